Context: an optimization exercise on an open-source flow, tuned for small area and a short achievable clock period. The choices shown serve that exercise and are no tape-out recipe. RTL that was checked went through simulation tests only; none was proved equivalent to the original. Order is by start time. A run may have started before the one above it ended, and the first run may already hold edits. Some runs may be left out. An edit can pass the tests and still lose a function that they never use. Function not checked in run 2: the RTL went through the layout flow alone. Power and IR drop assume default switching activity.

### design/flow/run.sh
#!/bin/bash
# synth_recipe.tcl (not shown) runs the flow's synth.tcl, then flattens the netlist and writes it again
# the make line also repeats each setting of config.mk as NAME=value (left out here)
make -C /OpenROAD-flow-scripts/flow DESIGN_CONFIG=/design/flow/config.mk WORK_HOME=/design/flow/orfs CLKGATE_MAP_FILE= SYNTH_SCRIPT=/design/flow/synth_recipe.tcl finish
### design/flow/config.mk
export PLATFORM = sky130hd
export DESIGN_NAME = rob
export DESIGN_NICKNAME = rob
export VERILOG_FILES = /design/flow/design.v
export SDC_FILE = /design/flow/constraint.sdc
export NUM_CORES = 8
export LEC_CHECK = 0
export CAP_MARGIN = 40
export CORE_MARGIN = 2
export CORE_UTILIZATION = 25
export PLACE_DENSITY = 0.32
export SETUP_SLACK_MARGIN = 0.3
export SLEW_MARGIN = 40
### design/flow/constraint.sdc
create_clock -name core_clock -period 12.0 [get_ports {clk}]
set_input_delay 2.4000 -clock core_clock [delete_from_list [all_inputs] [get_ports {clk}]]
set_output_delay 2.4000 -clock core_clock [all_outputs]
set_load 0.01 [all_outputs]
### design/flow/design.v
`timescale 1ns / 1ps
module rob(
    input clk,
    input reset,
    input logic [3:0] inserted,
    input logic [4:0] archReg0,
    input logic [7:0] physReg0,
    input logic [10:0] opcode0,
    input logic [4:0] archReg1,
    input logic [7:0] physReg1,
    input logic [10:0] opcode1,
    input logic [4:0] archReg2,
    input logic [7:0] physReg2,
    input logic [10:0] opcode2,
    input logic [4:0] archReg3,
    input logic [7:0] physReg3,
    input logic [10:0] opcode3,
    input logic flushInst,
    input logic [6:0] flushIndex,
    input logic exception,
    input logic [6:0] exceptionIndex,
    input logic [3:0] executed,
    input logic [6:0] executedIndex0,
    input logic [6:0] executedIndex1,
    input logic [6:0] executedIndex2,
    input logic [6:0] executedIndex3,
    output logic [2:0] numCommited,
    output logic [3:0] commitValid,
    output logic [4:0] commitArchReg0,
    output logic [7:0] commitPhysReg0,
    output logic [10:0] commitOpcode0,
    output logic [4:0] commitArchReg1,
    output logic [7:0] commitPhysReg1,
    output logic [10:0] commitOpcode1,
    output logic [4:0] commitArchReg2,
    output logic [7:0] commitPhysReg2,
    output logic [10:0] commitOpcode2,
    output logic [4:0] commitArchReg3,
    output logic [7:0] commitPhysReg3,
    output logic [10:0] commitOpcode3,
    output logic full
);
    logic [26:0] Q[127:0];
    logic [6:0] head;
    logic [6:0] head_next;
    logic [6:0] tail;
    logic [6:0] tail_next;
    logic [6:0] sum_head;
    logic [6:0] sum_tail;
    logic [26:0] inserted_0_reg;
    logic [26:0] inserted_1_reg;
    logic [26:0] inserted_2_reg;
    logic [26:0] inserted_3_reg;
    logic executed_0_reg;
    logic executed_1_reg;
    logic executed_2_reg;
    logic executed_3_reg;
    logic flushbit;
    logic exceptionbit;
    logic [3:0] executedCommitTime;    
    logic [3:0] validCommitTime;
    logic [3:0] exceptionCommitTime;
    logic full_reg;
    logic [7:0] full_count;
    logic [2:0] insert_amount;
    logic [2:0] retire_amount;
    logic [3:0] retireMask;
    logic [6:0] head_p1, head_p2, head_p3;
    logic [6:0] tail_p1, tail_p2, tail_p3;
    assign head_p1 = head + 7'd1;
    assign head_p2 = head + 7'd2;
    assign head_p3 = head + 7'd3;
    assign tail_p1 = tail + 7'd1;
    assign tail_p2 = tail + 7'd2;
    assign tail_p3 = tail + 7'd3;
    assign full = full_reg;
    assign insert_amount = (full_reg) ? 0:({2'b0, inserted[0]} + {2'b0, inserted[1]} + {2'b0, inserted[2]} + {2'b0, inserted[3]});
    assign tail_next = (full_reg) ? tail:(tail + insert_amount);
    assign full_reg = (full_count > 124);
    assign flushbit = (flushInst) ? 1'b0 : Q[flushIndex][0];
    assign exceptionbit = (exception) ? 1'b1 : Q[exceptionIndex][1];
    assign executedCommitTime = {Q[head_p3][2], Q[head_p2][2], Q[head_p1][2], Q[head][2]};
    assign validCommitTime = {Q[head_p3][0], Q[head_p2][0], Q[head_p1][0], Q[head][0]};
    assign exceptionCommitTime = {Q[head_p3][1], Q[head_p2][1], Q[head_p1][1], Q[head][1]};
    assign inserted_0_reg = (full_reg) ? Q[tail]:{archReg0, physReg0, opcode0, 1'b0, 1'b0, 1'b1}; 
    assign inserted_1_reg = (full_reg) ? Q[tail_p1]:{archReg1, physReg1, opcode1, 1'b0, 1'b0, 1'b1}; 
    assign inserted_2_reg = (full_reg) ? Q[tail_p2]:{archReg2, physReg2, opcode2, 1'b0, 1'b0, 1'b1};      
    assign inserted_3_reg = (full_reg) ? Q[tail_p3]:{archReg3, physReg3, opcode3, 1'b0, 1'b0, 1'b1}; 
    assign executed_0_reg = (executed[0]) ? 1'b1 : Q[executedIndex0][2];
    assign executed_1_reg = (executed[1]) ? 1'b1 : Q[executedIndex1][2];    
    assign executed_2_reg = (executed[2]) ? 1'b1 : Q[executedIndex2][2];
    assign executed_3_reg = (executed[3]) ? 1'b1 : Q[executedIndex3][2];
    always_comb begin
        casex (executedCommitTime)
            4'bxxx0:begin
            head_next = head + 0;
            numCommited = 0;
            retireMask = 4'b0000;
            end
            4'bxx01: begin
            head_next = head + 1;
            retireMask = 4'b0001;
            numCommited = {2'b0,validCommitTime[0] & (~exceptionCommitTime[0])};
            end
            4'bx011:begin
            head_next = head + 2;
            retireMask = 4'b0011;
            numCommited = {2'b0,validCommitTime[0] & (~exceptionCommitTime[0])} + {2'b0,validCommitTime[1] & (~exceptionCommitTime[1])}; 
            end
            4'b0111:begin
            head_next = head + 3;
            retireMask = 4'b0111;
            numCommited = {2'b0,validCommitTime[0] & (~exceptionCommitTime[0])} + {2'b0,validCommitTime[1] & (~exceptionCommitTime[1])} + {2'b0,validCommitTime[2] & (~exceptionCommitTime[2])};   
            end
            4'b1111:begin
            head_next = head + 4;            
            retireMask = 4'b1111;
            numCommited = {2'b0,validCommitTime[0] & (~exceptionCommitTime[0])} + {2'b0,validCommitTime[1] & (~exceptionCommitTime[1])} + {2'b0,validCommitTime[2] & (~exceptionCommitTime[2])} + {2'b0,validCommitTime[3] & (~exceptionCommitTime[3])};    
            end
            default:begin            
            head_next = head + 0;
            numCommited = 0;
            retireMask = 4'b0000;
            end
        endcase
    end
    assign retire_amount = {2'b0, retireMask[0]} + {2'b0, retireMask[1]} + {2'b0, retireMask[2]} + {2'b0, retireMask[3]};
    assign commitValid = retireMask & validCommitTime & (~exceptionCommitTime);
    assign {commitArchReg0, commitPhysReg0, commitOpcode0} = Q[head][26:3];
    assign {commitArchReg1, commitPhysReg1, commitOpcode1} = Q[head_p1][26:3];
    assign {commitArchReg2, commitPhysReg2, commitOpcode2} = Q[head_p2][26:3];
    assign {commitArchReg3, commitPhysReg3, commitOpcode3} = Q[head_p3][26:3];
    always_ff @ (posedge clk) begin
        if(~reset) begin
           for (int r = 0; r < 128; r++) Q[r] <= 27'b0;
           head <= 0;
           tail <= 0;
           full_count <= 0;
        end
        else begin
            full_count <= full_count + insert_amount - retire_amount;
            Q[tail] <= inserted_0_reg;
            Q[tail_p1] <= inserted_1_reg;
            Q[tail_p2] <= inserted_2_reg;
            Q[tail_p3] <= inserted_3_reg;
            tail <= tail_next;   
            if (flushInst) Q[flushIndex][0] <= flushbit;
            if (exception) Q[exceptionIndex][1] <= exceptionbit;
            if (executed[0]) Q[executedIndex0][2] <= executed_0_reg;
            if (executed[1]) Q[executedIndex1][2] <= executed_1_reg;
            if (executed[2]) Q[executedIndex2][2] <= executed_2_reg;
            if (executed[3]) Q[executedIndex3][2] <= executed_3_reg;
            head <= head_next;
        end
    end
endmodule
==> results of run 1 <==
[sequential cells by signal, indices dropped and copies added, names as in the netlist, named ones only]
register and flops:
Q 3456, full_count 8, head 7, tail 7
[cell usage after synthesis, drive strengths merged (92+ instances only)]
library cell	count	share of area
o21ai	92	0.0016
a22oi	133	0.0035
nand2	5440	0.072
a21oi	988	0.017
mux4	4200	0.33
nor2	1516	0.020
buf	822	0.014
nor2b	101	0.0022
o22ai	252	0.0055
mux2i	94	0.0033
nor3	97	0.0018
dfxtp	413	0.029
a222oi	2975	0.10
edfxtp	3072	0.32
nand3	284	0.0050
inv	120	0.0016
clkbuf	2888	0.038
[worst paths after layout]
path                                    to  slack [ns]                 start
setup / recovery          commitOpcode3[8]        1.12  head[1]$_SDFFE_PN0P_
setup reg to reg  full_count[7]$_SDFF_PN0_        4.44  head[1]$_SDFFE_PN0P_
hold reg to reg          Q[114][1]$_DFF_P_        0.45     Q[114][1]$_DFF_P_
hold / removal           Q[114][1]$_DFF_P_        0.45     Q[114][1]$_DFF_P_
[tightest hold or removal path: stages (launching register included)]
cell,delay [ns]
dfxtp_1,0.32
nand2_1,0.04
o21ai_0,0.05
[layout make-up]
| cell class | count | area (um2) | area share |
|---|---|---|---|
| sequential | 3485 | 101000 | 0.301 |
| antenna | 1542 | 3860 | 0.0116 |
| tap | 15200 | 19000 | 0.0569 |
| multi-input combinational | 17100 | 176000 | 0.527 |
| timing repair buffer | 1791 | 17800 | 0.0535 |
| clock buffer | 688 | 14300 | 0.0430 |
| inverter | 122 | 503 | 0.00151 |
| clock inverter | 231 | 1830 | 0.00549 |
[cells in the final DEF, fill, tap and decap left out, types with 140 or more instances in the layout]
cell type | synthesis | routed
nand2_1 | 5440 | 5304
mux4_2 | 4179 | 4178
edfxtp_1 | 3072 | 3072
a222oi_1 | 2975 | 2975
diode_2 | 0 | 1542
buf_4 | 37 | 1129
nor2_1 | 1516 | 1050
a21oi_1 | 987 | 987
clkbuf_16 | 0 | 548
dfxtp_1 | 413 | 402
nor2_4 | 0 | 333
buf_6 | 10 | 288
nand3_1 | 284 | 252
o22ai_1 | 252 | 252
clkdlybuf4s50_1 | 0 | 140
[metal layers]
layer	GRT usage	wire, um
met1	0.482	853000
met2	0.548	982000
met3	0.221	396000
met4	0.354	248000
met5	0.0424	8020
[report_power, final]
| group | switching (uW) | internal [uW] |
|---|---|---|
| clock | 7190 | 8850 |
| sequential | 824 | 14100 |
| combinational | 9100 | 3280 |
| total | 17100 | 26200 |
[cells by family (layout without fill, tap and decap cells)]
kind of cell,Yosys count,after routing,share of synthesized area
AO/OA/AOI/OAI,4860,4860,0.145
XOR/XNOR,51,51,0.00157
adder cells (fa/ha/maj),38,38,0.00190
buffers and inverters,3832,2832,0.0535
flip-flops,3485,3485,0.353
multiplexers,4346,4346,0.337
other,0,1542,0
AND/OR/NAND/NOR,7775,7775,0.108
[metrics by stage]
step / hold slack (ns) / power [uW] / instances / utilization
global route: 0.468 / 43200 / 39700 / 0.292
finish: 0.447 / 43300 / 40100 / 0.293
detailed placement: 0.436 / 26300 / 37600 / 0.274
floorplan: 0.416 / 19300 / 24400 / -
CTS: 0.449 / 42000 / 38500 / 0.289
global placement: 0.425 / 26200 / 37500 / 0.271
==> impl_metrics.ini, run 1 <==
[logic_synthesis]
avgSynthCellArea_um2 = 11.7
async_flop_share = 0
synth_ff_type = edfxtp_1
netlist_area_um2 = 285000
syn_nets = 24600
synth-edff-count = 3072
ys_ff_latch = 3485
yosysUniqueCellTypes = 87
syn_inst = 24400
ys_seq_area_frac = 0.353
synth_warnings = 1

[power]
leakage_uw = 0.110
powerDensity_nw_per_um2 = 130
ir_worst_vdd_uv = 180

[worst_setup_path]
critPathRequiredTime_ns = 9.60
cp-end-kind = primary output
crit_family = buffers and inverters
path_max_fanout = 86
reg2reg_depth = 24
crit_cells = 13
critPathKind = reg -> out
cp_cell_sequence = inv_2 > buf_4 > ha_4 > buf_12 > buf_12 > buf_12 > buf_12 > mux4_2 > mux4_2 > mux4_2 > nand2_1 > nand2_1 > clkdlybuf4s50_1
max_stage_delay_ns = 0.92
cp_common_cell = buf_12
path_buf_inv = 7
crit_arrival_ns = 8.48
critical_path.slowest_cell = dfxtp_4
critPathLaunchType = flip-flop

[placement]
gp_congestion = 1.02
dp_hpwl_mm = 1580
io_buffers = 253
dpl_cell_area_um2 = 312000
post-place-ws_ns = 2.61

[clock_tree]
root_buffer = clkbuf_16
htree_levels = 6
cts_resized = 0
clock_latency_ns = 1.27
post-cts-setup-buffers = 0
cts_hold_buf = 0
clockBufferDepth = 5
cts_buffers = 528
cts_tree = yes
cts.sinks = 3485
path_clk_slew_ns = 0.06

[sta]
rsz0062_at_grt = false
maxSlewViolCount = 0
fmax_mhz = 91.9
setup_viol = 0
setup_tns_ns = 0
max-slew-margin-rel = 0.215
post-route-min-period_ns = 10.88
tightest_slew_ns = 1.18
layout_setup_ws_ns = 1.12
finalHoldViolCount = 0
finalClockSkew_ns = 0.126
fin_crit_sh = 0.907

[detailed_routing]
drt_iter0_drc = 80700
antenna_left = 0
wl_mm = 2490
vias_per_cell = 7.42
first_pass_iters = 15
wl_per_cell_um = 62.0
drcViolationCount = 0
num_vias = 298000

[floorplan]
die_h_mm = 1.07
start_util = 0.250
fp.dieW_mm = 1.07
ioPinCount = 254
num_rows = 392
dieArea_um2 = 1150000
core-area_um2 = 1140000

[global_routing]
grt_max_degree = 143
grt_antenna_before_repair = 592
overflow = 0
grt_pass1_vias = 258000
grt_util_all_layers = 0.415
grt_pass1_wl_mm = 3090

[cells_and_area]
final_net_count = 23200
fin_area_um2 = 334000
syn_to_final_growth_pct = 17.0
drive_above_1_share = 0.322
nFillCells = 115000

[worst_hold_path]
min_path_cells = 2
holdCritPathClass = reg -> reg

[run_status]
outcome = finished clean

[run]
cap_violations = 0
==> run 2: changes to the inputs <==
==> design/flow/design.v (replaced) <==
`timescale 1ns / 1ps
module rob(
    input clk,
    input reset,
    input logic [3:0] inserted,
    input logic [4:0] archReg0,
    input logic [7:0] physReg0,
    input logic [10:0] opcode0,
    input logic [4:0] archReg1,
    input logic [7:0] physReg1,
    input logic [10:0] opcode1,
    input logic [4:0] archReg2,
    input logic [7:0] physReg2,
    input logic [10:0] opcode2,
    input logic [4:0] archReg3,
    input logic [7:0] physReg3,
    input logic [10:0] opcode3,
    input logic flushInst,
    input logic [6:0] flushIndex,
    input logic exception,
    input logic [6:0] exceptionIndex,
    input logic [3:0] executed,
    input logic [6:0] executedIndex0,
    input logic [6:0] executedIndex1,
    input logic [6:0] executedIndex2,
    input logic [6:0] executedIndex3,
    output logic [2:0] numCommited,
    output logic [3:0] commitValid,
    output logic [4:0] commitArchReg0,
    output logic [7:0] commitPhysReg0,
    output logic [10:0] commitOpcode0,
    output logic [4:0] commitArchReg1,
    output logic [7:0] commitPhysReg1,
    output logic [10:0] commitOpcode1,
    output logic [4:0] commitArchReg2,
    output logic [7:0] commitPhysReg2,
    output logic [10:0] commitOpcode2,
    output logic [4:0] commitArchReg3,
    output logic [7:0] commitPhysReg3,
    output logic [10:0] commitOpcode3,
    output logic full
);
    logic [6:0] head, tail;
    logic [7:0] count;
    logic full_r;
    logic [127:0][23:0] P;      
    logic [127:0] E, OK;        
    logic [3:0] FE, FOK;        
    logic [3:0][4:0] rq;        
    logic [3:0][23:0] din;
    assign din[0] = {archReg0, physReg0, opcode0};
    assign din[1] = {archReg1, physReg1, opcode1};
    assign din[2] = {archReg2, physReg2, opcode2};
    assign din[3] = {archReg3, physReg3, opcode3};
    logic [3:0][6:0] xidx;
    assign xidx[0] = executedIndex0;
    assign xidx[1] = executedIndex1;
    assign xidx[2] = executedIndex2;
    assign xidx[3] = executedIndex3;
    logic [4:0] N;              
    logic [3:0] T;              
    always_comb begin
        T[0] = FE[0];
        T[1] = FE[0] & FE[1];
        T[2] = FE[0] & FE[1] & FE[2];
        T[3] = FE[0] & FE[1] & FE[2] & FE[3];
        N[0] = ~FE[0];
        N[1] = T[0] & ~FE[1];
        N[2] = T[1] & ~FE[2];
        N[3] = T[2] & ~FE[3];
        N[4] = T[3];
    end
    logic [3:0] H;              
    always_comb for (int b = 0; b < 4; b++) H[b] = (head[1:0] == 2'(b));
    logic [3:0] cvr;
    logic [2:0] ncr;
    logic [3:0][23:0] O;        
    assign commitValid = cvr;
    assign numCommited = ncr;
    assign full = full_r;
    assign {commitArchReg0, commitPhysReg0, commitOpcode0} = O[0];
    assign {commitArchReg1, commitPhysReg1, commitOpcode1} = O[1];
    assign {commitArchReg2, commitPhysReg2, commitOpcode2} = O[2];
    assign {commitArchReg3, commitPhysReg3, commitOpcode3} = O[3];
    logic [4:0] M;              
    always_comb begin
        case (inserted)
            4'b0000: M = 5'b00001;
            4'b0001, 4'b0010, 4'b0100, 4'b1000: M = 5'b00010;
            4'b0111, 4'b1011, 4'b1101, 4'b1110: M = 5'b01000;
            4'b1111: M = 5'b10000;
            default: M = 5'b00100;
        endcase
        if (full_r) M = 5'b00001;
    end
    logic [3:0] TL;             
    always_comb for (int b = 0; b < 4; b++) TL[b] = (tail[1:0] == 2'(b));
    logic [3:0][4:0] wrow;      
    logic [3:0][23:0] wd;       
    logic [3:0][31:0] wsel;     
    always_comb begin
        for (int b = 0; b < 4; b++) begin
            wrow[b] = tail[6:2] + {4'd0, (2'(b) < tail[1:0])};
            wd[b] = 24'd0;
            for (int k = 0; k < 4; k++)
                wd[b] = wd[b] | ({24{TL[(b - k) & 3]}} & din[k]);
            for (int r = 0; r < 32; r++)
                wsel[b][r] = ~full_r & (wrow[b] == 5'(r));
        end
    end
    logic [127:0] hitE, hitF;
    always_comb begin
        for (int i = 0; i < 128; i++) begin
            hitE[i] = 1'b0;
            for (int p = 0; p < 4; p++)
                if (executed[p] && xidx[p] == 7'(i)) hitE[i] = 1'b1;
            hitF[i] = (flushInst && flushIndex == 7'(i)) || (exception && exceptionIndex == 7'(i));
        end
    end
    logic [3:0] AE, AOK;
    logic [3:0][23:0] rdat;
    always_comb begin
        for (int b = 0; b < 4; b++) begin
            AE[b] = 1'b0;
            AOK[b] = 1'b0;
            rdat[b] = 24'd0;
            for (int r = 0; r < 32; r++) begin
                if (rq[b] == 5'(r)) begin
                    AE[b] = AE[b] | E[4*r+b];
                    AOK[b] = AOK[b] | OK[4*r+b];
                end
                rdat[b] = rdat[b] | ({24{rq[b] == 5'(r)}} & P[4*r+b]);
            end
        end
    end
    logic [7:0] SE, SOK;
    always_comb begin
        for (int j = 0; j < 4; j++) begin
            SE[j] = FE[j];
            SOK[j] = FOK[j];
            SE[4+j] = 1'b0;
            SOK[4+j] = 1'b0;
            for (int b = 0; b < 4; b++) begin
                SE[4+j] = SE[4+j] | (H[(b - j) & 3] & AE[b]);
                SOK[4+j] = SOK[4+j] | (H[(b - j) & 3] & AOK[b]);
            end
        end
    end
    logic [7:0][6:0] hp;
    logic [7:0] wrh;
    always_comb begin
        for (int j = 0; j < 8; j++) begin
            hp[j] = head + 7'(j);
            wrh[j] = ~full_r && (count <= 8'(j)) && (count + 8'd3 >= 8'(j));
        end
    end
    logic [3:0] FE_n, FOK_n;
    always_comb begin
        for (int k = 0; k < 4; k++) begin
            logic [6:0] tgt;
            logic srcE, srcOK, wr, hit, hitf;
            tgt = 7'd0;
            srcE = 1'b0;
            srcOK = 1'b0;
            wr = 1'b0;
            for (int j = 0; j < 5; j++) begin
                tgt = tgt | ({7{N[j]}} & hp[j+k]);
                srcE = srcE | (N[j] & SE[j+k]);
                srcOK = srcOK | (N[j] & SOK[j+k]);
                wr = wr | (N[j] & wrh[j+k]);
            end
            hit = 1'b0;
            for (int p = 0; p < 4; p++)
                hit = hit | (executed[p] & (xidx[p] == tgt));
            hitf = (flushInst & (flushIndex == tgt)) | (exception & (exceptionIndex == tgt));
            FE_n[k] = hit | (srcE & ~wr);
            FOK_n[k] = ~hitf & (srcOK | wr);
        end
    end
    logic [3:0] cv_n;
    always_comb begin
        cv_n[0] = FE_n[0] & FOK_n[0];
        cv_n[1] = FE_n[0] & FE_n[1] & FOK_n[1];
        cv_n[2] = FE_n[0] & FE_n[1] & FE_n[2] & FOK_n[2];
        cv_n[3] = FE_n[0] & FE_n[1] & FE_n[2] & FE_n[3] & FOK_n[3];
    end
    logic [3:0] retire_b;
    always_comb begin
        for (int b = 0; b < 4; b++) begin
            retire_b[b] = 1'b0;
            for (int k = 0; k < 4; k++)
                retire_b[b] = retire_b[b] | (H[(b - k) & 3] & T[k]);
        end
    end
    logic [4:0][6:0] tail_c;
    logic [4:0][7:0] count_c;
    logic [4:0] full_c;
    logic [8:0][7:0] cd;        
    always_comb begin
        for (int d = 0; d < 9; d++) cd[d] = count + 8'(d) - 8'd4;
        for (int j = 0; j < 5; j++) begin
            tail_c[j] = tail + 7'(j);
            count_c[j] = 8'd0;
            for (int i = 0; i < 5; i++)
                count_c[j] = count_c[j] | ({8{N[i]}} & cd[j - i + 4]);
            full_c[j] = 1'b0;
            for (int i = 0; i < 5; i++)
                full_c[j] = full_c[j] | (N[i] & (cd[j - i + 4] > 8'd124));
        end
    end
    always_ff @(posedge clk) begin
        for (int i = 0; i < 128; i++)
            if (wsel[i % 4][i / 4]) P[i] <= wd[i % 4];
    end
    always_ff @(posedge clk) begin
        for (int i = 0; i < 128; i++) begin
            if (!reset && i < 4) E[i] <= 1'b0;
            else E[i] <= hitE[i] | (E[i] & ~wsel[i % 4][i / 4]);
            OK[i] <= ~hitF[i] & (OK[i] | wsel[i % 4][i / 4]);
        end
    end
    logic [3:0][23:0] O_n;
    always_comb begin
        for (int k = 0; k < 4; k++) begin
            logic [3:0] selO, selB, selD;
            logic wr;
            wr = 1'b0;
            for (int j = 0; j < 5; j++) wr = wr | (N[j] & wrh[j+k]);
            for (int q = 0; q < 4; q++) selO[q] = (q >= k) ? (N[(q - k) % 5] & ~wr) : 1'b0;
            for (int b = 0; b < 4; b++) begin
                selB[b] = 1'b0;
                for (int j = 0; j < 5; j++)
                    if (j + k >= 4) selB[b] = selB[b] | (N[j] & H[(b - j - k) & 3]);
                selB[b] = selB[b] & ~wr;
            end
            for (int p = 0; p < 4; p++) begin
                selD[p] = 1'b0;
                for (int j = 0; j < 5; j++)
                    selD[p] = selD[p] | (N[j] & wrh[j+k] & (count[1:0] == 2'(j + k - p)));
            end
            O_n[k] = 24'd0;
            for (int q = 0; q < 4; q++) O_n[k] = O_n[k] | ({24{selO[q]}} & O[q]);
            for (int b = 0; b < 4; b++) O_n[k] = O_n[k] | ({24{selB[b]}} & rdat[b]);
            for (int p = 0; p < 4; p++) O_n[k] = O_n[k] | ({24{selD[p]}} & din[p]);
        end
    end
    always_ff @(posedge clk) O <= O_n;
    always_ff @(posedge clk) begin
        FOK <= FOK_n;
        if (!reset) begin
            head <= 7'd0;
            tail <= 7'd0;
            count <= 8'd0;
            full_r <= 1'b0;
            FE <= 4'd0;
            cvr <= 4'd0;
            ncr <= 3'd0;
            for (int b = 0; b < 4; b++) rq[b] <= 5'd1;
        end else begin
            logic [6:0] tn;
            logic [7:0] cn;
            logic fn;
            tn = 7'd0;
            cn = 8'd0;
            fn = 1'b0;
            for (int j = 0; j < 5; j++) begin
                tn = tn | ({7{M[j]}} & tail_c[j]);
                cn = cn | ({8{M[j]}} & count_c[j]);
                fn = fn | (M[j] & full_c[j]);
            end
            tail <= tn;
            count <= cn;
            full_r <= fn;
            head <= head + {4'd0, n_bin(N)};
            FE <= FE_n;
            cvr <= cv_n;
            ncr <= {2'b0, cv_n[0]} + {2'b0, cv_n[1]} + {2'b0, cv_n[2]} + {2'b0, cv_n[3]};
            for (int b = 0; b < 4; b++) rq[b] <= rq[b] + {4'd0, retire_b[b]};
        end
    end
    function automatic [2:0] n_bin(input [4:0] oh);
        n_bin = {oh[4], oh[3] | oh[2], oh[3] | oh[1]};
    endfunction
endmodule
==> design/flow/flow/run.sh (new file) <==
#!/bin/bash
# The standard layout, with timing repair aimed at a slack margin of MARGIN ns
# (the clock period and constraints stay the design's).
set -euo pipefail
MARGIN=8.3
bash standard.sh SETUP_SLACK_MARGIN=$MARGIN finish > standard.log 2>&1
==> design/flow/standard.sh (new file) <==
#!/bin/bash
# synth_recipe.tcl (not shown) runs the flow's synth.tcl, then flattens the netlist and writes it again
# the make line also repeats each setting of config.mk as NAME=value (left out here)
make -C /OpenROAD-flow-scripts/flow DESIGN_CONFIG=/design/flow/config.mk WORK_HOME=/design/flow/orfs CLKGATE_MAP_FILE= SYNTH_SCRIPT=/design/flow/synth_recipe.tcl "${@:-finish}"
==> design/flow/config.mk (replaced) <==
export PLATFORM = sky130hd
export DESIGN_NAME = rob
export DESIGN_NICKNAME = rob
export VERILOG_FILES = /design/flow/design.v
export SDC_FILE = /design/flow/constraint.sdc
export NUM_CORES = 8
export LEC_CHECK = 0
export CAP_MARGIN = 20
export CORE_MARGIN = 2
export CORE_UTILIZATION = 45
export PLACE_DENSITY = 0.6
export SLEW_MARGIN = 20
removed: design/flow/run.sh
==> run 2 against run 1 <==
The flow now stops in 5_1_grt. Synthesized area fell by 49%. Synthesized cell count fell by 56%.
==> impl_metrics.ini, run 2 <==
[run_status]
outcome = did not finish
stop_stage = 5_1_grt
tool.error = [ERROR GRT-0232] Routing congestion too high. Check the congestion heatmap in the GUI.

[logic_synthesis]
ys_ff_latch = 3482
ys_seq_area_frac = 0.690
yosysUniqueCellTypes = 110
avgSynthCellArea_um2 = 13.6
synth_warnings = 1
yosysMostFrequentCell = edfxtp_1
netlist_area_um2 = 146000
synth_ff_type = edfxtp_1
syn_inst = 10700
async_flop_share = 0
synthTopCellsByCount = edfxtp_1, a22oi_1, nand2_1
synth-edff-count = 3072
synth_top_area_cell = edfxtp_1
syn_nets = 10900
synth_top_area_share = 0.633
synthTopCellsByArea = edfxtp_1, a22oi_1, dfxtp_1

[floorplan]
start_util = 0.453
fp.dieW_um = 573
die_h_um = 573
ioPinCount = 254
num_rows = 208

[placement]
dp_hpwl_mm = 401
gp_congestion = 1.03
dp_cells = 14900
io_buffers = 253

[clock_tree]
clockBufferDepth = 4
cts_hold_buf = 0
root_buffer = clkbuf_16
cts.sinks = 3482
htree_levels = 5
cts_buffers = 358

[global_routing]
grt_max_degree = 65
overflow = 1
grt_util_all_layers = 0.414
==> run 2: cell count changes after synthesis, sizes merged, moves of 567 or more <==
| cell | previous run | this run |
|---|---|---|
| clkbuf | 2888 | 621 |
| nor2 | 1516 | 584 |
| a21oi | 988 | 135 |
| a222oi | 2975 | 142 |
| mux4 | 4200 | 1 |
| a22oi | 133 | 1981 |
| nand2 | 5440 | 769 |
| buf | 822 | 255 |
==> run 2: how the worst min path moves through the flow <==
stage / startpoint / to / slack (ns) / cells after the start
2_1_floorplan: E[28]$_DFF_P_ / E[28]$_DFF_P_ / 0.43 / 2
3_3_place_gp: E[59]$_DFF_P_ / E[59]$_DFF_P_ / 0.45 / 2
3_5_place_dp: E[59]$_DFF_P_ / E[59]$_DFF_P_ / 0.45 / 2
4_1_cts: E[59]$_DFF_P_ / E[59]$_DFF_P_ / 0.46 / 2
==> run 2: cell families after synthesis <==
group,synth area share
AOI/OAI and AO/OA,0.173
xor gates and xnor gates,0.0119
adders and majority gates,0.00586
buffers and inverters,0.0273
DFF,0.690
muxes,0.00416
and+or+nand+nor,0.0885
==> run 2: metrics by stage <==
| step | hold WS (ns) | total power, uW | area (um2) | worst slack (ns) | util |
|---|---|---|---|---|---|
| after CTS | 0.459 | 31900 | 172000 | 7.27 | 0.534 |
| after detailed placement | 0.449 | 20300 | 156000 | 5.30 | 0.484 |
| after global placement | 0.453 | 20200 | 156000 | 5.25 | 0.484 |
| after floorplan | 0.431 | 17500 | 146000 | 6.96 | - |
==> run 2: power by group through the flow <==
stage / combinational (uW) / sequential, uW / clock [uW]
detailed placement: 4650 / 15700 / 0
floorplan: 2130 / 15400 / 0
CTS: 5310 / 15500 / 11100
global placement: 4540 / 15700 / 0
==> run 2: repair_timing <==
action	in CTS
buffers inserted	209
cloned	19
gates resized for setup	1282
endpoints found under the setup margin	3844
pin swaps	85
==> run 2: metal layers <==
| metal | GRT overflow | track usage |
|---|---|---|
| met1 | 0 | 0.502 |
| met4 | 0 | 0.287 |
| met2 | 0 | 0.604 |
| met5 | 0 | 0.0147 |
| met3 | 1 | 0.163 |
==> run 3: changes to the inputs <==
--- a/design/flow/design.v
+++ b/design/flow/design.v
@@ -42,4 +42,5 @@
 );
     logic [6:0] head, tail;
+    logic [3:0] hhi1;           
     logic [7:0] count;
     logic full_r;
@@ -48,4 +49,6 @@
     logic [3:0] FE, FOK;        
     logic [3:0][4:0] rq;        
+    logic [3:0][3:0] rfa;       
+    logic [3:0][7:0] rfb;       
     logic [3:0][23:0] din;
     assign din[0] = {archReg0, physReg0, opcode0};
@@ -126,8 +129,6 @@
             rdat[b] = 24'd0;
             for (int r = 0; r < 32; r++) begin
-                if (rq[b] == 5'(r)) begin
-                    AE[b] = AE[b] | E[4*r+b];
-                    AOK[b] = AOK[b] | OK[4*r+b];
-                end
+                AE[b] = AE[b] | (rfa[b][r / 8] & rfb[b][r % 8] & E[4*r+b]);
+                AOK[b] = AOK[b] | (rfa[b][r / 8] & rfb[b][r % 8] & OK[4*r+b]);
                 rdat[b] = rdat[b] | ({24{rq[b] == 5'(r)}} & P[4*r+b]);
             end
@@ -151,5 +152,7 @@
     always_comb begin
         for (int j = 0; j < 8; j++) begin
-            hp[j] = head + 7'(j);
+            logic [3:0] lo;
+            lo = {1'b0, head[2:0]} + 4'(j);
+            hp[j] = {lo[3] ? hhi1 : head[6:3], lo[2:0]};
             wrh[j] = ~full_r && (count <= 8'(j)) && (count + 8'd3 >= 8'(j));
         end
@@ -185,4 +188,14 @@
         cv_n[3] = FE_n[0] & FE_n[1] & FE_n[2] & FE_n[3] & FOK_n[3];
     end
+    logic [2:0] nc_n;
+    always_comb begin
+        case (cv_n)
+            4'b0000: nc_n = 3'd0;
+            4'b0001, 4'b0010, 4'b0100, 4'b1000: nc_n = 3'd1;
+            4'b0111, 4'b1011, 4'b1101, 4'b1110: nc_n = 3'd3;
+            4'b1111: nc_n = 3'd4;
+            default: nc_n = 3'd2;
+        endcase
+    end
     logic [3:0] retire_b;
     always_comb begin
@@ -250,4 +263,5 @@
         if (!reset) begin
             head <= 7'd0;
+            hhi1 <= 4'd1;
             tail <= 7'd0;
             count <= 8'd0;
@@ -256,5 +270,9 @@
             cvr <= 4'd0;
             ncr <= 3'd0;
-            for (int b = 0; b < 4; b++) rq[b] <= 5'd1;
+            for (int b = 0; b < 4; b++) begin
+                rq[b] <= 5'd1;
+                rfa[b] <= 4'b0001;
+                rfb[b] <= 8'b00000010;
+            end
         end else begin
             logic [6:0] tn;
@@ -272,13 +290,22 @@
             count <= cn;
             full_r <= fn;
-            head <= head + {4'd0, n_bin(N)};
+            begin
+                logic [6:0] hn;
+                hn = 7'd0;
+                for (int j = 0; j < 5; j++) hn = hn | ({7{N[j]}} & hp[j]);
+                head <= hn;
+                hhi1 <= hn[6:3] + 4'd1;
+            end
             FE <= FE_n;
             cvr <= cv_n;
-            ncr <= {2'b0, cv_n[0]} + {2'b0, cv_n[1]} + {2'b0, cv_n[2]} + {2'b0, cv_n[3]};
-            for (int b = 0; b < 4; b++) rq[b] <= rq[b] + {4'd0, retire_b[b]};
-        end
-    end
-    function automatic [2:0] n_bin(input [4:0] oh);
-        n_bin = {oh[4], oh[3] | oh[2], oh[3] | oh[1]};
-    endfunction
+            ncr <= nc_n;
+            for (int b = 0; b < 4; b++) begin
+                rq[b] <= rq[b] + {4'd0, retire_b[b]};
+                if (retire_b[b]) begin
+                    rfb[b] <= {rfb[b][6:0], rfb[b][7]};
+                    if (rfb[b][7]) rfa[b] <= {rfa[b][2:0], rfa[b][3]};
+                end
+            end
+        end
+    end
 endmodule
==> design/flow/flow/run.sh (replaced) <==
#!/bin/bash
# The standard layout (standard.sh), with two changes to how it is made:
#  - timing repair aims at a setup slack of MARGIN ns instead of the default, so the
#    resizer keeps working on paths well inside the (unchanged) clock period;
#  - clock tree sinks are clustered in groups of up to 24 flip-flops, without dummy loads.
# The clock period and constraints are the design's; make's output goes to standard.log,
# each ORFS step's own log is under orfs/logs/.
set -euo pipefail
MARGIN=8.2
CTS="-sink_clustering_enable -repair_clock_nets -sink_clustering_size 24 -sink_clustering_max_diameter 100 -dont_use_dummy_load"
bash standard.sh SETUP_SLACK_MARGIN=$MARGIN "CTS_ARGS=$CTS" finish > standard.log 2>&1
--- a/design/flow/config.mk
+++ b/design/flow/config.mk
@@ -8,5 +8,5 @@
 export CAP_MARGIN = 20
 export CORE_MARGIN = 2
-export CORE_UTILIZATION = 45
-export PLACE_DENSITY = 0.6
+export CORE_UTILIZATION = 40
+export PLACE_DENSITY = 0.52
 export SLEW_MARGIN = 20
==> run 3 against run 2 <==
Now clean on timing, DRC and antenna. Synthesized cell count decreased by 3.3%. Synthesized area decreased by 0.38%.
==> impl_metrics.ini, run 3 <==
[run_status]
outcome = finished clean

[floorplan]
num_rows = 221
dieArea_um2 = 368000
ioPinCount = 254
start_util = 0.401
core-area_um2 = 362000
fp.dieW_um = 606
die_h_um = 606

[clock_tree]
path_clk_slew_ns = 0.07
root_buffer = clkbuf_16
cts_tree = yes
htree_levels = 4
cts_buffers = 180
clock_latency_ns = 1.00
clockBufferDepth = 4
cts_hold_buf = 0
cts.sinks = 3534

[detailed_routing]
wl_per_cell_um = 46.5
wl_mm = 721
antenna_left = 0
drt_iter0_drc = 21500
vias_per_cell = 7.26
num_vias = 112000
drcViolationCount = 0
first_pass_iters = 15

[cells_and_area]
regMostFlops = P
syn_to_final_growth_pct = 14.7
final_common_cell = edfxtp_1
final_net_count = 10900
largest_reg_flops = 3072
top_regs = P x3072, E x128, OK x128
final_cell_mix = edfxtp_1, a22oi_1, a221oi_1
drive_above_1_share = 0.171
nFillCells = 31900

[logic_synthesis]
synth_ff_type = edfxtp_1
synth_warnings = 1
syn_nets = 10600
ys_ff_latch = 3534
yosysMostFrequentCell = edfxtp_1
synthTopCellsByCount = edfxtp_1, a22oi_1, clkbuf_1
ys_seq_area_frac = 0.699
synth_top_area_share = 0.636
syn_inst = 10400
yosysUniqueCellTypes = 109
async_flop_share = 0
synth_top_area_cell = edfxtp_1
synthTopCellsByArea = edfxtp_1, a22oi_1, dfxtp_1
avgSynthCellArea_um2 = 14.0
netlist_area_um2 = 145000
synth-edff-count = 3072

[worst_setup_path]
reg2reg_from = rfb[9]$_SDFFE_PN1N_
crit_arrival_ns = 4.90
crit_family = simple AND/OR/NAND/NOR gates
critPathKind = in -> reg
path_max_fanout = 13
path_buf_inv = 1
worstSetupStartpoint = executedIndex0[5]
reg2reg_slack_ns = 7.95
cp_cell_sequence = buf_2 > or3_1 > a211o_1 > nor4_1 > or4_4 > o32ai_4 > nor4_4 > ha_2 > or3b_1 > a31oi_1
r2r_end = ncr[1]$_SDFF_PN0_
endpoint = ncr[1]$_SDFF_PN0_
critical_path.slowest_cell = or3_1
critPathLaunchType = primary input
max_stage_delay_ns = 0.40
critPathRequiredTime_ns = 12.81
reg2reg_depth = 13
crit_cells = 10
cp-end-kind = flip-flop

[global_routing]
grt_pass1_vias = 104000
grt_pass1_wl_mm = 941
grt_max_degree = 62
grt_antenna_before_repair = 37
overflow = 0
grt_util_all_layers = 0.377

[sta]
fin_crit_sh = 0.341
setup_tns_ns = 0
max-slew-margin-rel = 0.185
tightest_slew_ns = 1.22
layout_setup_ws_ns = 7.91
setup_viol = 0
post-route-min-period_ns = 4.09
maxSlewViolCount = 0
rsz0062_at_grt = true
finalClockSkew_ns = 0.166
fmax_mhz = 244
finalHoldViolCount = 0

[power]
p_sw_frac = 0.306
leakage_uw = 0.0518
internal_power_uw = 19100
p_switching_uw = 8460
power_uw = 27600
powerDensity_nw_per_um2 = 166
pwr-share-clk = 0.240
p_seq_frac = 0.559
ir_worst_vdd_uv = 117
p_comb_frac = 0.201

[worst_hold_path]
holdCritPathClass = reg -> reg

[placement]
gp_congestion = 0.984
dp_hpwl_mm = 407
io_buffers = 253
post-place-ws_ns = 6.21

[run]
cap_violations = 0
run 3: changes by cell type after synthesis, moves of 50 or more:
cell | previous run | this run
a21oi_1 | 131 | 189
a221oi_1 | 280 | 529
a22o_1 | 166 | 450
a22oi_1 | 1981 | 1542
and2_1 | 86 | 34
buf_2 | 99 | 27
clkbuf_1 | 619 | 688
dfxtp_1 | 410 | 462
nand2_1 | 768 | 446
nand3_1 | 251 | 332
nor3_1 | 184 | 102
nor4_1 | 74 | 24
run 3: final cells by class:
| cell class | instances | area (um2) | area share |
|---|---|---|---|
| antenna | 24 | 60.1 | 0.000361 |
| clock buffer | 180 | 4500 | 0.0271 |
| inverter | 90 | 393 | 0.00236 |
| multi-input combinational | 5919 | 44000 | 0.264 |
| sequential | 3534 | 102000 | 0.612 |
| tap | 4794 | 6000 | 0.0360 |
| timing repair buffer | 944 | 9590 | 0.0576 |
run 3: power groups by stage:
stage	Combinational [uW]	Sequential, uW	Clock [uW]
2_1_floorplan	1920	15300	0
3_3_place_gp	4240	15600	0
3_5_place_dp	4330	15600	0
4_1_cts	4950	15400	6610
5_1_grt	5560	15400	6990
6_report	5540	15400	6630
run 3: through the flow:
step | instance area (um2) | instances | util | hold WS [ns]
global route | 166000 | 15500 | 0.460 | 0.503
global placement | 156000 | 14900 | 0.430 | 0.454
finish | 166000 | 15500 | 0.460 | 0.468
detailed placement | 156000 | 15000 | 0.430 | 0.453
CTS | 164000 | 15300 | 0.453 | 0.465
floorplan | 145000 | 10400 | - | 0.434
run 3: metal layers:
| metal | GRT usage | share of wire |
|---|---|---|
| met1 | 0.481 | 0.36 |
| met2 | 0.568 | 0.43 |
| met3 | 0.109 | 0.13 |
| met4 | 0.229 | 0.079 |
| met5 | 0.000653 | 0.00053 |
run 3: worst min-delay path by stage:
stage,startpoint,end,slack (ns),cells after the start
finish,E[57]$_DFF_P_,E[57]$_DFF_P_,0.47,2
global route,E[53]$_DFF_P_,E[53]$_DFF_P_,0.50,2
CTS,E[57]$_DFF_P_,E[57]$_DFF_P_,0.46,2
detailed placement,E[57]$_DFF_P_,E[57]$_DFF_P_,0.45,2
global placement,E[94]$_DFF_P_,E[94]$_DFF_P_,0.45,2
floorplan,E[31]$_DFF_P_,E[31]$_DFF_P_,0.43,2
run 3: kinds of logic (layout without fill, tap and decap cells):
| family | count (synthesis) | in the layout | synth area share |
|---|---|---|---|
| muxes | 52 | 52 | 0.00372 |
| DFF | 3534 | 3534 | 0.699 |
| xor gates and xnor gates | 177 | 177 | 0.0109 |
| adders and majority gates | 60 | 60 | 0.00517 |
| and+or+nand+nor | 2237 | 2252 | 0.0762 |
| buffers and inverters | 924 | 1214 | 0.0245 |
| AOI/OAI and AO/OA | 3378 | 3378 | 0.180 |
| other | 0 | 24 | 0 |
run 3: worst reg2reg max path, stage by stage (launching register included):
cell       delay, ns
dfxtp_1         0.81
a22oi_1         0.22
a21oi_1         0.26
or3_1           0.39
o31ai_1         0.17
and4_1          0.32
a211oi_1        0.37
a2111oi_2       0.11
nor3_1          0.36
nand2b_1        0.17
inv_1           0.13
ha_2            0.17
or3b_1          0.34
a31oi_1         0.13
run 3: timing repair:
item / 4_1_cts / 5_1_grt
pin swaps: 74 / 85
setup endpoints to repair: 3199 / 2159
gates resized for setup: 1259 / 260
setup buffers: 177 / 111
cloned: 16 / 17
==> run 4: changes to the inputs <==
--- a/design/flow/design.v
+++ b/design/flow/design.v
@@ -44,5 +44,8 @@
     logic [3:0] hhi1;           
     logic [7:0] count;
-    logic full_r;
+    logic full_r;               
+    logic nfull_r;              
+    logic fi;
+    assign fi = ~nfull_r;
     logic [127:0][23:0] P;      
     logic [127:0] E, OK;        
@@ -78,12 +81,13 @@
     logic [3:0] cvr;
     logic [2:0] ncr;
-    logic [3:0][23:0] O;        
+    logic [3:0][23:0] Oq;       
+    logic [3:0][23:0] On;       
     assign commitValid = cvr;
     assign numCommited = ncr;
     assign full = full_r;
-    assign {commitArchReg0, commitPhysReg0, commitOpcode0} = O[0];
-    assign {commitArchReg1, commitPhysReg1, commitOpcode1} = O[1];
-    assign {commitArchReg2, commitPhysReg2, commitOpcode2} = O[2];
-    assign {commitArchReg3, commitPhysReg3, commitOpcode3} = O[3];
+    assign {commitArchReg0, commitPhysReg0, commitOpcode0} = Oq[0];
+    assign {commitArchReg1, commitPhysReg1, commitOpcode1} = Oq[1];
+    assign {commitArchReg2, commitPhysReg2, commitOpcode2} = Oq[2];
+    assign {commitArchReg3, commitPhysReg3, commitOpcode3} = Oq[3];
     logic [4:0] M;              
     always_comb begin
@@ -95,19 +99,19 @@
             default: M = 5'b00100;
         endcase
-        if (full_r) M = 5'b00001;
+        if (fi) M = 5'b00001;
     end
     logic [3:0] TL;             
     always_comb for (int b = 0; b < 4; b++) TL[b] = (tail[1:0] == 2'(b));
-    logic [3:0][4:0] wrow;      
+    logic [3:0][3:0] wa;        
+    logic [3:0][7:0] wb;        
     logic [3:0][23:0] wd;       
     logic [3:0][31:0] wsel;     
     always_comb begin
         for (int b = 0; b < 4; b++) begin
-            wrow[b] = tail[6:2] + {4'd0, (2'(b) < tail[1:0])};
             wd[b] = 24'd0;
             for (int k = 0; k < 4; k++)
                 wd[b] = wd[b] | ({24{TL[(b - k) & 3]}} & din[k]);
             for (int r = 0; r < 32; r++)
-                wsel[b][r] = ~full_r & (wrow[b] == 5'(r));
+                wsel[b][r] = ~fi & wa[b][r / 8] & wb[b][r % 8];
         end
     end
@@ -149,5 +153,5 @@
     end
     logic [7:0][6:0] hp;
-    logic [7:0] wrh;
+    logic [7:0] wrh;            
     always_comb begin
         for (int j = 0; j < 8; j++) begin
@@ -155,5 +159,4 @@
             lo = {1'b0, head[2:0]} + 4'(j);
             hp[j] = {lo[3] ? hhi1 : head[6:3], lo[2:0]};
-            wrh[j] = ~full_r && (count <= 8'(j)) && (count + 8'd3 >= 8'(j));
         end
     end
@@ -189,12 +192,42 @@
     end
     logic [2:0] nc_n;
+    logic [4:0] Nn;
     always_comb begin
-        case (cv_n)
-            4'b0000: nc_n = 3'd0;
-            4'b0001, 4'b0010, 4'b0100, 4'b1000: nc_n = 3'd1;
-            4'b0111, 4'b1011, 4'b1101, 4'b1110: nc_n = 3'd3;
-            4'b1111: nc_n = 3'd4;
-            default: nc_n = 3'd2;
-        endcase
+        Nn[0] = ~FE_n[0];
+        Nn[1] = FE_n[0] & ~FE_n[1];
+        Nn[2] = FE_n[0] & FE_n[1] & ~FE_n[2];
+        Nn[3] = FE_n[0] & FE_n[1] & FE_n[2] & ~FE_n[3];
+        Nn[4] = FE_n[0] & FE_n[1] & FE_n[2] & FE_n[3];
+        nc_n[0] = (Nn[1] & FOK_n[0])
+            | (Nn[2] & ~FOK_n[0] & FOK_n[1])
+            | (Nn[2] & FOK_n[0] & ~FOK_n[1])
+            | (Nn[3] & ~FOK_n[0] & ~FOK_n[1] & FOK_n[2])
+            | (Nn[3] & ~FOK_n[0] & FOK_n[1] & ~FOK_n[2])
+            | (Nn[3] & FOK_n[0] & ~FOK_n[1] & ~FOK_n[2])
+            | (Nn[3] & FOK_n[0] & FOK_n[1] & FOK_n[2])
+            | (Nn[4] & ~FOK_n[0] & ~FOK_n[1] & ~FOK_n[2] & FOK_n[3])
+            | (Nn[4] & ~FOK_n[0] & ~FOK_n[1] & FOK_n[2] & ~FOK_n[3])
+            | (Nn[4] & ~FOK_n[0] & FOK_n[1] & ~FOK_n[2] & ~FOK_n[3])
+            | (Nn[4] & ~FOK_n[0] & FOK_n[1] & FOK_n[2] & FOK_n[3])
+            | (Nn[4] & FOK_n[0] & ~FOK_n[1] & ~FOK_n[2] & ~FOK_n[3])
+            | (Nn[4] & FOK_n[0] & ~FOK_n[1] & FOK_n[2] & FOK_n[3])
+            | (Nn[4] & FOK_n[0] & FOK_n[1] & ~FOK_n[2] & FOK_n[3])
+            | (Nn[4] & FOK_n[0] & FOK_n[1] & FOK_n[2] & ~FOK_n[3]);
+        nc_n[1] = (Nn[2] & FOK_n[0] & FOK_n[1])
+            | (Nn[3] & ~FOK_n[0] & FOK_n[1] & FOK_n[2])
+            | (Nn[3] & FOK_n[0] & ~FOK_n[1] & FOK_n[2])
+            | (Nn[3] & FOK_n[0] & FOK_n[1] & ~FOK_n[2])
+            | (Nn[3] & FOK_n[0] & FOK_n[1] & FOK_n[2])
+            | (Nn[4] & ~FOK_n[0] & ~FOK_n[1] & FOK_n[2] & FOK_n[3])
+            | (Nn[4] & ~FOK_n[0] & FOK_n[1] & ~FOK_n[2] & FOK_n[3])
+            | (Nn[4] & ~FOK_n[0] & FOK_n[1] & FOK_n[2] & ~FOK_n[3])
+            | (Nn[4] & ~FOK_n[0] & FOK_n[1] & FOK_n[2] & FOK_n[3])
+            | (Nn[4] & FOK_n[0] & ~FOK_n[1] & ~FOK_n[2] & FOK_n[3])
+            | (Nn[4] & FOK_n[0] & ~FOK_n[1] & FOK_n[2] & ~FOK_n[3])
+            | (Nn[4] & FOK_n[0] & ~FOK_n[1] & FOK_n[2] & FOK_n[3])
+            | (Nn[4] & FOK_n[0] & FOK_n[1] & ~FOK_n[2] & ~FOK_n[3])
+            | (Nn[4] & FOK_n[0] & FOK_n[1] & ~FOK_n[2] & FOK_n[3])
+            | (Nn[4] & FOK_n[0] & FOK_n[1] & FOK_n[2] & ~FOK_n[3]);
+        nc_n[2] = (Nn[4] & FOK_n[0] & FOK_n[1] & FOK_n[2] & FOK_n[3]);
     end
     logic [3:0] retire_b;
@@ -210,4 +243,5 @@
     logic [4:0] full_c;
     logic [8:0][7:0] cd;        
+    logic [4:0][7:0] wrh_c;
     always_comb begin
         for (int d = 0; d < 9; d++) cd[d] = count + 8'(d) - 8'd4;
@@ -220,4 +254,6 @@
             for (int i = 0; i < 5; i++)
                 full_c[j] = full_c[j] | (N[i] & (cd[j - i + 4] > 8'd124));
+            for (int q = 0; q < 8; q++)
+                wrh_c[j][q] = ~full_c[j] && (count_c[j] <= 8'(q)) && (count_c[j] + 8'd3 >= 8'(q));
         end
     end
@@ -253,10 +289,13 @@
             end
             O_n[k] = 24'd0;
-            for (int q = 0; q < 4; q++) O_n[k] = O_n[k] | ({24{selO[q]}} & O[q]);
+            for (int q = 0; q < 4; q++) O_n[k] = O_n[k] | ({24{selO[q]}} & ~On[q]);
             for (int b = 0; b < 4; b++) O_n[k] = O_n[k] | ({24{selB[b]}} & rdat[b]);
             for (int p = 0; p < 4; p++) O_n[k] = O_n[k] | ({24{selD[p]}} & din[p]);
         end
     end
-    always_ff @(posedge clk) O <= O_n;
+    always_ff @(posedge clk) begin
+        Oq <= O_n;
+        On <= ~O_n;
+    end
     always_ff @(posedge clk) begin
         FOK <= FOK_n;
@@ -267,4 +306,6 @@
             count <= 8'd0;
             full_r <= 1'b0;
+            nfull_r <= 1'b1;
+            wrh <= 8'b00001111;
             FE <= 4'd0;
             cvr <= 4'd0;
@@ -274,4 +315,6 @@
                 rfa[b] <= 4'b0001;
                 rfb[b] <= 8'b00000010;
+                wa[b] <= 4'b0001;
+                wb[b] <= 8'b00000001;
             end
         end else begin
@@ -290,4 +333,11 @@
             count <= cn;
             full_r <= fn;
+            nfull_r <= ~fn;
+            begin
+                logic [7:0] wn;
+                wn = 8'd0;
+                for (int j = 0; j < 5; j++) wn = wn | ({8{M[j]}} & wrh_c[j]);
+                wrh <= wn;
+            end
             begin
                 logic [6:0] hn;
@@ -301,4 +351,15 @@
             ncr <= nc_n;
             for (int b = 0; b < 4; b++) begin
+                logic adv;
+                adv = 1'b0;
+                for (int j = 1; j < 5; j++)
+                    for (int o = 0; o < 4; o++)
+                        if (o < j) adv = adv | (M[j] & TL[(b - o) & 3]);
+                if (adv) begin
+                    wb[b] <= {wb[b][6:0], wb[b][7]};
+                    if (wb[b][7]) wa[b] <= {wa[b][2:0], wa[b][3]};
+                end
+            end
+            for (int b = 0; b < 4; b++) begin
                 rq[b] <= rq[b] + {4'd0, retire_b[b]};
                 if (retire_b[b]) begin
==> design/flow/flow/run.sh (replaced) <==
#!/bin/bash
# The standard layout (standard.sh), with these changes to how it is made:
#  - timing repair aims at a setup slack of MARGIN ns instead of the default, so the
#    resizer keeps working on paths well inside the (unchanged) clock period;
#  - clock tree sinks are clustered in groups of up to 24 flip-flops, without dummy loads;
#  - the port buffers are plain buffers (buf_2), which the resizer can size, rather than
#    delay cells;
#  - before detailed placement, flow/pre_dp.tcl puts each flip-flop that drives an output
#    port buffer beside that buffer.
# The clock period and constraints are the design's; make's output goes to standard.log,
# each ORFS step's own log is under orfs/logs/.
set -euo pipefail
HERE=$(pwd)
MARGIN=8.1
CTS="-sink_clustering_enable -repair_clock_nets -sink_clustering_size 24 -sink_clustering_max_diameter 100 -dont_use_dummy_load"
bash standard.sh SETUP_SLACK_MARGIN=$MARGIN "CTS_ARGS=$CTS" \
  "BUFFER_PORTS_ARGS=-buffer_cell sky130_fd_sc_hd__buf_2" \
  PRE_DETAIL_PLACE_TCL=$HERE/flow/pre_dp.tcl finish > standard.log 2>&1
==> design/flow/flow/pre_dp.tcl (new file) <==
# Before detailed placement: put each flip-flop that drives an output port's buffer (and
# nothing else) right beside that buffer, so the register-to-port wire is short. Detailed
# placement then legalizes the moved cells.
set block [ord::get_db_block]
set die [$block getDieArea]
set cx [expr {([$die xMin] + [$die xMax]) / 2}]
set cy [expr {([$die yMin] + [$die yMax]) / 2}]
set moved 0
foreach bt [$block getBTerms] {
  if {[$bt getIoType] != "OUTPUT"} { continue }
  set net [$bt getNet]
  if {$net == "NULL"} { continue }
  set buf ""
  foreach it [$net getITerms] { if {[$it isOutputSignal]} { set buf [$it getInst] } }
  if {$buf == ""} { continue }
  set in ""
  foreach it [$buf getITerms] { if {[$it isInputSignal]} { set in [$it getNet] } }
  if {$in == "" || $in == "NULL"} { continue }
  if {[llength [$in getITerms]] != 2 || [llength [$in getBTerms]] != 0} { continue }
  set ff ""
  foreach it [$in getITerms] { if {[$it isOutputSignal]} { set ff [$it getInst] } }
  if {$ff == "" || ![[$ff getMaster] isSequential]} { continue }
  set bl [$buf getLocation]
  set bx [lindex $bl 0]; set by [lindex $bl 1]
  set dx [expr {$cx - $bx}]; set dy [expr {$cy - $by}]
  set d [expr {sqrt(double($dx*$dx + $dy*$dy))}]
  if {$d < 1} { set d 1 }
  set step 8000.0
  set nx [expr {int($bx + $dx / $d * $step)}]
  set ny [expr {int($by + $dy / $d * $step)}]
  $ff setLocation $nx $ny
  incr moved
}
puts "pre_dp: moved $moved output flip-flops beside their port buffers"
==> design/flow/config.mk (replaced) <==
export PLATFORM = sky130hd
export DESIGN_NAME = rob
export DESIGN_NICKNAME = rob
export VERILOG_FILES = /design/flow/design.v
export SDC_FILE = /design/flow/constraint.sdc
export NUM_CORES = 8
export LEC_CHECK = 0
export CAP_MARGIN = 10
export CORE_MARGIN = 2
export CORE_UTILIZATION = 42
export PLACE_DENSITY = 0.55
export SLEW_MARGIN = 10
==> run 4 against run 3 <==
Still clean on timing, DRC and antenna. Synthesized area is 3.4% higher. Register-to-register slack better by 0.06 ns. Critical path depth is 4 lower. Sequential power is 4% higher. Clock power is 3% higher. Hold slack better by 0.011 ns. First-iteration DRC count is 0.52% higher. Count of clock-buffer cells in the layout is 5 higher. Critical endpoint is now P[1231]$_DFFE_PP_. Largest cell class unchanged.
==> impl_metrics.ini, run 4 <==
[run_status]
outcome = finished clean

[sta]
fin_crit_sh = 0.332
tightest_slew_ns = 1.35
maxSlewViolCount = 0
finalClockSkew_ns = 0.0804
layout_setup_ws_ns = 8.01
max-slew-margin-rel = 0.0915
fmax_mhz = 251
post-route-min-period_ns = 3.99
setup_viol = 0
rsz0062_at_grt = true
finalHoldViolCount = 0
setup_tns_ns = 0

[logic_synthesis]
syn_nets = 11100
yosysUniqueCellTypes = 111
ys_seq_area_frac = 0.696
synth-edff-count = 3072
avgSynthCellArea_um2 = 13.7
synthTopCellsByCount = edfxtp_1, a22oi_1, nand2_1
synth_top_area_share = 0.615
yosysMostFrequentCell = edfxtp_1
netlist_area_um2 = 150000
syn_inst = 10900
synth_top_area_cell = edfxtp_1
synth_warnings = 1
synth_ff_type = edfxtp_1
async_flop_share = 0
synthTopCellsByArea = edfxtp_1, dfxtp_1, a22oi_1
ys_ff_latch = 3682

[cells_and_area]
top_regs = P x3072, E x128, OK x128
drive_above_1_share = 0.151
largest_reg_flops = 3072
regMostFlops = P
final_cell_mix = edfxtp_1, a22oi_1, nand2_1
final_common_cell = edfxtp_1
fin_cells = 15900
final_net_count = 11400
nFillCells = 31300
syn_to_final_growth_pct = 11.2

[global_routing]
grt_max_degree = 63
overflow = 0
gr-usage-met3 = 0.102
grt.busiest_layer = met2
use_met2 = 0.556
grt_pass1_vias = 106000
grt_antenna_before_repair = 30
grt_util_all_layers = 0.371
grt_pass1_wl_mm = 922
use_met1 = 0.492

[floorplan]
num_rows = 219
ioPinCount = 254
die_h_um = 602
start_util = 0.422
dieArea_um2 = 362000
fp.dieW_um = 602
core-area_um2 = 356000

[clock_tree]
root_buffer = clkbuf_16
cts_tree = yes
cts.sinks = 3682
htree_levels = 4
cts_hold_buf = 0
clock_latency_ns = 0.97
clockBufferDepth = 4
cts_buffers = 185
path_clk_slew_ns = 0.09

[worst_setup_path]
path_max_fanout = 60
crit_arrival_ns = 4.55
cp-end-kind = flip-flop
critPathKind = reg -> reg
critPathLaunchType = flip-flop
critPathRequiredTime_ns = 12.56

[power]
ir_worst_vdd_uv = 115
leakage_uw = 0.0537
power_uw = 28100
powerDensity_nw_per_um2 = 168

[detailed_routing]
antenna_left = 0
first_pass_iters = 24
drcViolationCount = 0
num_vias = 114000
wl_mm = 694
wl_per_cell_um = 43.6
vias_per_cell = 7.15
drt_iter0_drc = 21700

[run]
cap_violations = 0

[placement]
dp_cells = 15500
post-place-ws_ns = 6.72
io_buffers = 253
gp_congestion = 0.993
dp_hpwl_mm = 416

[worst_hold_path]
holdCritPathClass = reg -> reg
==> run 4: cell count changes after synthesis, sizes merged, moves of 56 or more <==
cell	before	now
nand2	446	662
dfxtp	462	610
inv	88	291
a222oi	95	39
o22ai	62	125
o22a	4	62
==> run 4: layout make-up <==
type | instances | area (um2) | share of cell area
Sequential cell | 3682 | 105000 | 0.626
Multi-Input combinational cell | 6140 | 44200 | 0.265
Timing Repair Buffer | 852 | 6410 | 0.0384
Tap cell | 4751 | 5940 | 0.0356
Clock buffer | 185 | 4630 | 0.0277
Inverter | 295 | 1160 | 0.00694
Antenna cell | 20 | 50.0 | 0.000300
==> run 4: path summary, 6_finish.rpt <==
check / startpoint / to / slack, ns / depth (start not counted)
setup reg to reg: tail[0]$_SDFF_PN0_ / P[1231]$_DFFE_PP_ / 8.01 / 6
setup / recovery: tail[0]$_SDFF_PN0_ / P[1231]$_DFFE_PP_ / 8.01 / 6
hold / removal: wa[3]$_SDFFE_PN0P_ / wa[3]$_SDFFE_PN0P_ / 0.48 / 2
hold reg to reg: wa[3]$_SDFFE_PN0P_ / wa[3]$_SDFFE_PN0P_ / 0.48 / 2
==> run 4: per-stage QoR <==
stage	area, um2	hold slack [ns]	utilization
2_1_floorplan	150000	0.445	-
3_3_place_gp	159000	0.455	0.446
3_5_place_dp	159000	0.473	0.446
4_1_cts	165000	0.482	0.465
5_1_grt	167000	0.496	0.469
6_report	167000	0.479	0.469
==> run 4: cells by family after synthesis <==
logic type                 Yosys count  synth area share
adders and majority gates           62           0.00517
buffers and inverters             1109            0.0288
DFF                               3682             0.696
muxes                               88           0.00597
AOI/OAI and AO/OA                 3369             0.174
and+or+nand+nor                   2447            0.0794
xor gates and xnor gates           172            0.0105
==> run 4: worst max-delay path: stages, from the launching register on <==
cell     delay, ns
dfxtp_1       0.40
inv_1         0.20
ha_4          0.21
buf_4         0.54
buf_4         0.87
a22oi_1       0.17
nand2_1       0.97
==> run 4: routing by layer <==
metal	vias to the layer above	share of wire
met3	1830	0.13
met2	9226	0.43
li1	44200	-
met5	-	0.00056
met1	58600	0.37
met4	22	0.065
==> run 4: power breakdown <==
group          internal [uW]  switching [uW]
registers              15600             458
logic                   1350            3910
clock network           2760            4050
total                  19700            8420
==> run 4: timing repair <==
item,4_1_cts,5_1_grt
hold endpoints to repair,0,0
setup buffers,98,70
setup endpoints to repair,248,353
gates resized for setup,234,170
gates cloned,3,1
pin swaps,53,48
==> run 5: changes to the inputs <==
--- a/design/flow/design.v
+++ b/design/flow/design.v
@@ -82,5 +82,4 @@
     logic [2:0] ncr;
     logic [3:0][23:0] Oq;       
-    logic [3:0][23:0] On;       
     assign commitValid = cvr;
     assign numCommited = ncr;
@@ -289,5 +288,5 @@
             end
             O_n[k] = 24'd0;
-            for (int q = 0; q < 4; q++) O_n[k] = O_n[k] | ({24{selO[q]}} & ~On[q]);
+            for (int q = 0; q < 4; q++) O_n[k] = O_n[k] | ({24{selO[q]}} & Oq[q]);
             for (int b = 0; b < 4; b++) O_n[k] = O_n[k] | ({24{selB[b]}} & rdat[b]);
             for (int p = 0; p < 4; p++) O_n[k] = O_n[k] | ({24{selD[p]}} & din[p]);
@@ -296,5 +295,4 @@
     always_ff @(posedge clk) begin
         Oq <= O_n;
-        On <= ~O_n;
     end
     always_ff @(posedge clk) begin
--- a/design/flow/flow/pre_dp.tcl
+++ b/design/flow/flow/pre_dp.tcl
@@ -1,4 +1,4 @@
-# Before detailed placement: put each flip-flop that drives an output port's buffer (and
-# nothing else) right beside that buffer, so the register-to-port wire is short. Detailed
+# Before detailed placement: put each flip-flop that drives an output port's buffer right
+# beside that buffer, so the register-to-port wire is short. Detailed
 # placement then legalizes the moved cells.
 set block [ord::get_db_block]
@@ -17,5 +17,5 @@
   foreach it [$buf getITerms] { if {[$it isInputSignal]} { set in [$it getNet] } }
   if {$in == "" || $in == "NULL"} { continue }
-  if {[llength [$in getITerms]] != 2 || [llength [$in getBTerms]] != 0} { continue }
+  if {[llength [$in getBTerms]] != 0} { continue }
   set ff ""
   foreach it [$in getITerms] { if {[$it isOutputSignal]} { set ff [$it getInst] } }
==> run 5 against run 4 <==
Now fails the layout checks on antenna rules. Flip-flop and latch count is 96 lower. Highest routed layer unchanged. Fmax shrank 0.11%. Critical path depth is 1 lower. Sequential power down 3%. Core utilization about the same. Cell count fell by 3.2%. Routed wire length shrank 0.52%. Count of clock-buffer cells in the layout down 2. Via count shrank 0.70%. Total power shrank 2.4%. First-iteration DRC count is 12% higher.
==> impl_metrics.ini, run 5 <==
[cells_and_area]
final-seq-area_um2 = 103000
largest_reg_flops = 3072
final_cell_mix = edfxtp_1, a22oi_1, nand2_1
drive_above_1_share = 0.157
top_regs = P x3072, E x128, OK x128
final_net_count = 11000
regMostFlops = P
syn_to_final_growth_pct = 11.3
nFillCells = 30400
fin_cells = 15400
multi_input_area_um2 = 43400
final_common_cell = edfxtp_1

[clock_tree]
cts_tree = yes
htree_levels = 4
cts_buffers = 183
path_clk_slew_ns = 0.10
root_buffer = clkbuf_16
cts.sinks = 3586
cts_hold_buf = 0
clock_latency_ns = 0.98
clockBufferDepth = 4

[sta]
fmax_mhz = 251
finalClockSkew_ns = 0.137
whs_ns = 0.470
rsz0062_at_grt = true
fin_crit_sh = 0.332
maxSlewViolCount = 0
max-slew-margin-rel = 0.0686
post-route-min-period_ns = 3.99
finalHoldViolCount = 0
setup_viol = 0
tightest_slew_ns = 1.40
setup_tns_ns = 0

[power]
internal_power_uw = 19300
powerDensity_nw_per_um2 = 167
leakage_uw = 0.0523
p_sw_frac = 0.297
ir_worst_vdd_uv = 117
p_comb_frac = 0.190
p_seq_frac = 0.565
pwr-share-clk = 0.245
p_switching_uw = 8140
power_uw = 27400

[floorplan]
core-area_um2 = 349000
dieArea_um2 = 355000
fp.dieW_um = 596
die_h_um = 596
num_rows = 217
start_util = 0.422
ioPinCount = 254

[global_routing]
grt_pass1_wl_mm = 916
grt.busiest_layer = met2
use_met1 = 0.504
gr-usage-met3 = 0.112
use_met2 = 0.552
grt_pass1_vias = 104000
overflow = 0
grt_antenna_before_repair = 64
grt_max_degree = 65
grt_util_all_layers = 0.376

[worst_setup_path]
path_max_fanout = 13
critPathLaunchType = primary input
cp-end-kind = flip-flop
reg2reg_depth = 16
endpoint = E[2]$_SDFF_PN0_
r2r_end = wrh[5]$_SDFF_PN0_
crit_arrival_ns = 4.86
critPathKind = in -> reg
critPathRequiredTime_ns = 12.87
worstSetupStartpoint = executedIndex3[4]
reg2reg_from = count[2]$_SDFF_PN0_
reg2reg_slack_ns = 8.03

[detailed_routing]
antenna_left = 1
num_vias = 113000
first_pass_iters = 14
wl_mm = 691
vias_per_cell = 7.34
wl_per_cell_um = 44.8
drt_iter0_drc = 24200
drcViolationCount = 0

[logic_synthesis]
avgSynthCellArea_um2 = 13.9
syn_inst = 10600
synth-edff-count = 3072
netlist_area_um2 = 147000
ys_seq_area_frac = 0.697
synth_warnings = 1
async_flop_share = 0
yosysUniqueCellTypes = 101
synth_ff_type = edfxtp_1
synthTopCellsByCount = edfxtp_1, a22oi_1, clkbuf_1
synth_top_area_cell = edfxtp_1
ys_ff_latch = 3586
syn_nets = 10800
synth_top_area_share = 0.627
yosysMostFrequentCell = edfxtp_1
synthTopCellsByArea = edfxtp_1, a22oi_1, dfxtp_1

[worst_hold_path]
holdCritPathClass = reg -> reg
min_path_cells = 2

[placement]
gp_congestion = 0.958
dp_cells = 15000
dp_hpwl_mm = 404
io_buffers = 253

[run]
cap_violations = 0

[run_status]
outcome = complete, but fails checks
so.violations = antenna rules
[run 5: changes by cell type after synthesis, sizes merged, moves of 65 or more]
| cell | change |
|---|---|
| o21ai | -76 |
| nor3 | -65 |
| o22ai | -94 |
| inv | -101 |
| a22oi | +217 |
| dfxtp | -96 |
[run 5: cell families (layout without fill, tap and decap cells)]
logic type | Yosys count | after routing | synth area share
AO/OA/AOI/OAI | 3286 | 3286 | 0.175
AND/OR/NAND/NOR | 2328 | 2330 | 0.0785
XOR/XNOR | 190 | 190 | 0.0118
adder cells (fa/ha/maj) | 62 | 62 | 0.00527
other | 0 | 50 | 0
multiplexers | 94 | 94 | 0.00648
flip-flops | 3586 | 3586 | 0.697
buffers and inverters | 1016 | 1212 | 0.0267
[run 5: metal layers]
metal	share of wire	up-vias	wire, um
li1	-	43200	-
met1	0.37	57600	252000
met2	0.43	10200	294000
met3	0.14	2106	98500
met4	0.066	32	45300
met5	0.00078	-	540
[run 5: cell type report]
class                           instances  share of cell area
Sequential cell                      3586               0.628
Clock buffer                          183              0.0280
Multi-Input combinational cell       5962               0.265
Inverter                              193             0.00466
Timing Repair Buffer                  836              0.0390
Tap cell                             4599              0.0351
Antenna cell                           50            0.000764
[run 5: worst min path at each step]
stage / startpoint / end / slack (ns)
5_1_grt: wa[6]$_SDFFE_PN0P_ / wa[6]$_SDFFE_PN0P_ / 0.50
3_5_place_dp: wa[6]$_SDFFE_PN0P_ / wa[6]$_SDFFE_PN0P_ / 0.46
6_report: wa[10]$_SDFFE_PN0P_ / wa[11]$_SDFFE_PN0P_ / 0.47
2_1_floorplan: wa[10]$_SDFFE_PN0P_ / wa[10]$_SDFFE_PN0P_ / 0.44
3_3_place_gp: wa[7]$_SDFFE_PN0P_ / wa[7]$_SDFFE_PN0P_ / 0.46
4_1_cts: wa[10]$_SDFFE_PN0P_ / wa[11]$_SDFFE_PN0P_ / 0.46
[run 5: power groups by stage]
stage	sequential (uW)	combinational, uW	clock (uW)
2_1_floorplan	15600	2210	0
4_1_cts	15500	4800	6700
3_5_place_dp	15700	4350	0
5_1_grt	15500	5300	7070
3_3_place_gp	15700	4190	0
6_report	15500	5200	6720
[run 5: metrics by stage]
stage                     area, um2  worst slack, ns  utilization
after global placement       156000             6.31        0.446
after floorplan              147000             7.45            -
final                        164000             8.01        0.469
after global routing         164000             7.93        0.469
after CTS                    162000             8.04        0.465
after detailed placement     156000             6.30        0.446
[run 5: critical path: stages]
cell     delay [ns]
buf_2          0.22
nor3_1         1.09
and2_1         0.69
a22oi_1        0.22
a31oi_1        0.23
[run 5: repair_timing]
item | 4_1_cts | 5_1_grt
resized for setup | 417 | 133
setup endpoints to repair | 256 | 356
cloned | 1 | 4
setup buffers | 101 | 64
pin swaps | 26 | 36
==> run 6: changes to the inputs <==
--- a/design/flow/design.v
+++ b/design/flow/design.v
@@ -51,5 +51,4 @@
     logic [127:0] E, OK;        
     logic [3:0] FE, FOK;        
-    logic [3:0][4:0] rq;        
     logic [3:0][3:0] rfa;       
     logic [3:0][7:0] rfb;       
@@ -78,5 +77,4 @@
     end
     logic [3:0] H;              
-    always_comb for (int b = 0; b < 4; b++) H[b] = (head[1:0] == 2'(b));
     logic [3:0] cvr;
     logic [2:0] ncr;
@@ -101,5 +99,4 @@
     end
     logic [3:0] TL;             
-    always_comb for (int b = 0; b < 4; b++) TL[b] = (tail[1:0] == 2'(b));
     logic [3:0][3:0] wa;        
     logic [3:0][7:0] wb;        
@@ -134,5 +131,5 @@
                 AE[b] = AE[b] | (rfa[b][r / 8] & rfb[b][r % 8] & E[4*r+b]);
                 AOK[b] = AOK[b] | (rfa[b][r / 8] & rfb[b][r % 8] & OK[4*r+b]);
-                rdat[b] = rdat[b] | ({24{rq[b] == 5'(r)}} & P[4*r+b]);
+                rdat[b] = rdat[b] | ({24{rfa[b][r / 8] & rfb[b][r % 8]}} & P[4*r+b]);
             end
         end
@@ -300,4 +297,6 @@
         if (!reset) begin
             head <= 7'd0;
+            H <= 4'b0001;
+            TL <= 4'b0001;
             hhi1 <= 4'd1;
             tail <= 7'd0;
@@ -310,5 +309,4 @@
             ncr <= 3'd0;
             for (int b = 0; b < 4; b++) begin
-                rq[b] <= 5'd1;
                 rfa[b] <= 4'b0001;
                 rfb[b] <= 8'b00000010;
@@ -329,4 +327,15 @@
             end
             tail <= tn;
+            for (int b = 0; b < 4; b++) begin
+                logic tl, hh;
+                tl = 1'b0;
+                hh = 1'b0;
+                for (int j = 0; j < 5; j++) begin
+                    tl = tl | (M[j] & TL[(b - j) & 3]);
+                    hh = hh | (N[j] & H[(b - j) & 3]);
+                end
+                TL[b] <= tl;
+                H[b] <= hh;
+            end
             count <= cn;
             full_r <= fn;
@@ -360,5 +369,4 @@
             end
             for (int b = 0; b < 4; b++) begin
-                rq[b] <= rq[b] + {4'd0, retire_b[b]};
                 if (retire_b[b]) begin
                     rfb[b] <= {rfb[b][6:0], rfb[b][7]};
--- a/design/flow/flow/run.sh
+++ b/design/flow/flow/run.sh
@@ -7,5 +7,6 @@
 #    delay cells;
 #  - before detailed placement, flow/pre_dp.tcl puts each flip-flop that drives an output
-#    port buffer beside that buffer.
+#    port buffer beside that buffer;
+#  - up to 15 rounds of antenna repair after detailed routing (default 5).
 # The clock period and constraints are the design's; make's output goes to standard.log,
 # each ORFS step's own log is under orfs/logs/.
@@ -16,3 +17,3 @@
 bash standard.sh SETUP_SLACK_MARGIN=$MARGIN "CTS_ARGS=$CTS" \
   "BUFFER_PORTS_ARGS=-buffer_cell sky130_fd_sc_hd__buf_2" \
-  PRE_DETAIL_PLACE_TCL=$HERE/flow/pre_dp.tcl finish > standard.log 2>&1
+  PRE_DETAIL_PLACE_TCL=$HERE/flow/pre_dp.tcl MAX_REPAIR_ANTENNAS_ITER_DRT=15 finish > standard.log 2>&1
--- a/design/flow/config.mk
+++ b/design/flow/config.mk
@@ -6,7 +6,7 @@
 export NUM_CORES = 8
 export LEC_CHECK = 0
-export CAP_MARGIN = 10
+export CAP_MARGIN = 20
 export CORE_MARGIN = 2
 export CORE_UTILIZATION = 42
 export PLACE_DENSITY = 0.55
-export SLEW_MARGIN = 10
+export SLEW_MARGIN = 20
==> run 6 against run 5 <==
The run now finishes clean. Register-to-register slack lost 0.09 ns. Combinational power down 19%. Total power down 5.7%. Clock power shrank 2%. Flip-flop and latch count decreased by 14. First-iteration DRC count is 12% lower. Highest routed layer unchanged. Via count fell by 0.15%.
==> impl_metrics.ini, run 6 <==
[worst_hold_path]
holdCritPathClass = reg -> reg
min_path_cells = 2

[worst_setup_path]
critPathLaunchType = flip-flop
path_buf_inv = 1
reg2reg_depth = 9
cp_cell_sequence = and2_1 > buf_4 > a22o_1 > a221oi_1 > nand3_1 > or4_4 > a22o_1 > a221oi_1 > nand4_1
path_max_fanout = 24
max_stage_delay_ns = 0.66
crit_cells = 9
critical_path.slowest_cell = or4_4
cp-end-kind = flip-flop
crit_family = simple AND/OR/NAND/NOR gates
critPathRequiredTime_ns = 12.50
critPathKind = reg -> reg
crit_arrival_ns = 4.56

[clock_tree]
root_buffer = clkbuf_16
cts.sinks = 3572
clock_latency_ns = 0.96
clockBufferDepth = 4
htree_levels = 4
cts_tree = yes
cts_hold_buf = 0
cts_buffers = 178
path_clk_slew_ns = 0.08

[floorplan]
dieArea_um2 = 355000
num_rows = 217
fp.dieW_um = 596
core-area_um2 = 349000
start_util = 0.422
die_h_um = 596
ioPinCount = 254

[logic_synthesis]
netlist_area_um2 = 147000
yosys.area_share.adder = 0.00408
avgSynthCellArea_um2 = 13.8
syn_inst = 10700
ys_ff_latch = 3572
yosysUniqueCellTypes = 104
synth_compound_area_frac = 0.177
ys_seq_area_frac = 0.694
async_flop_share = 0
synth-xor-area-share = 0.0101
synth_ff_type = edfxtp_1
synthTopCellsByArea = edfxtp_1, a22oi_1, dfxtp_1
synth-edff-count = 3072
syn_nets = 10900
synth_top_area_cell = edfxtp_1
synth_top_family_by_area = compound AO/OA/AOI/OAI gates
synthTopCellsByCount = edfxtp_1, a22oi_1, clkbuf_1
muxShareOfSynthArea = 0.00515
synth_simple_gate_area_frac = 0.0795
synth_top_area_share = 0.626
synth_warnings = 1
yosysMostFrequentCell = edfxtp_1

[power]
powerDensity_nw_per_um2 = 159
leakage_uw = 0.0525
ir_worst_vdd_uv = 130

[placement]
dp_cells = 15000
dpl_cell_area_um2 = 154000
io_buffers = 253
dp_hpwl_mm = 389
gp_congestion = 0.973

[cells_and_area]
final_net_count = 11000
final_cell_mix = edfxtp_1, a22oi_1, nand2_1
post-route-util = 0.466
largest_reg_flops = 3072
final-seq-area_um2 = 103000
fin_area_um2 = 163000
nFillCells = 30600
top_regs = P x3072, E x128, OK x128
syn_to_final_growth_pct = 10.4
drive_above_1_share = 0.159
multi_input_area_um2 = 42700
final_common_cell = edfxtp_1
regMostFlops = P
fin_cells = 15400

[run_status]
outcome = finished clean

[detailed_routing]
route.met2.wl_mm = 298
met1_length_mm = 252
wl_mm = 692
vias_per_cell = 7.33
wl_per_cell_um = 44.9
num_vias = 113000
wl_met3_mm = 95.9
drcViolationCount = 0
drt_iter0_drc = 21400
dr.max_layer_used = met5
antenna_left = 0
first_pass_iters = 12

[global_routing]
grt_pass1_wl_mm = 915
grt_max_degree = 68
overflow = 0
grt_antenna_before_repair = 73
grt_util_all_layers = 0.376
grt_pass1_vias = 104000

[run]
cap_violations = 0

[sta]
rsz0062_at_grt = true
setup_tns_ns = 0
setup_viol = 0
post-route-min-period_ns = 4.06
max-slew-margin-rel = 0.0890
tightest_slew_ns = 1.37
maxSlewViolCount = 0
finalHoldViolCount = 0
fin_crit_sh = 0.338
finalClockSkew_ns = 0.0926
fmax_mhz = 246
[run 6: logic make-up after synthesis]
family,Yosys count
XOR/XNOR,159
AO/OA/AOI/OAI,3319
buffers and inverters,1150
AND/OR/NAND/NOR,2374
flip-flops,3572
adder cells (fa/ha/maj),48
multiplexers,74
[run 6: worst reg2reg max path: stages (launching register included)]
cell and delay (ns):
dfxtp_1 0.50, and2_1 0.25, buf_4 0.32, a22o_1 0.38, a221oi_1 0.21, nand3_1 0.17
or4_4 0.66, a22o_1 0.27, a221oi_1 0.27, nand4_1 0.66
[run 6: final cells by class]
cell class,instances,share of cell area
Clock buffer,178,0.0274
Multi-Input combinational cell,5975,0.262
Inverter,212,0.00541
Sequential cell,3572,0.630
Tap cell,4599,0.0354
Timing Repair Buffer,817,0.0384
Antenna cell,58,0.000892
[run 6: path summary, 6_finish.rpt]
path,startpoint,end,slack [ns]
setup / recovery,rfa[12]$_SDFFE_PN1P_,Oq[9]$_DFF_P_,7.94
hold / removal,wa[2]$_SDFFE_PN0P_,wa[2]$_SDFFE_PN0P_,0.48
setup reg to reg,rfa[12]$_SDFFE_PN1P_,Oq[9]$_DFF_P_,7.94
hold reg to reg,wa[2]$_SDFFE_PN0P_,wa[2]$_SDFFE_PN0P_,0.48
[run 6: per-layer routing]
metal	track usage	vias up
li1	-	43100
met1	0.492	58000
met2	0.562	9631
met3	0.119	2151
met4	0.189	32
met5	0.00554	-
[run 6: repair_timing]
item                                    in CTS  in global routing
gates cloned                                 3                  4
pin swaps                                   50                 62
buffers inserted                            85                 76
endpoints found under the setup margin     250                117
gates resized for setup                    361                185
[run 6: power by group]
group | switching, uW | leakage (uW) | internal, uW
Combinational | 3010 | 0.0182 | 1180
Clock | 3920 | 0.00219 | 2660
Sequential | 479 | 0.0320 | 14600
Total | 7410 | 0.0525 | 18500
[run 6: metrics by stage]
step           total power [uW]  hold slack (ns)  setup slack, ns
2_1_floorplan             17000            0.445             7.29
3_3_place_gp              18800            0.465             6.31
3_5_place_dp              19000            0.469             6.37
4_1_cts                   25500            0.483             8.08
5_1_grt                   26400            0.514             7.98
6_report                  25900            0.484             7.94
==> run 7: changes to the inputs <==
--- a/design/flow/flow/run.sh
+++ b/design/flow/flow/run.sh
@@ -13,5 +13,5 @@
 set -euo pipefail
 HERE=$(pwd)
-MARGIN=8.1
+MARGIN=8.25
 CTS="-sink_clustering_enable -repair_clock_nets -sink_clustering_size 24 -sink_clustering_max_diameter 100 -dont_use_dummy_load"
 bash standard.sh SETUP_SLACK_MARGIN=$MARGIN "CTS_ARGS=$CTS" \
==> run 7 against run 6 <==
Still clean on timing, DRC and antenna. Clock power about the same. Register-to-register slack improved by 0.15 ns. Routed wire length decreased by 1.8%. Core utilization increased by 0.37 points. Flip-flop and latch count unchanged. Synthesized cell count unchanged. First-iteration DRC count about the same. Global-route usage decreased by 0.63 points. Die area unchanged. Via count decreased by 0.76%. Critical path depth increased by 1. Largest power group unchanged. Highest routed layer unchanged.
==> impl_metrics.ini, run 7 <==
[run_status]
outcome = finished clean

[clock_tree]
clockBufferDepth = 4
cts.sinks = 3572
cts_buffers = 180
clock_latency_ns = 0.99
root_buffer = clkbuf_16
cts_tree = yes
path_clk_slew_ns = 0.11
cts_hold_buf = 0
htree_levels = 4

[logic_synthesis]
yosysMostFrequentCell = edfxtp_1
netlist_area_um2 = 147000
ys_seq_area_frac = 0.694
ys_ff_latch = 3572
syn_nets = 10900
async_flop_share = 0
synth_warnings = 1
yosysUniqueCellTypes = 104
synthTopCellsByArea = edfxtp_1, a22oi_1, dfxtp_1
synth_top_area_cell = edfxtp_1
synth-edff-count = 3072
synth_ff_type = edfxtp_1
avgSynthCellArea_um2 = 13.8
syn_inst = 10700
synth_top_area_share = 0.626
synthTopCellsByCount = edfxtp_1, a22oi_1, clkbuf_1

[power]
p_sw_frac = 0.285
powerDensity_nw_per_um2 = 161
internal_power_uw = 18800
p_switching_uw = 7500
ir_worst_vdd_uv = 114
p_seq_frac = 0.571
pwr-share-clk = 0.251
p_comb_frac = 0.178
leakage_uw = 0.0530

[cells_and_area]
largest_reg_flops = 3072
drive_above_1_share = 0.167
syn_to_final_growth_pct = 11.3
final_net_count = 11000
final_common_cell = edfxtp_1
fin_area_um2 = 164000
top_regs = P x3072, E x128, OK x128
regMostFlops = P
final_cell_mix = edfxtp_1, a22oi_1, buf_4

[sta]
finalHoldViolCount = 0
fin_crit_sh = 0.326
post-route-min-period_ns = 3.92
fmax_mhz = 255
rsz0062_at_grt = true
maxSlewViolCount = 0
finalClockSkew_ns = 0.135
max-slew-margin-rel = 0.141
setup_tns_ns = 0
tightest_slew_ns = 1.28
setup_viol = 0

[worst_hold_path]
holdCritPathClass = reg -> reg

[placement]
io_buffers = 253
dp_hpwl_mm = 389
gp_congestion = 0.973
dpl_cell_area_um2 = 154000

[detailed_routing]
vias_per_cell = 7.25
wl_mm = 679
drt_iter0_drc = 21300
drcViolationCount = 0
num_vias = 112000
wl_per_cell_um = 43.9
first_pass_iters = 13
antenna_left = 0

[floorplan]
dieArea_um2 = 355000
fp.dieW_um = 596
core-area_um2 = 349000
num_rows = 217
start_util = 0.422
die_h_um = 596
ioPinCount = 254

[global_routing]
grt_pass1_wl_mm = 904
grt_antenna_before_repair = 75
overflow = 0
grt_util_all_layers = 0.369
grt_max_degree = 77
grt_pass1_vias = 104000

[worst_setup_path]
critical_path.slowest_cell = nor4_1
max_stage_delay_ns = 0.44
critPathRequiredTime_ns = 12.74
crit_arrival_ns = 4.65
path_max_fanout = 9
reg2reg_slack_ns = 8.09
crit_family = simple AND/OR/NAND/NOR gates
critPathLaunchType = primary input
cp_common_cell = xnor2_2
cp_cell_sequence = buf_2 > xor2_1 > nor4_1 > nand4_1 > o211ai_4 > inv_2 > xnor2_2 > xnor2_2 > nor3_2 > a221o_1
cp-end-kind = flip-flop
critPathKind = in -> reg
path_buf_inv = 2

[run]
cap_violations = 0
-- run 7: through the flow --
step / util / setup WS [ns] / power, uW / hold WS, ns / cells
2_1_floorplan: - / 7.29 / 17100 / 0.445 / 10700
3_5_place_dp: 0.442 / 6.44 / 19000 / 0.467 / 15000
4_1_cts: 0.466 / 8.06 / 25900 / 0.483 / 15400
5_1_grt: 0.470 / 7.98 / 26900 / 0.505 / 15500
3_3_place_gp: 0.442 / 6.50 / 18800 / 0.464 / 15000
6_report: 0.470 / 8.08 / 26300 / 0.486 / 15500
-- run 7: logic make-up after synthesis --
logic type,after synthesis,share of synthesized area
AOI/OAI and AO/OA,3319,0.177
xor gates and xnor gates,159,0.0101
adders and majority gates,48,0.00408
buffers and inverters,1150,0.0303
DFF,3572,0.694
muxes,74,0.00515
and+or+nand+nor,2374,0.0795
-- run 7: timing repair --
action / 4_1_cts / 5_1_grt
endpoints found under the setup margin: 329 / 201
setup buffers: 175 / 67
cloned: 3 / 2
gates resized for setup: 591 / 142
pin swaps: 62 / 50
-- run 7: path summary, 6_finish.rpt --
kind / from / to / cells past startpoint
worst max-delay path: exceptionIndex[1] / ncr[0]$_SDFF_PN0_ / 10
worst min-delay path: wa[0]$_SDFFE_PN1P_ / wa[1]$_SDFFE_PN0P_ / 2
worst max register to register: rfb[20]$_SDFFE_PN0N_ / ncr[0]$_SDFF_PN0_ / 12
worst min register to register: wa[0]$_SDFFE_PN1P_ / wa[1]$_SDFFE_PN0P_ / 2
-- run 7: cell type report --
cell class	instances	area, um2
clock buffer	180	4500
antenna	21	52.6
fill	30500	185000
multi-input combinational	5974	42600
tap	4599	5750
inverter	212	888
timing repair buffer	906	7520
sequential	3572	103000
-- run 7: tightest hold or removal path, stage by stage, from the launching register on --
cell and delay (ns):
dfxtp_1 0.35, nand3_1 0.09, a21oi_1 0.07
-- run 7: power groups by stage --
| stage | combinational, uW | sequential, uW | clock (uW) |
|---|---|---|---|
| floorplan | 1880 | 15200 | 0 |
| global placement | 3500 | 15300 | 0 |
| detailed placement | 3650 | 15300 | 0 |
| CTS | 4300 | 15000 | 6610 |
| global route | 4800 | 15100 | 7000 |
| finish | 4700 | 15000 | 6600 |
-- run 7: layer usage --
metal | vias to the layer above | global-route usage | share of wire
met4 | 40 | 0.178 | 0.061
met5 | - | 0.000270 | 0.00051
met2 | 9226 | 0.557 | 0.43
met3 | 1913 | 0.103 | 0.13
met1 | 57700 | 0.493 | 0.37
li1 | 43300 | - | -
==> run 8: changes to the inputs <==
--- a/design/flow/flow/run.sh
+++ b/design/flow/flow/run.sh
@@ -13,5 +13,5 @@
 set -euo pipefail
 HERE=$(pwd)
-MARGIN=8.25
+MARGIN=8.4
 CTS="-sink_clustering_enable -repair_clock_nets -sink_clustering_size 24 -sink_clustering_max_diameter 100 -dont_use_dummy_load"
 bash standard.sh SETUP_SLACK_MARGIN=$MARGIN "CTS_ARGS=$CTS" \
==> run 8 against run 7 <==
Clock skew decreased by 0.054 ns. Die area unchanged. Hold slack gained 0.0056 ns. Routed wire length increased by 1.6%. Core utilization rose by 0.32 points. Critical endpoint is now ncr[1]$_SDFF_PN0_. Largest power group unchanged. Highest routed layer unchanged.
==> impl_metrics.ini, run 8 <==
[clock_tree]
cts_buffers = 181
htree_levels = 4
root_buffer = clkbuf_16
clock_latency_ns = 0.92
path_clk_slew_ns = 0.09
clockBufferDepth = 4
cts_tree = yes
cts.sinks = 3572
cts_hold_buf = 0

[sta]
max-slew-margin-rel = 0.160
setup_tns_ns = 0
finalClockSkew_ns = 0.0801
fmax_mhz = 243
layout_setup_ws_ns = 7.88
whs_ns = 0.492
maxSlewViolCount = 0
fin_crit_sh = 0.343
finalHoldViolCount = 0
setup_viol = 0
rsz0062_at_grt = true
post-route-min-period_ns = 4.12
tightest_slew_ns = 1.26

[worst_setup_path]
crit_arrival_ns = 4.85
critPathRequiredTime_ns = 12.73
path_buf_inv = 3
critical_path.slowest_cell = buf_2
crit_family = compound AO/OA/AOI/OAI gates
cp_cell_sequence = buf_2 > nor3_1 > o2111ai_1 > nor4_1 > a211o_2 > inv_4 > buf_4 > nand2b_4 > or3_1 > and3_1 > o311a_1
cp-end-kind = flip-flop
max_stage_delay_ns = 0.48
critPathKind = in -> reg
path_max_fanout = 11
critPathLaunchType = primary input

[cells_and_area]
final_net_count = 11100
regMostFlops = P
syn_to_final_growth_pct = 12.1
final_cell_mix = edfxtp_1, a22oi_1, nand2_1
drive_above_1_share = 0.176
largest_reg_flops = 3072
final_common_cell = edfxtp_1
top_regs = P x3072, E x128, OK x128

[detailed_routing]
first_pass_iters = 20
vias_per_cell = 7.24
antenna_left = 0
wl_mm = 690
wl_per_cell_um = 44.5
num_vias = 112000
drcViolationCount = 0
drt_iter0_drc = 20600

[logic_synthesis]
ys_seq_area_frac = 0.694
avgSynthCellArea_um2 = 13.8
syn_nets = 10900
syn_inst = 10700
synthTopCellsByArea = edfxtp_1, a22oi_1, dfxtp_1
synth_top_area_share = 0.626
synth_top_area_cell = edfxtp_1
yosysUniqueCellTypes = 104
yosysMostFrequentCell = edfxtp_1
netlist_area_um2 = 147000
synth_warnings = 1
synth_ff_type = edfxtp_1
synth-edff-count = 3072
synthTopCellsByCount = edfxtp_1, a22oi_1, clkbuf_1
ys_ff_latch = 3572
async_flop_share = 0

[global_routing]
grt_antenna_before_repair = 64
grt_pass1_wl_mm = 915
grt_util_all_layers = 0.375
grt_max_degree = 62
grt_pass1_vias = 105000
overflow = 0

[floorplan]
core-area_um2 = 349000
num_rows = 217
fp.dieW_um = 596
ioPinCount = 254
start_util = 0.422
die_h_um = 596
dieArea_um2 = 355000

[power]
ir_worst_vdd_uv = 147
powerDensity_nw_per_um2 = 161
leakage_uw = 0.0533
power_uw = 26500

[placement]
io_buffers = 253
gp_congestion = 0.953
dp_hpwl_mm = 393
post-place-ws_ns = 6.50

[run_status]
outcome = finished clean

[run]
cap_violations = 0

[worst_hold_path]
holdCritPathClass = reg -> reg
run 8: what timing repair did:
item	in CTS	in global routing
endpoints found under the setup margin	311	272
gates cloned	4	4
pin swaps	59	70
resized for setup	617	230
buffers inserted	191	63
run 8: where the power goes:
group	internal, uW	switching, uW	leakage [uW]
clock network	2700	3930	0.00223
logic	1610	3230	0.0190
registers	14600	434	0.0320
total	18900	7590	0.0533
run 8: through the flow:
| step | std cells | cell area (um2) | utilization |
|---|---|---|---|
| floorplan | 10700 | 148000 | - |
| detailed placement | 15000 | 155000 | 0.443 |
| global route | 15500 | 165000 | 0.473 |
| finish | 15500 | 165000 | 0.473 |
| CTS | 15400 | 163000 | 0.467 |
| global placement | 15000 | 155000 | 0.443 |
run 8: layer usage:
metal	track usage	share of wire
met5	0.000135	0.00036
met4	0.190	0.064
met3	0.109	0.13
met2	0.568	0.44
met1	0.491	0.37
run 8: final timing paths:
check / from / endpoint / slack, ns / depth (start not counted)
worst max-delay path: flushIndex[3] / ncr[1]$_SDFF_PN0_ / 7.88 / 11
worst min-delay path: wa[10]$_SDFFE_PN0P_ / wa[11]$_SDFFE_PN0P_ / 0.49 / 2
worst max register to register: rfb[24]$_SDFFE_PN0N_ / ncr[1]$_SDFF_PN0_ / 7.89 / 12
worst min register to register: wa[10]$_SDFFE_PN0P_ / wa[11]$_SDFFE_PN0P_ / 0.49 / 2
run 8: area by class of cell:
cell class / count / area [um2]
Antenna cell: 35 / 87.6
Clock buffer: 181 / 4530
Fill cell: 30400 / 184000
Inverter: 212 / 871
Multi-Input combinational cell: 5976 / 43400
Sequential cell: 3572 / 103000
Tap cell: 4599 / 5750
Timing Repair Buffer: 929 / 7800
run 8: cell families after synthesis:
group	Yosys count	synth area share
buffers and inverters	1150	0.0303
adders and majority gates	48	0.00408
xor gates and xnor gates	159	0.0101
DFF	3572	0.694
and+or+nand+nor	2374	0.0795
muxes	74	0.00515
AOI/OAI and AO/OA	3319	0.177
run 8: worst register-to-register path, stage by stage, from the launching register on:
cell	delay, ns
dfxtp_4	0.36
and2_1	0.17
a222oi_1	0.54
or4b_4	0.59
or2_4	0.27
buf_4	0.13
buf_4	0.13
a22o_1	0.21
o21ai_0	0.51
a311o_2	0.44
o211ai_1	0.13
and3_1	0.17
o311a_1	0.37
==> run 9: changes to the inputs <==
--- a/design/flow/design.v
+++ b/design/flow/design.v
@@ -51,4 +51,5 @@
     logic [127:0] E, OK;        
     logic [3:0] FE, FOK;        
+    logic [3:0][4:0] rq;        
     logic [3:0][3:0] rfa;       
     logic [3:0][7:0] rfb;       
@@ -131,5 +132,5 @@
                 AE[b] = AE[b] | (rfa[b][r / 8] & rfb[b][r % 8] & E[4*r+b]);
                 AOK[b] = AOK[b] | (rfa[b][r / 8] & rfb[b][r % 8] & OK[4*r+b]);
-                rdat[b] = rdat[b] | ({24{rfa[b][r / 8] & rfb[b][r % 8]}} & P[4*r+b]);
+                rdat[b] = rdat[b] | ({24{rq[b] == 5'(r)}} & P[4*r+b]);
             end
         end
@@ -309,4 +310,5 @@
             ncr <= 3'd0;
             for (int b = 0; b < 4; b++) begin
+                rq[b] <= 5'd1;
                 rfa[b] <= 4'b0001;
                 rfb[b] <= 8'b00000010;
@@ -369,4 +371,5 @@
             end
             for (int b = 0; b < 4; b++) begin
+                rq[b] <= rq[b] + {4'd0, retire_b[b]};
                 if (retire_b[b]) begin
                     rfb[b] <= {rfb[b][6:0], rfb[b][7]};
--- a/design/flow/flow/run.sh
+++ b/design/flow/flow/run.sh
@@ -3,5 +3,5 @@
 #  - timing repair aims at a setup slack of MARGIN ns instead of the default, so the
 #    resizer keeps working on paths well inside the (unchanged) clock period;
-#  - clock tree sinks are clustered in groups of up to 24 flip-flops, without dummy loads;
+#  - clock tree sinks are clustered in groups of up to 22 flip-flops, without dummy loads;
 #  - the port buffers are plain buffers (buf_2), which the resizer can size, rather than
 #    delay cells;
@@ -13,6 +13,6 @@
 set -euo pipefail
 HERE=$(pwd)
-MARGIN=8.4
-CTS="-sink_clustering_enable -repair_clock_nets -sink_clustering_size 24 -sink_clustering_max_diameter 100 -dont_use_dummy_load"
+MARGIN=8.25
+CTS="-sink_clustering_enable -repair_clock_nets -sink_clustering_size 22 -sink_clustering_max_diameter 100 -dont_use_dummy_load"
 bash standard.sh SETUP_SLACK_MARGIN=$MARGIN "CTS_ARGS=$CTS" \
   "BUFFER_PORTS_ARGS=-buffer_cell sky130_fd_sc_hd__buf_2" \
==> run 9 against run 8 <==
Non-clock buffer count decreased by 28. Routed wire length decreased by 1.6%. Critical path depth decreased by 10. Sequential power about the same. Global-route usage decreased by 0.61 points. Die area decreased by 0.12%. Cell count about the same. Total power increased by 1.5%. Hold slack about the same. Flip-flop and latch count increased by 20. Synthesized cell count decreased by 1.1%. Clock power increased by 4.4%.
==> impl_metrics.ini, run 9 <==
[run_status]
outcome = finished clean

[logic_synthesis]
synth_ff_type = edfxtp_1
syn_nets = 10800
muxShareOfSynthArea = 0.00652
netlist_area_um2 = 147000
yosysMostFrequentCell = edfxtp_1
synth_simple_gate_area_frac = 0.0777
synth_top_area_cell = edfxtp_1
synth_compound_area_frac = 0.175
synth_top_area_share = 0.627
synthTopCellsByArea = edfxtp_1, a22oi_1, dfxtp_1
synthTopCellsByCount = edfxtp_1, a22oi_1, clkbuf_1
syn_inst = 10600
synth-xor-area-share = 0.0116
yosys.area_share.adder = 0.00476
avgSynthCellArea_um2 = 13.9
ys_ff_latch = 3592
async_flop_share = 0
yosysUniqueCellTypes = 107
synth_warnings = 1
ys_seq_area_frac = 0.698
synth-edff-count = 3072
synth_top_family_by_area = compound AO/OA/AOI/OAI gates

[cells_and_area]
fin_cells = 15500
final_cell_mix = edfxtp_1, a22oi_1, buf_4
final_net_count = 11100
largest_reg_flops = 3072
syn_to_final_growth_pct = 12.4
drive_above_1_share = 0.169
regMostFlops = P
top_regs = P x3072, E x128, OK x128
nFillCells = 30100
final_common_cell = edfxtp_1
post-route-util = 0.474

[placement]
io_buffers = 253
dp_hpwl_mm = 401
dp_cells = 15000
gp_congestion = 0.951

[worst_setup_path]
crit_family = flip-flops
cp_cell_sequence = buf_8
path_max_fanout = 2
worstSetupStartpoint = Oq[78]$_DFF_P_
reg2reg_from = FE[3]$_SDFF_PN0_
cp-end-kind = primary output
crit_arrival_ns = 1.55
r2r_end = ncr[0]$_SDFF_PN0_
max_stage_delay_ns = 0.37
critical_path.slowest_cell = dfxtp_4
path_buf_inv = 1
reg2reg_slack_ns = 8.15
critPathRequiredTime_ns = 9.60
reg2reg_depth = 13
critPathKind = reg -> out
critPathLaunchType = flip-flop

[worst_hold_path]
min_path_cells = 2
holdCritPathClass = reg -> reg
hold-path-endpoint = wa[11]$_SDFFE_PN0P_
min_from = wa[11]$_SDFFE_PN0P_

[clock_tree]
cts_tree = yes
path_clk_slew_ns = 0.09
root_buffer = clkbuf_16
clock_latency_ns = 1.03
cts.sinks = 3592
cts_buffers = 195
htree_levels = 4
clockBufferDepth = 4

[detailed_routing]
first_pass_iters = 14
route.met2.wl_mm = 291
num_vias = 113000
vias_per_cell = 7.28
wl_met3_mm = 91.8
wl_mm = 679
antenna_left = 0
wl_per_cell_um = 43.8
dr.max_layer_used = met5
drcViolationCount = 0
drt_iter0_drc = 21400
met1_length_mm = 249

[global_routing]
grt_pass1_vias = 105000
grt_pass1_wl_mm = 901
grt_util_all_layers = 0.369
grt_antenna_before_repair = 36
grt_max_degree = 69
overflow = 0

[sta]
maxSlewViolCount = 0
setup_tns_ns = 0
post-route-min-period_ns = 3.95
tightest_slew_ns = 1.30
max-slew-margin-rel = 0.129
fmax_mhz = 253
setup_viol = 0
finalHoldViolCount = 0
finalClockSkew_ns = 0.146
rsz0062_at_grt = true
fin_crit_sh = 0.329

[floorplan]
die_h_um = 596
ioPinCount = 254
fp.dieW_um = 596
start_util = 0.422
dieArea_um2 = 355000
core-area_um2 = 349000
num_rows = 217

[power]
leakage_uw = 0.0530
ir_worst_vdd_uv = 130
powerDensity_nw_per_um2 = 163

[run]
cap_violations = 0
## run 9: logic make-up after synthesis
group | Yosys count
buffers and inverters | 1012
AO/OA/AOI/OAI | 3292
multiplexers | 91
flip-flops | 3592
AND/OR/NAND/NOR | 2351
adder cells (fa/ha/maj) | 56
XOR/XNOR | 187
## run 9: how the worst max path moves through the flow
stage	endpoint	slack (ns)	cells after the start
after detailed placement	wa[7]$_SDFFE_PN0P_	6.31	13
final	commitOpcode3[6]	8.05	1
after global routing	commitOpcode2[5]	8.04	1
after CTS	commitOpcode1[7]	8.05	1
after floorplan	wa[4]$_SDFFE_PN1P_	7.30	14
after global placement	wa[4]$_SDFFE_PN1P_	6.33	13
## run 9: metrics by stage
stage	setup WS, ns	instance area, um2	hold WS [ns]	power [uW]
5_1_grt	8.04	165000	0.512	27400
4_1_cts	8.05	164000	0.490	26500
6_report	8.05	165000	0.492	26900
2_1_floorplan	7.30	147000	0.436	17100
3_3_place_gp	6.33	155000	0.459	19000
3_5_place_dp	6.31	155000	0.472	19200
## run 9: cell type report
class                   count  area, um2  area share
diodes                     38       95.1    0.000575
clock buffers             195       4880      0.0295
inverters                 198        833     0.00504
multi-input cells        5983      43300       0.262
flip-flops and latches   3592     103000       0.623
well taps                4599       5750      0.0348
repair buffers            901       7500      0.0453
## run 9: layer usage
| metal | GRT usage | up-vias |
|---|---|---|
| met3 | 0.105 | 1928 |
| met1 | 0.489 | 57900 |
| met5 | 0.00717 | - |
| met2 | 0.546 | 9615 |
| li1 | - | 43400 |
| met4 | 0.201 | 18 |
## run 9: power breakdown
part / total, uW / leakage [uW] / switching (uW) / internal (uW)
registers: 15100 / 0.0322 / 410 / 14700
logic: 4920 / 0.0184 / 3340 / 1580
clock network: 6910 / 0.00240 / 4020 / 2890
total: 26900 / 0.0530 / 7770 / 19200
## run 9: worst min-delay path: stages, from the launching register on
cell and delay [ns]:
dfxtp_1 0.33, nand2_1 0.06, a21oi_1 0.06
## run 9: repair_timing
| item | CTS | global route |
|---|---|---|
| pin swaps | 35 | 63 |
| cloned | 7 | 3 |
| endpoints found under the setup margin | 295 | 191 |
| endpoints found under the hold margin | 0 | 0 |
| setup buffers | 161 | 77 |
| gates resized for setup | 558 | 188 |
| hold buffers | 0 | 0 |
==> run 10: changes to the inputs <==
--- a/design/flow/flow/run.sh
+++ b/design/flow/flow/run.sh
@@ -4,5 +4,5 @@
 #    resizer keeps working on paths well inside the (unchanged) clock period;
 #  - clock tree sinks are clustered in groups of up to 22 flip-flops, without dummy loads;
-#  - the port buffers are plain buffers (buf_2), which the resizer can size, rather than
+#  - the port buffers are plain buffers (buf_4), which the resizer can size, rather than
 #    delay cells;
 #  - before detailed placement, flow/pre_dp.tcl puts each flip-flop that drives an output
@@ -16,4 +16,4 @@
 CTS="-sink_clustering_enable -repair_clock_nets -sink_clustering_size 22 -sink_clustering_max_diameter 100 -dont_use_dummy_load"
 bash standard.sh SETUP_SLACK_MARGIN=$MARGIN "CTS_ARGS=$CTS" \
-  "BUFFER_PORTS_ARGS=-buffer_cell sky130_fd_sc_hd__buf_2" \
+  "BUFFER_PORTS_ARGS=-buffer_cell sky130_fd_sc_hd__buf_4" \
   PRE_DETAIL_PLACE_TCL=$HERE/flow/pre_dp.tcl MAX_REPAIR_ANTENNAS_ITER_DRT=15 finish > standard.log 2>&1
==> run 10 against run 9 <==
Still clean on timing, DRC and antenna. Synthesized cell count unchanged. Sequential power about the same. Flip-flop and latch count unchanged. Core utilization increased by 0.24 points. First-iteration DRC count rose by 1.1%. Non-clock buffer count increased by 53. Via count is essentially flat. Clock skew up 0.015 ns. Register-to-register slack got worse by 0.08 ns. Design area rose by 0.51%. Synthesized area is the same. Critical endpoint is now commitOpcode3[9].
==> impl_metrics.ini, run 10 <==
[clock_tree]
htree_levels = 4
root_buffer = clkbuf_16
cts_tree = yes
clockBufferDepth = 4
path_clk_slew_ns = 0.09
cts.sinks = 3592
cts_buffers = 196
cts_hold_buf = 0
clock_latency_ns = 1.03

[global_routing]
grt_pass1_vias = 105000
grt_pass1_wl_mm = 913
grt_antenna_before_repair = 32
overflow = 0
grt_util_all_layers = 0.374
grt_max_degree = 64

[placement]
io_buffers = 253
gp_congestion = 0.943
dp_hpwl_mm = 402
post-place-ws_ns = 6.19

[cells_and_area]
syn_to_final_growth_pct = 13.0
regMostFlops = P
drive_above_1_share = 0.174
post-route-util = 0.476
final_net_count = 11100
top_regs = P x3072, E x128, OK x128
largest_reg_flops = 3072
nFillCells = 30200
final_cell_mix = edfxtp_1, a22oi_1, buf_4
final_common_cell = edfxtp_1

[logic_synthesis]
synth-edff-count = 3072
synthTopCellsByCount = edfxtp_1, a22oi_1, clkbuf_1
ys_ff_latch = 3592
ys_seq_area_frac = 0.698
syn_nets = 10800
synthTopCellsByArea = edfxtp_1, a22oi_1, dfxtp_1
synth_warnings = 1
yosysMostFrequentCell = edfxtp_1
synth_top_area_cell = edfxtp_1
synth_ff_type = edfxtp_1
avgSynthCellArea_um2 = 13.9
syn_inst = 10600
async_flop_share = 0
yosysUniqueCellTypes = 107
netlist_area_um2 = 147000
synth_top_area_share = 0.627

[floorplan]
start_util = 0.422
dieArea_um2 = 355000
ioPinCount = 254
die_h_um = 596
fp.dieW_um = 596
num_rows = 217
core-area_um2 = 349000

[worst_setup_path]
r2r_end = Oq[18]$_DFF_P_
crit_arrival_ns = 1.54
cp_cell_sequence = buf_12
critical_path.slowest_cell = dfxtp_4
critPathLaunchType = flip-flop
worstSetupStartpoint = Oq[81]$_DFF_P_
critPathKind = reg -> out
reg2reg_depth = 11
cp-end-kind = primary output
crit_family = flip-flops
critPathRequiredTime_ns = 9.60
path_max_fanout = 2
path_buf_inv = 1
crit_cells = 1
reg2reg_from = FE[0]$_SDFF_PN0_
endpoint = commitOpcode3[9]
reg2reg_slack_ns = 8.07
max_stage_delay_ns = 0.37

[detailed_routing]
antenna_left = 0
wl_mm = 688
dr.max_layer_used = met5
wl_per_cell_um = 44.3
drt_iter0_drc = 21600
met1_length_mm = 254
drcViolationCount = 0
vias_per_cell = 7.27
wl_met3_mm = 91.6
num_vias = 113000
first_pass_iters = 11
route.met2.wl_mm = 294

[sta]
setup_viol = 0
post-route-min-period_ns = 3.94
finalHoldViolCount = 0
rsz0062_at_grt = true
tightest_slew_ns = 1.25
layout_setup_ws_ns = 8.06
fmax_mhz = 254
setup_tns_ns = 0
maxSlewViolCount = 0
finalClockSkew_ns = 0.161
fin_crit_sh = 0.329
max-slew-margin-rel = 0.163

[run]
cap_violations = 0

[run_status]
outcome = finished clean

[power]
powerDensity_nw_per_um2 = 163
leakage_uw = 0.0534
ir_worst_vdd_uv = 132

[worst_hold_path]
holdCritPathClass = reg -> reg
## run 10: through the flow
step	power, uW	instance area (um2)	std cells	hold slack (ns)
2_1_floorplan	17100	147000	10600	0.436
3_3_place_gp	19100	156000	15000	0.457
3_5_place_dp	19400	156000	15000	0.475
4_1_cts	26600	164000	15400	0.477
5_1_grt	27600	166000	15500	0.504
6_report	27100	166000	15500	0.476
## run 10: what timing repair did
item | in CTS | in global routing
buffers inserted | 177 | 101
endpoints found under the setup margin | 292 | 223
endpoints found under the hold margin | 0 | 0
pin swaps | 32 | 61
resized for setup | 538 | 191
cloned | 7 | 5
## run 10: layout make-up
type / instances / area, um2 / share of cell area
timing repair buffer: 954 / 8370 / 0.0503
tap: 4599 / 5750 / 0.0346
sequential: 3592 / 103000 / 0.620
inverter: 198 / 821 / 0.00494
antenna: 24 / 60.1 / 0.000361
multi-input combinational: 5983 / 43200 / 0.260
clock buffer: 196 / 4900 / 0.0295
## run 10: worst min path at each step
| stage | to | depth (start not counted) | startpoint |
|---|---|---|---|
| after floorplan | E[17]$_DFF_P_ | 2 | E[17]$_DFF_P_ |
| after global placement | wa[1]$_SDFFE_PN0P_ | 2 | wa[1]$_SDFFE_PN0P_ |
| after detailed placement | OK[14]$_DFF_P_ | 2 | OK[14]$_DFF_P_ |
| after CTS | wa[2]$_SDFFE_PN0P_ | 2 | wa[1]$_SDFFE_PN0P_ |
| after global routing | wa[2]$_SDFFE_PN0P_ | 2 | wa[1]$_SDFFE_PN0P_ |
| final | wa[2]$_SDFFE_PN0P_ | 2 | wa[1]$_SDFFE_PN0P_ |
## run 10: power breakdown
group / switching [uW] / internal (uW) / leakage, uW
combinational: 3440 / 1650 / 0.0188
sequential: 380 / 14700 / 0.0322
clock: 4020 / 2900 / 0.00242
## run 10: cells by family (layout without fill, tap and decap cells)
logic type,after synthesis,after routing,synth area share
other,0,24,0
AOI/OAI and AO/OA,3292,3292,0.175
muxes,91,91,0.00652
xor gates and xnor gates,187,187,0.0116
buffers and inverters,1012,1348,0.0269
DFF,3592,3592,0.698
adders and majority gates,56,56,0.00476
and+or+nand+nor,2351,2357,0.0777
## run 10: routing by layer
metal,track usage,vias up
li1,-,43400
met1,0.502,58000
met2,0.553,9643
met3,0.0972,1875
met4,0.209,28
met5,0.00595,-
==> run 11: changes to the inputs <==
--- a/design/flow/flow/run.sh
+++ b/design/flow/flow/run.sh
@@ -4,5 +4,5 @@
 #    resizer keeps working on paths well inside the (unchanged) clock period;
 #  - clock tree sinks are clustered in groups of up to 22 flip-flops, without dummy loads;
-#  - the port buffers are plain buffers (buf_4), which the resizer can size, rather than
+#  - the port buffers are plain buffers (buf_2), which the resizer can size, rather than
 #    delay cells;
 #  - before detailed placement, flow/pre_dp.tcl puts each flip-flop that drives an output
@@ -16,4 +16,4 @@
 CTS="-sink_clustering_enable -repair_clock_nets -sink_clustering_size 22 -sink_clustering_max_diameter 100 -dont_use_dummy_load"
 bash standard.sh SETUP_SLACK_MARGIN=$MARGIN "CTS_ARGS=$CTS" \
-  "BUFFER_PORTS_ARGS=-buffer_cell sky130_fd_sc_hd__buf_4" \
+  "BUFFER_PORTS_ARGS=-buffer_cell sky130_fd_sc_hd__buf_2" \
   PRE_DETAIL_PLACE_TCL=$HERE/flow/pre_dp.tcl MAX_REPAIR_ANTENNAS_ITER_DRT=15 finish > standard.log 2>&1
--- a/design/flow/config.mk
+++ b/design/flow/config.mk
@@ -8,5 +8,5 @@
 export CAP_MARGIN = 20
 export CORE_MARGIN = 2
-export CORE_UTILIZATION = 42
-export PLACE_DENSITY = 0.55
+export CORE_UTILIZATION = 45
+export PLACE_DENSITY = 0.58
 export SLEW_MARGIN = 20
==> run 11 against run 10 <==
Combinational power down 4.1%. Via count is 0.72% lower. Core utilization up 3.0 points. Count of clock-buffer cells in the layout down 2. Clock power down 2%. Critical path depth increased by 10. Critical endpoint is now ncr[0]$_SDFF_PN0_. Largest cell class unchanged. Largest power group unchanged. Highest routed layer unchanged.
==> impl_metrics.ini, run 11 <==
[worst_setup_path]
cp_common_cell = a221o_1
r2r_end = ncr[0]$_SDFF_PN0_
crit_arrival_ns = 4.77
crit_family = compound AO/OA/AOI/OAI gates
max_stage_delay_ns = 0.93
reg2reg_from = rfb[21]$_SDFFE_PN0N_
cp_cell_sequence = a22o_1 > a221o_1 > a221o_1 > o21ai_0 > nand4_1 > a222oi_1 > a211oi_4 > xor2_1 > xnor3_1 > nand3_1 > o2bb2ai_2
reg2reg_depth = 11
critPathKind = reg -> reg
reg2reg_slack_ns = 8.04
critical_path.slowest_cell = a222oi_1
path_max_fanout = 10
path_buf_inv = 0
worstSetupStartpoint = rfb[21]$_SDFFE_PN0N_
cp-end-kind = flip-flop
critPathRequiredTime_ns = 12.82
critPathLaunchType = flip-flop

[worst_hold_path]
min_path_cells = 2
min_from = OK[25]$_DFF_P_
hold-path-endpoint = OK[25]$_DFF_P_
holdCritPathClass = reg -> reg

[sta]
maxSlewViolCount = 0
finalHoldViolCount = 0
fmax_mhz = 253
finalClockSkew_ns = 0.0919
tightest_slew_ns = 1.39
setup_tns_ns = 0
max-slew-margin-rel = 0.0723
rsz0062_at_grt = true
fin_crit_sh = 0.330
post-route-min-period_ns = 3.96
setup_viol = 0

[logic_synthesis]
synth_top_area_cell = edfxtp_1
syn_inst = 10600
yosysMostFrequentCell = edfxtp_1
async_flop_share = 0
synth-edff-count = 3072
synthTopCellsByCount = edfxtp_1, a22oi_1, clkbuf_1
synth_top_area_share = 0.627
ys_ff_latch = 3592
ys_seq_area_frac = 0.698
synth_ff_type = edfxtp_1
synth_warnings = 1
syn_nets = 10800
synthTopCellsByArea = edfxtp_1, a22oi_1, dfxtp_1
avgSynthCellArea_um2 = 13.9
netlist_area_um2 = 147000
yosysUniqueCellTypes = 107

[cells_and_area]
final_cell_mix = edfxtp_1, a22oi_1, nand2_1
final_common_cell = edfxtp_1
syn_to_final_growth_pct = 11.7
regMostFlops = P
final_net_count = 11000
fin_cells = 15200
fin_area_um2 = 164000
post-route-util = 0.506
largest_reg_flops = 3072
top_regs = P x3072, E x128, OK x128
drive_above_1_share = 0.162

[floorplan]
die_h_um = 576
num_rows = 209
ioPinCount = 254
start_util = 0.453
core-area_um2 = 325000
dieArea_um2 = 331000
fp.dieW_um = 576

[global_routing]
grt_util_all_layers = 0.388
grt_antenna_before_repair = 28
grt_pass1_vias = 104000
overflow = 0
grt_max_degree = 66
grt_pass1_wl_mm = 886

[detailed_routing]
antenna_left = 0
wl_per_cell_um = 43.8
first_pass_iters = 20
drcViolationCount = 0
vias_per_cell = 7.38
wl_mm = 666
num_vias = 112000
drt_iter0_drc = 22100

[placement]
gp_congestion = 0.960
dp_cells = 14700
dpl_cell_area_um2 = 155000
dp_hpwl_mm = 394
io_buffers = 253

[power]
power_uw = 26800
powerDensity_nw_per_um2 = 163
ir_worst_vdd_uv = 139
leakage_uw = 0.0527

[clock_tree]
cts_buffers = 194
cts.sinks = 3592
root_buffer = clkbuf_16
clock_latency_ns = 0.94
path_clk_slew_ns = 0.09
clockBufferDepth = 4
htree_levels = 4
cts_tree = yes

[run_status]
outcome = finished clean

[run]
cap_violations = 0
-- run 11: cell count changes in the layout (fill, tap and decap cells not counted), moves of 8 or more --
cell      delta
buf_12       -8
buf_2      +144
buf_4      -212
buf_6       -11
clkinv_1     +9
dfxtp_2     +14
dfxtp_4     -18
diode_2      +8
inv_2       -14
nor2_2      +13
nor2_4      -18
-- run 11: cells by family after synthesis --
group,count (synthesis),synth area share
and+or+nand+nor,2351,0.0777
buffers and inverters,1012,0.0269
AOI/OAI and AO/OA,3292,0.175
adders and majority gates,56,0.00476
xor gates and xnor gates,187,0.0116
DFF,3592,0.698
muxes,91,0.00652
-- run 11: metal layers --
metal  vias up  GRT usage  part of all wire
li1      43300          -                 -
met1     57100      0.512              0.36
met2      9760      0.570              0.42
met3      2027      0.114              0.14
met4        20      0.223             0.074
met5         -    0.00100           0.00073
-- run 11: power breakdown --
part	leakage (uW)	switching [uW]	total [uW]	internal, uW
sequential	0.0322	412	15100	14700
clock	0.00239	3950	6820	2880
combinational	0.0181	3310	4880	1570
total	0.0527	7660	26800	19100
-- run 11: tightest hold or removal path: cells and delay by family (launching register included) --
kind          cells  cell delay, ns
simple gates      2            0.13
flops             1            0.33
-- run 11: area by class of cell --
type,instances,area [um2]
Timing Repair Buffer,866,7130
Tap cell,4325,5410
Sequential cell,3592,103000
Multi-Input combinational cell,5986,43000
Antenna cell,32,80.1
Inverter,198,815
Fill cell,27400,161000
Clock buffer,194,4850
-- run 11: how the worst max path moves through the flow --
stage | slack (ns) | depth (start not counted) | end
finish | 8.04 | 11 | ncr[0]$_SDFF_PN0_
global route | 8.01 | 9 | ncr[0]$_SDFF_PN0_
CTS | 8.07 | 11 | ncr[0]$_SDFF_PN0_
detailed placement | 6.30 | 13 | wa[14]$_SDFFE_PN0P_
global placement | 6.33 | 13 | wa[14]$_SDFFE_PN0P_
floorplan | 7.30 | 14 | wa[4]$_SDFFE_PN1P_
-- run 11: per-stage QoR --
| stage | worst slack (ns) | hold WS (ns) |
|---|---|---|
| finish | 8.04 | 0.491 |
| global route | 8.01 | 0.516 |
| CTS | 8.07 | 0.491 |
| detailed placement | 6.30 | 0.469 |
| global placement | 6.33 | 0.454 |
| floorplan | 7.30 | 0.436 |
-- run 11: what timing repair did --
action / 4_1_cts / 5_1_grt
resized for setup: 536 / 160
pin swaps: 38 / 28
buffers inserted: 160 / 53
gates cloned: 7 / 4
hold buffers: 0 / 0
endpoints found under the setup margin: 275 / 198

[what the ideal ports hide]
How much do the figures lean on ideal ports? The routed layouts below were timed once more, with nothing changed but the port constraints.
Step 1 sets driving cells, clkbuf_16 on the clock port and buf_2 on the other inputs (assumed; they add their load-dependent delay and slew).
Step 2 also shifts input and output timing later by t, the mid clock arrival at the registers, as if the neighbouring blocks saw the same clock.
Three values: ideal ports, drivers, drivers and shift; two values: the first two.
run | t, ns | setup slack, ns | latest minus earliest clock arrival (ns) | worst register clock-pin slew, ns | worst data-port slew with drivers (ns)
run 1 | 1.397 | 1.119 / 0.930 / 2.327 | 0.132 / 0.132 | 0.07 / 0.07 | 0.45
run 3 | 1.027 | 7.909 / 7.808 / 6.931 | 0.179 / 0.179 | 0.11 / 0.11 | 0.17
run 4 | 1.055 | 8.015 / 8.015 / 7.080 | 0.088 / 0.088 | 0.10 / 0.10 | 0.13
run 5 | 1.022 | 8.010 / 7.972 / 7.083 | 0.151 / 0.152 | 0.11 / 0.11 | 0.29
run 6 | 1.027 | 7.940 / 7.940 / 6.993 | 0.098 / 0.098 | 0.11 / 0.11 | 0.30
run 7 | 1.010 | 8.083 / 8.004 / 7.067 | 0.177 / 0.176 | 0.12 / 0.12 | 0.30
run 8 | 0.996 | 7.882 / 7.893 / 6.924 | 0.096 / 0.096 | 0.10 / 0.10 | 0.30
run 9 | 1.050 | 8.052 / 7.955 / 7.209 | 0.161 / 0.161 | 0.11 / 0.11 | 0.13
run 10 | 1.048 | 8.055 / 7.947 / 7.185 | 0.172 / 0.172 | 0.11 / 0.11 | 0.07
run 11 | 1.004 | 8.043 / 8.043 / 7.148 | 0.095 / 0.095 | 0.10 / 0.10 | 0.10
The setup slack of run 7, which loses most, moves by -0.079 ns with the drivers and by -1.016 ns with both steps.
